Context: an optimization exercise on an open-source flow, tuned for a short achievable clock period and few clock cycles. The choices shown serve that exercise and are no tape-out recipe. RTL that was checked went through simulation tests only; none was proved equivalent to the original. The runs stand in the order in which they began. Some may have run side by side, so a run need not build on the results above it, and the first need not be the original design. The series may have gaps, and a smaller design here may also do less where the tests do not look. The RTL of run 2 was laid out without a check of its function. Power figures rest on the tool's default switching activity, not on a simulated workload.

File: flow/run.sh
#!/bin/bash
# synth_recipe.tcl (not shown) runs the flow's synth.tcl, then flattens the netlist and writes it again
# the make line also repeats each setting of config.mk as NAME=value (left out here)
make -C /OpenROAD-flow-scripts/flow DESIGN_CONFIG=/design/flow/config.mk WORK_HOME=/design/flow/orfs CLKGATE_MAP_FILE= SYNTH_SCRIPT=/design/flow/synth_recipe.tcl finish
File: flow/config.mk
export PLATFORM = sky130hd
export DESIGN_NAME = mips
export DESIGN_NICKNAME = mips
export VERILOG_FILES = /design/flow/design.v
export SDC_FILE = /design/flow/constraint.sdc
export NUM_CORES = 4
export LEC_CHECK = 0
export CAP_MARGIN = 20
export CORE_MARGIN = 2
export CORE_UTILIZATION = 40
export SLEW_MARGIN = 20
File: flow/constraint.sdc
create_clock -name core_clock -period 5.5 [get_ports {clk}]
set_input_delay 1.1000 -clock core_clock [delete_from_list [all_inputs] [get_ports {clk}]]
set_output_delay 1.1000 -clock core_clock [all_outputs]
set_load 0.01 [all_outputs]
File: flow/design.v
module mips(input  logic       clk, reset,
            input  logic [7:0] memdata,
            output logic [7:0] adr,
            output logic       memread, memwrite,
            output logic [7:0] writedata);
  logic       alusrca, iord, memtoreg, hit, cachewrite, morc, morw, pcen, regdst;
  logic       regwrite, zero;
  logic [2:0] alucontrol;
  logic [1:0] alusrcb;
  logic [5:0] funct;
  logic [3:0] irwrite;
  logic [7:0] cachedata, dpdata, cacheout;
  logic [5:0] op;
  logic [1:0] pcsrc;
  cache cache_0(.address(adr), .clk(clk), .reset(reset), .data_in(cachedata),
                .we(cachewrite), .data_out(cacheout), .hit(hit));
  controller_plabased controll_0(clk, reset, hit, op, funct, zero, memread, memwrite,
                    cachewrite, morc, morw,
                    alusrca, memtoreg, iord, pcen, regwrite, regdst,
                    pcsrc, alusrcb, alucontrol, irwrite);
  datapath0 #(8, 3)
            dp(clk, reset, dpdata, alusrca, memtoreg, iord, pcen,
               regwrite, regdst, pcsrc, alusrcb, irwrite, alucontrol,
               zero, op, funct, adr, writedata);
  mux2 #(8) cachemux(memdata, writedata, morw, cachedata);
  mux2 #(8) dpmux(memdata, cacheout, morc, dpdata);
endmodule
module controller_plabased(input  logic       clk, reset, hit,
                           input  logic [5:0] op,
                           input  logic [5:0] funct,
                           input  logic       zero,
                           output logic       memread, memwrite, cachewrite, morc, morw, alusrca,
                           output logic       memtoreg, iord, pcen,
                           output logic       regwrite, regdst,
                           output logic [1:0] pcsrc, alusrcb,
                           output logic [2:0] alucontrol,
                           output logic [3:0] irwrite);
  logic            pcwrite, branch;
  logic     [1:0]  aluop;
  logic     [10:0] in;
  logic            cw, cr;
  logic     [26:0] out;
  logic     [4:0]  state;
  logic     [4:0]  nextstate;
  always_ff @(posedge clk)
     if(reset) state <= 5'b00000;
     else      state <= nextstate;
  assign in = {op,state};
  assign {aluop, branch, pcwrite, irwrite, alusrcb, pcsrc, regdst, regwrite,
          iord, memtoreg, alusrca, memwrite, memread, nextstate, cw, cr, morw} = out;
  assign cachewrite = cw | (cr & ~hit);
  assign morc       = cr & hit;
  aludec  ac(aluop, funct, alucontrol);
  assign pcen = pcwrite | (branch & zero);  
  always_comb
    casez(in)
      11'b??????00000: out = 27'b000000000000000000010000000;
      11'b??????10000: out = 27'b000100010100000000100001010;
      11'b??????00001: out = 27'b000000000000000000010001000;
      11'b??????10001: out = 27'b000100100100000000100010010;
      11'b??????00010: out = 27'b000000000000000000010010000;
      11'b??????10010: out = 27'b000101000100000000100011010;
      11'b??????00011: out = 27'b000000000000000000010011000;
      11'b??????10011: out = 27'b000110000100000000100100010;
      11'b10000000100: out = 27'b000000001100000000000101000;
      11'b10100000100: out = 27'b000000001100000000000101000;
      11'b00000000100: out = 27'b000000001100000000001001000;
      11'b00010000100: out = 27'b000000001100000000001011000;
      11'b00001000100: out = 27'b000000001100000000001100000;
      11'b10000000101: out = 27'b000000001000000010000110000;
      11'b10100000101: out = 27'b000000001000000010001000000;
      11'b??????00110: out = 27'b000000001000000010010110000;
      11'b??????10110: out = 27'b000000000000001000100111010;
      11'b??????00111: out = 27'b000000000000010100000000000;
      11'b??????01000: out = 27'b000000000000001001000000101;
      11'b??????01001: out = 27'b100000000000000010001010000;
      11'b??????01010: out = 27'b000000000000110000000000000;
      11'b??????01011: out = 27'b011000000001000010000000000;
      11'b??????01100: out = 27'b000100000010000000000000000;
      default:          out = 27'b000000000000000000000000000;
    endcase
endmodule
module aludec(input  logic [1:0] aluop,
              input  logic [5:0] funct,
              output logic [2:0] alucontrol);
  localparam logic [5:0] ADD = 6'b100000,
                         SUB = 6'b100010,
                         AND = 6'b100100,
                         OR  = 6'b100101,
                         SLT = 6'b101010;
  always_comb
    case (aluop)
      2'b00: alucontrol = 3'b010;   
      2'b01: alucontrol = 3'b110;   
      default: case(funct)       
                 ADD: alucontrol = 3'b010;
                 SUB: alucontrol = 3'b110;
                 AND: alucontrol = 3'b000;
                 OR:  alucontrol = 3'b001;
                 SLT: alucontrol = 3'b111;
                 default:   alucontrol = 3'b101;  
               endcase
    endcase
endmodule
module datapath0 #(parameter WIDTH = 8, REGBITS = 3)
                 (input  logic             clk, reset,
                  input  logic [WIDTH-1:0] memdata,
                  input  logic             alusrca, memtoreg, iord,
                  input  logic             pcen, regwrite, regdst,
                  input  logic [1:0]       pcsrc, alusrcb,
                  input  logic [3:0]       irwrite,
                  input  logic [2:0]       alucontrol,
                  output logic             zero,
                  output logic [5:0]       op,
                  output logic [5:0]       funct,
                  output logic [WIDTH-1:0] adr, writedata);
  logic [REGBITS-1:0] ra1, ra2, wa;
  logic [WIDTH-1:0]   pc, nextpc, data, rd1, rd2, wd, a, srca,
                      srcb, aluresult, aluout, immx4;
  logic [31:0]        instr;
  localparam logic [WIDTH-1:0] CONST_ONE = 1;
  assign op = instr[31:26];
  assign funct = instr[5:0];
  assign immx4 = {instr[WIDTH-3:0],2'b00};
  assign ra1 = instr[REGBITS+20:21];
  assign ra2 = instr[REGBITS+15:16];
  mux2       #(REGBITS) regmux(instr[REGBITS+15:16],
                               instr[REGBITS+10:11], regdst, wa);
  flopen     #(8)      ir0(clk, irwrite[0], memdata[7:0], instr[7:0]);
  flopen     #(8)      ir1(clk, irwrite[1], memdata[7:0], instr[15:8]);
  flopen     #(8)      ir2(clk, irwrite[2], memdata[7:0], instr[23:16]);
  flopen     #(8)      ir3(clk, irwrite[3], memdata[7:0], instr[31:24]);
  flopenr    #(WIDTH)  pcreg(clk, reset, pcen, nextpc, pc);
  flop       #(WIDTH)  datareg(clk, memdata, data);
  flop       #(WIDTH)  areg(clk, rd1, a);
  flop       #(WIDTH)  wrdreg(clk, rd2, writedata);
  flop       #(WIDTH)  resreg(clk, aluresult, aluout);
  mux2       #(WIDTH)  adrmux(pc, aluout, iord, adr);
  mux2       #(WIDTH)  src1mux(pc, a, alusrca, srca);
  mux4       #(WIDTH)  src2mux(writedata, CONST_ONE, instr[WIDTH-1:0],
                               immx4, alusrcb, srcb);
  mux3       #(WIDTH)  pcmux(aluresult, aluout, immx4,
                             pcsrc, nextpc);
  mux2       #(WIDTH)  wdmux(aluout, data, memtoreg, wd);
  regfile    #(WIDTH,REGBITS) rf(clk, regwrite, ra1, ra2,
                                 wa, wd, rd1, rd2);
  alu        #(WIDTH) alunit(srca, srcb, alucontrol, aluresult, zero);
endmodule
module alu #(parameter WIDTH = 8)
            (input  logic [WIDTH-1:0] a, b,
             input  logic [2:0]       alucontrol,
             output logic [WIDTH-1:0] result,
             output logic             zero);
  logic [WIDTH-1:0] b2, andresult, orresult, sumresult, sltresult;
  andN    andblock(a, b, andresult);
  orN     orblock(a, b, orresult);
  condinv binv(b, alucontrol[2], b2);
  adder   addblock(a, b2, alucontrol[2], sumresult);
  assign sltresult = {{(WIDTH-1){1'b0}}, sumresult[WIDTH-1]};
  mux4 resultmux(andresult, orresult, sumresult, sltresult, alucontrol[1:0], result);
  zerodetect #(WIDTH) zd(result, zero);
endmodule
module regfile #(parameter WIDTH = 8, REGBITS = 3)
                (input  logic               clk,
                 input  logic               regwrite,
                 input  logic [REGBITS-1:0] ra1, ra2, wa,
                 input  logic [WIDTH-1:0]   wd,
                 output logic [WIDTH-1:0]   rd1, rd2);
   logic [WIDTH-1:0] RAM [2**REGBITS-1:0];
  always @(posedge clk)
    if (regwrite) RAM[wa] <= wd;
  assign rd1 = (ra1 != 0) ? RAM[ra1] : 0;
  assign rd2 = (ra2 != 0) ? RAM[ra2] : 0;
endmodule
module zerodetect #(parameter WIDTH = 8)
                   (input  logic [WIDTH-1:0] a,
                    output logic             y);
   assign y = (a==0);
endmodule
module flop #(parameter WIDTH = 8)
             (input  logic             clk,
              input  logic [WIDTH-1:0] d,
              output logic [WIDTH-1:0] q);
  always_ff @(posedge clk)
    q <= d;
endmodule
module flopen #(parameter WIDTH = 8)
               (input  logic             clk, en,
                input  logic [WIDTH-1:0] d,
                output logic [WIDTH-1:0] q);
  always_ff @(posedge clk)
    if (en) q <= d;
endmodule
module flopenr #(parameter WIDTH = 8)
                (input  logic             clk, reset, en,
                 input  logic [WIDTH-1:0] d,
                 output logic [WIDTH-1:0] q);
  always_ff @(posedge clk)
    if      (reset) q <= 0;
    else if (en)    q <= d;
endmodule
module mux2 #(parameter WIDTH = 8)
             (input  logic [WIDTH-1:0] d0, d1,
              input  logic             s,
              output logic [WIDTH-1:0] y);
  assign y = s ? d1 : d0;
endmodule
module mux3 #(parameter WIDTH = 8)
             (input  logic [WIDTH-1:0] d0, d1, d2,
              input  logic [1:0]       s,
              output logic [WIDTH-1:0] y);
  always_comb
    casez (s)
      2'b00:   y = d0;
      2'b01:   y = d1;
      default: y = d2;
    endcase
endmodule
module mux4 #(parameter WIDTH = 8)
             (input  logic [WIDTH-1:0] d0, d1, d2, d3,
              input  logic [1:0]       s,
              output logic [WIDTH-1:0] y);
  always_comb
    case (s)
      2'b00: y = d0;
      2'b01: y = d1;
      2'b10: y = d2;
      2'b11: y = d3;
    endcase
endmodule
module andN #(parameter WIDTH = 8)
             (input  logic [WIDTH-1:0] a, b,
              output logic [WIDTH-1:0] y);
  assign y = a & b;
endmodule
module orN #(parameter WIDTH = 8)
            (input  logic [WIDTH-1:0] a, b,
             output logic [WIDTH-1:0] y);
  assign y = a | b;
endmodule
module inv #(parameter WIDTH = 8)
            (input  logic [WIDTH-1:0] a,
             output logic [WIDTH-1:0] y);
  assign y = ~a;
endmodule
module condinv #(parameter WIDTH = 8)
                (input  logic [WIDTH-1:0] a,
                 input  logic             invert,
                 output logic [WIDTH-1:0] y);
  logic [WIDTH-1:0] ab;
  inv  inverter(a, ab);
  mux2 invmux(a, ab, invert, y);
endmodule
module adder #(parameter WIDTH = 8)
              (input  logic [WIDTH-1:0] a, b,
               input  logic             cin,
               output logic [WIDTH-1:0] y);
  assign y = a + b + cin;
endmodule
module cache(input  logic [7:0] address,
             input  logic       clk, reset,
             input  logic [7:0] data_in,
             input  logic       we,
             output logic [7:0] data_out,
             output logic       hit);
  logic [15:0] wl;
  logic [3:0]  tag_out;
  logic        valid_out, tag_match;
  decoder dec(address[3:0], wl);
  sram sram_0(clk, reset, we, wl, we, address[7:4], data_in, tag_out, data_out, valid_out);
  assign tag_match = (address[7:4] == tag_out);
  assign hit = valid_out & tag_match;
endmodule
module sram(clk, reset, we, wl, valid_in, tag_in, data_in, tag_out, data_out, valid_out);
	input logic clk;
	input logic reset;
	input logic we;
	input logic valid_in;
	input logic [15:0] wl;
	input logic [3:0] tag_in;
	input logic [7:0] data_in;
	output logic [3:0] tag_out;
	output logic [7:0] data_out;
	output logic valid_out;
	logic [7:0] ramD[15:0];
	logic [3:0] ramT[15:0];
	logic [15:0] ramV;
	logic [3:0] addr;
	encoder enc(wl, addr);
	always @ (posedge clk)
	begin
		if (we)
		begin
			ramT[addr] <= tag_in;
			ramD[addr] <= data_in;
		end
	end
	always @ (posedge clk)
	begin
		if (reset)
			ramV <= 16'b0;
		else if (we)
			ramV[addr] <= valid_in;
	end
	assign	tag_out = ramT[addr];
	assign	data_out = ramD[addr];
	assign 	valid_out = ramV[addr];
endmodule
module encoder(input logic [15:0] in, output logic [3:0] out);
	always_comb
	  casez (in)
		  16'b0000000000000001 : out = 0;
		  16'b0000000000000010 : out = 1;
		  16'b0000000000000100 : out = 2;
		  16'b0000000000001000 : out = 3;
		  16'b0000000000010000 : out = 4;
		  16'b0000000000100000 : out = 5;
		  16'b0000000001000000 : out = 6;
		  16'b0000000010000000 : out = 7;
		  16'b0000000100000000 : out = 8;
		  16'b0000001000000000 : out = 9;
		  16'b0000010000000000 : out = 10;
		  16'b0000100000000000 : out = 11;
		  16'b0001000000000000 : out = 12;
		  16'b0010000000000000 : out = 13;
		  16'b0100000000000000 : out = 14;
		  16'b1000000000000000 : out = 15;
	  default: out = 4'b0;
	  endcase
endmodule
module decoder(input logic [3:0] in, output logic [15:0] out);
	always_comb
	  case (in)
		  0 : out = 16'b0000000000000001;
		  1 : out = 16'b0000000000000010;
		  2 : out = 16'b0000000000000100;
		  3 : out = 16'b0000000000001000;
		  4 : out = 16'b0000000000010000;
		  5 : out = 16'b0000000000100000;
		  6 : out = 16'b0000000001000000;
		  7 : out = 16'b0000000010000000;
		  8 : out = 16'b0000000100000000;
		  9 : out = 16'b0000001000000000;
		  10 : out = 16'b0000010000000000;
		  11 : out = 16'b0000100000000000;
		  12 : out = 16'b0001000000000000;
		  13 : out = 16'b0010000000000000;
		  14 : out = 16'b0100000000000000;
		  15 : out = 16'b1000000000000000;
	  endcase
endmodule
==> results.txt, run 1 <==
The largest net degree at the start of global routing came out at 35. The number of buffers added to fix hold violations after cts is 0. The mean area per synthesized cell came out at around 13 µm². STA classifies the critical path startpoint as a register. Yosys mapped the design onto 83 distinct sky130hd cell types. Summed over all instances, the cell type with the most area after synthesis is sky130_fd_sc_hd__edfxtp_1. The initial antenna violation count came out at 0. The clock drives ~330 sinks. The total count of max-transition violations in the final report is 0. Before antenna repair, the detailed router went through 5 iterations. After clock tree synthesis, the repair step resized 0 gates.

The critical-path cell with the highest stage delay is sky130_fd_sc_hd__or3_1. The final worst clock skew is 0.0239 ns. The number of buffers added by the clock tree synthesis step came out at 38. Summing every instance area after synthesis gives approximately 15,000 µm². The data arrival time of the worst path is between 5 and 6 ns. The count of standard-cell rows is 71. At the worst endpoint, the required time is between 5 and 6 ns. Counting instances in the post-synthesis netlist gives the leading cell types as 273 x sky130_fd_sc_hd__edfxtp_1, 127 x sky130_fd_sc_hd__nand2_1, 69 x sky130_fd_sc_hd__nor2_1.

The routability-driven placement congestion ratio came out at roughly 0.9. The global-route wire length before repair came out at 61,600 µm. The worst slack at placement is about 0.42 ns. The total I/O pin count came out at 28.

Of the available clock period, the critical path in the final layout requires 0.927. Max-cap violations in this run came to 0. The initial utilization of the core area, before any placement, comes to 0.408. The clock latency on the worst-skew pair is between 0.5 and 0.6 ns. The flow ran to the end and the layout has no timing, DRC or antenna violations.

The width of the die is roughly 200 µm. The count of non-filler cells in the finished layout came out at about 1,700. Yosys attributes the largest share of cell area to sky130_fd_sc_hd__edfxtp_1 53%, sky130_fd_sc_hd__dfxtp_1 7.9%, sky130_fd_sc_hd__mux4_2 7.6%, sky130_fd_sc_hd__nand2_1 3.1%, sky130_fd_sc_hd__mux2_2 2.9%. The total power divided by cell area came out at around 340 nW/µm².

The combined global-route utilization of all metal layers came out at 0.200. The final critical-path setup slack came out at ~0.40 ns. The total count of hold-check failures in the final report is 0. The core region area is 37,800 µm². TritonCTS built the clock tree. The mean routed wirelength per cell is between 20 and 25 µm. The achievable clock frequency came out at between 0.15 and 0.2 GHz.

The post-synthesis cell count is ~1,200. Summed over all layers, the routed wires come to 40,400 µm. After detailed placement, the design holds a cell count of 1,658. The proportion of netlist area held by the largest area contributor came out at 0.531. The clock-pin slew on the worst setup and hold paths came out at about 0.06 ns. The total congestion overflow after global routing came out at 0. The area growth from synthesis to final layout came out at 13.6%.

Setup violations remaining at the end of the flow were counted as 0. The via count normalized by instance count is slightly below 6. The tightest slew margin relative to the limit came out at 0.267. The number of global-route vias before repair came out at 9,893.

The slew at the pin closest to its max-slew limit is ~1.1 ns. The number of DRC markers in iteration 0 is 976. The number of input and output port buffers inserted came out at 27. The leakage power summed over all cells is 5.96 nW. Along the worst path, the maximum fanout reaches 9. The fraction of final layout cells sized beyond drive strength 1 is 0.169. The register-to-register path setup slack came out at approximately 0.4 ns. After layout, the minimum clock period comes to 5.10 ns. The total number of H-tree levels came out at 2. The final net count came out at 1,210.

The post-synth net total is between 1,000 and 1,500. The number of setup buffers added after CTS came out at 0. In the synthesized netlist the dominant register cell turns out to be sky130_fd_sc_hd__edfxtp_1.

The total number of yosys warnings came out at 12. Walking the worst path, the cells encountered are or3_1 > o31a_1 > nor2_2 > nand2_1 > a21oi_1 > xnor2_1 > ha_1 > nand2_1 > a21oi_1 > mux2_2 > o21a_1 > a311o_1 > o211ai_2 > nand4_2 > o31ai_4 > buf_4 > nor2_1 > a211oi_1. The count of flip-flops with a built-in enable after synthesis is ~270. The area of placed instances came out at about 16,000 µm². Setup repair after global routing left no endpoint under its margin. The die covers 40,200 µm².

The worst setup path is captured at a register. The synthesized design contains roughly 330 register bits. The number of routed nets with antenna violations is 0.

The root cell of the clock tree is sky130_fd_sc_hd__clkbuf_16. The maximum resistive drop on vdd is about 240 µV. The proportion of register bits with asynchronous set or reset after synthesis is 0.

The total non-filler cell area in the finished layout came out at 17,500 µm². The detailed-placement wirelength estimate is ~27,000 µm. The most common cell in the synthesized netlist is sky130_fd_sc_hd__edfxtp_1. Of the synthesized area, sequential elements account for 0.610. The startpoint-to-endpoint class of the critical path is register to register. The number of vias after detailed routing is ~10,000. The stage delay of the slowest cell on the critical path came out at 0.47 ns. The clock passes through at most 3 buffers. The tightest min-delay check is of the register to register type. The final sum of negative setup slack is 0 ns. The height of the die came out at approximately 200 µm. The final antenna diode count is 0. For this run, design rule violations remaining after detail routing come to 0.
[area by class of cell]
cell class                      count  area, µm²
Fill cell                        3424      20300
Multi-Input combinational cell    731       5660
Inverter                           28        105
Tap cell                          511        639
Sequential cell                   334       9420
Timing Repair Buffer               55        500
Clock buffer                       50       1050
Clock inverter                     17        168
[power by group]
part | total [W] | switching (W) | internal (W)
clock | 0.00244 | 0.000999 | 0.00144
combinational | 0.000682 | 0.000431 | 0.000251
sequential | 0.00292 | 0.0000789 | 0.00284
total | 0.00604 | 0.00151 | 0.00453
[worst max-delay path: cells and delay by family, from the launching register on]
kind / cells / cell delay [ns]
DFF: 1 / 0.46
buffers and inverters: 1 / 0.23
muxes: 1 / 0.38
and+or+nand+nor: 6 / 1.21
adders and majority gates: 1 / 0.31
xor gates and xnor gates: 1 / 0.14
AOI/OAI and AO/OA: 8 / 2.26
[path summary, 6_finish.rpt]
path / depth (start not counted) / endpoint / start
setup / recovery: 18 / dp.pcreg.q[2] / dp.ir3.q[4]
hold / removal: 1 / cache_0.sram_0.ramV[8] / cache_0.sram_0.ramV[8]
setup reg to reg: 18 / dp.pcreg.q[2] / dp.ir3.q[4]
hold reg to reg: 1 / cache_0.sram_0.ramV[8] / cache_0.sram_0.ramV[8]
[per-stage QoR]
stage | total power, W | utilization | hold slack [ns]
floorplan | 0.00339 | - | 0.437
global placement | 0.00364 | 0.431 | 0.462
detailed placement | 0.00364 | 0.431 | 0.461
CTS | 0.00608 | 0.463 | 0.482
global route | 0.00625 | 0.463 | 0.504
finish | 0.00604 | 0.463 | 0.487
[cell families after synthesis]
| logic type | after synthesis | synth area share |
|---|---|---|
| AOI/OAI and AO/OA | 236 | 0.109 |
| xor gates and xnor gates | 21 | 0.0119 |
| adders and majority gates | 14 | 0.0115 |
| buffers and inverters | 90 | 0.0254 |
| DFF | 334 | 0.610 |
| muxes | 124 | 0.126 |
| and+or+nand+nor | 336 | 0.106 |
[routing by layer]
layer	wire [µm]	up-vias	global-route usage
met1	18900	5090	0.298
met2	18300	366	0.313
li1	-	4556	-
met3	2470	60	0.0261
met4	728	0	0.0468
met5	0	-	0
[sequential cells by signal (all words and copies together), names as in the netlist, 5 cells and up]
name,flops
cache_0.sram_0.ramD,128
dp.rf.RAM,58
dp.ir2.q,6
dp.wrdreg.q,8
dp.datareg.q,8
dp.ir0.q,8
dp.pcreg.q,8
controll_0.state,5
cache_0.sram_0.ramT,64
dp.ir3.q,6
cache_0.sram_0.ramV,16
dp.areg.q,8
dp.resreg.q,8
[placed cells by master (no fill, tap or decap), drive strengths merged, types with 4 or more instances in the layout]
cell | Yosys | final
nor3b | 5 | 5
nor2b | 5 | 5
mux2 | 40 | 40
or2 | 6 | 6
nand2 | 127 | 127
clkdlybuf4s50 | 0 | 27
nor2 | 70 | 70
o22ai | 5 | 5
clkinv | 0 | 11
a32oi | 13 | 13
inv | 28 | 29
o21ai | 41 | 41
nand4 | 6 | 6
ha | 11 | 11
o31ai | 14 | 14
nand3 | 22 | 22
edfxtp | 273 | 273
a22o | 5 | 5
a211oi | 9 | 9
a221o | 7 | 7
a22oi | 36 | 36
nor4 | 4 | 4
dfxtp | 61 | 61
or4b | 4 | 4
a31oi | 8 | 8
and3 | 33 | 33
nor3 | 20 | 20
and2 | 10 | 10
mux4 | 52 | 52
buf | 26 | 28
xor2 | 9 | 9
o21a | 5 | 5
a21oi | 48 | 48
o211ai | 6 | 6
xnor2 | 12 | 12
nand2b | 12 | 12
a221oi | 10 | 10
a21o | 5 | 5
mux2i | 32 | 32
clkbuf | 36 | 50
Testbench counts, summed over its fixed seeds: cycles 407,160.
==> run 2, diff against run 1 <==
==> flow/design.v (replaced) <==
module mips(input  logic       clk, reset,
            input  logic [7:0] memdata,
            output logic [7:0] adr,
            output logic       memread, memwrite,
            output logic [7:0] writedata);
  localparam logic [5:0] OP_R = 6'b000000, OP_LB = 6'b100000, OP_SB = 6'b101000,
                         OP_BEQ = 6'b000100, OP_J = 6'b000010;
  logic [7:0] adr_q, wd_q;
  logic       rd_q, wr_q, ld_q;       
  logic       rec_v, rec_ld;
  logic [7:0] rec_a, rec_d;
  assign adr       = adr_q;
  assign memread   = rd_q;
  assign memwrite  = wr_q;
  assign writedata = wd_q;
  always_ff @(posedge clk) begin
    rec_v  <= !reset && (rd_q || wr_q);
    rec_ld <= !reset && rd_q && ld_q;
    rec_a  <= adr_q;
    rec_d  <= wr_q ? wd_q : memdata;
  end
  logic [7:0]   md [0:255];
  logic [255:0] mv;
  always_ff @(posedge clk)
    if (rec_v) md[rec_a] <= rec_d;
  always_ff @(posedge clk)
    if (reset)      mv <= '0;
    else if (rec_v) mv[rec_a] <= 1'b1;
  logic [63:0] rdy_c, full_c, rdy_q;
  always_comb
    for (int w = 0; w < 64; w++) begin
      logic [5:0] o;
      o = md[4*w+3][7:2];
      rdy_c[w]  = mv[4*w+3] & mv[4*w] & (mv[4*w+2] | (o == OP_J)) &
                  (mv[4*w+1] | (o != OP_R));
      full_c[w] = &mv[4*w +: 4];
    end
  always_ff @(posedge clk)
    if (reset) rdy_q <= '0;
    else       rdy_q <= rdy_c;
  logic [7:0] rf [1:7];
  function automatic logic [7:0] rfr(input logic [2:0] a);
    rfr = (a == 3'd0) ? 8'd0 : rf[a];
  endfunction
  logic [5:0]  pcw;                  
  logic [31:0] ir;                   
  logic        ir_v;
  logic [5:0]  ir_pc1;               
  logic        e_v, e_r, e_lb, e_sb, e_beq;
  logic [2:0]  e_alu;                
  logic [7:0]  e_a, e_b, e_sd;
  logic [2:0]  e_wreg;               
  logic [2:0]  e_lrt;                
  logic [5:0]  e_bt;                 
  logic        m1_v, m2_v, ms1_v, ms2_v;
  logic [7:0]  ld_a;
  logic [2:0]  ld_rt;
  logic [8:0]  cand [0:15];
  logic        fw_v;
  logic [7:0]  fw_d;
  logic [5:0]  pf_w;
  logic [1:0]  pf_ph;                
  logic [5:0]  pf_op;
  logic        pf_stc, pf_stn;       
  logic [1:0]  pf_mv;                
  logic [7:0] sum, bb, alu_o;
  logic       sub;
  assign sub   = (e_alu == 3'd1) || (e_alu == 3'd4);
  assign bb    = sub ? ~e_b : e_b;
  assign sum   = e_a + bb + {7'd0, sub};
  always_comb
    case (e_alu)
      3'd2:    alu_o = e_a & e_b;
      3'd3:    alu_o = e_a | e_b;
      3'd4:    alu_o = {7'd0, sum[7]};
      default: alu_o = sum;
    endcase
  logic btaken, st_go;
  assign btaken = e_v && e_beq && (e_a == e_b);
  assign st_go  = e_v && e_sb;
  logic [5:0] d_op, d_fn;
  logic [2:0] d_rs, d_rt, d_rd;
  logic       d_r, d_lb, d_sb, d_beq, d_j;
  assign d_op  = ir[31:26];
  assign d_fn  = ir[5:0];
  assign d_rs  = ir[23:21];
  assign d_rt  = ir[18:16];
  assign d_rd  = ir[13:11];
  assign d_r   = d_op == OP_R;
  assign d_lb  = d_op == OP_LB;
  assign d_sb  = d_op == OP_SB;
  assign d_beq = d_op == OP_BEQ;
  assign d_j   = d_op == OP_J;
  logic       ld_busy;
  logic [2:0] busy_rt;
  assign ld_busy = (e_v && e_lb) || m1_v || m2_v || ms1_v || ms2_v;
  assign busy_rt = (e_v && e_lb) ? e_lrt : ld_rt;
  logic d_rd_rs, d_rd_rt, dstall;
  assign d_rd_rs = d_r || d_lb || d_sb || d_beq;
  assign d_rd_rt = d_r || d_sb || d_beq;
  assign dstall  = ir_v && ld_busy &&
                   (d_lb || d_sb ||
                    (busy_rt != 3'd0 &&
                     ((d_rd_rs && d_rs == busy_rt) || (d_rd_rt && d_rt == busy_rt) ||
                      (d_r && d_rd == busy_rt))));
  logic [7:0] d_a, d_b;
  always_comb begin
    d_a = (e_v && e_r && e_wreg != 3'd0 && e_wreg == d_rs) ? alu_o : rfr(d_rs);
    d_b = (e_v && e_r && e_wreg != 3'd0 && e_wreg == d_rt) ? alu_o : rfr(d_rt);
  end
  logic [2:0] d_alu;
  always_comb
    if (!d_r) d_alu = d_beq ? 3'd1 : 3'd0;
    else case (d_fn)
      6'b100010: d_alu = 3'd1;
      6'b100100: d_alu = 3'd2;
      6'b100101: d_alu = 3'd3;
      6'b101010: d_alu = 3'd4;
      default:   d_alu = 3'd0;
    endcase
  logic d_go, jredir;
  assign d_go   = ir_v && !dstall && !btaken;
  assign jredir = d_go && d_j;
  always_ff @(posedge clk) begin
    if (reset) e_v <= 1'b0;
    else       e_v <= d_go && !d_j;
    e_r   <= d_r;
    e_lb  <= d_lb;
    e_sb  <= d_sb;
    e_beq <= d_beq;
    e_alu <= d_alu;
    e_a   <= d_a;
    e_b   <= (d_lb || d_sb) ? ir[7:0] : d_b;
    e_sd  <= d_b;
    e_wreg <= d_r ? d_rd : 3'd0;
    e_lrt <= d_rt;
    e_bt  <= ir_pc1 + ir[5:0];
  end
  logic [31:0] fword;
  assign fword = {md[{pcw,2'd3}], md[{pcw,2'd2}], md[{pcw,2'd1}], md[{pcw,2'd0}]};
  logic frdy;
  assign frdy = rdy_q[pcw];
  always_ff @(posedge clk) begin
    if (reset) begin
      pcw  <= 6'd0;
      ir_v <= 1'b0;
    end else if (btaken) begin
      pcw  <= e_bt;
      ir_v <= 1'b0;
    end else if (jredir) begin
      pcw  <= ir[5:0];
      ir_v <= 1'b0;
    end else if (dstall) begin
    end else if (frdy) begin
      pcw    <= pcw + 6'd1;
      ir_v   <= 1'b1;
      ir     <= fword;
      ir_pc1 <= pcw + 6'd1;
    end else
      ir_v <= 1'b0;
  end
  logic       m2_hit, ld_miss;
  logic [7:0] m2_d;
  logic [8:0] c2;
  assign c2     = cand[ld_a[7:4]];
  assign m2_hit = fw_v || c2[8];
  assign m2_d   = fw_v ? fw_d : c2[7:0];
  assign ld_miss = m2_v && !m2_hit;
  always_ff @(posedge clk) begin
    if (reset) begin
      m1_v <= 1'b0; m2_v <= 1'b0; ms1_v <= 1'b0; ms2_v <= 1'b0;
    end else begin
      m1_v  <= e_v && e_lb;
      m2_v  <= m1_v;
      ms1_v <= ld_miss;
      ms2_v <= ms1_v;
    end
    if (e_v && e_lb) begin
      ld_a  <= alu_o;
      ld_rt <= e_lrt;
    end
    for (int g = 0; g < 16; g++)
      cand[g] <= {mv[{g[3:0], ld_a[3:0]}], md[{g[3:0], ld_a[3:0]}]};
    fw_v <= rec_v && rec_a == ld_a;
    fw_d <= rec_d;
  end
  always_ff @(posedge clk) begin
    if (e_v && e_r && e_wreg != 3'd0) rf[e_wreg] <= alu_o;
    if (m2_v && m2_hit && ld_rt != 3'd0) rf[ld_rt] <= m2_d;
    if (ms2_v && ld_rt != 3'd0) rf[ld_rt] <= rec_d;
  end
  logic [5:0] pf_dist, pf_back, pf_w1;
  logic       skip, fwait, pf_redir;
  assign pf_dist  = pf_w - pcw;
  assign pf_back  = pcw - pf_w;
  assign skip     = pf_dist <= 6'd2;
  assign fwait    = !frdy;
  assign pf_redir = fwait && pf_back >= 6'd3;
  assign pf_w1    = pf_w + 6'd1;
  logic [5:0] op_now;
  assign op_now = (rec_v && rec_a == {pf_w, 2'd3}) ? rec_d[7:2] : pf_op;
  logic       pf_req;
  logic [7:0] pf_adr;
  logic [5:0] pf_nw;
  logic [1:0] pf_nph;
  always_comb begin
    pf_req = 1'b1;
    pf_nw  = pf_w;
    pf_nph = pf_ph;
    pf_adr = {pf_w, 2'd3};
    if (pf_redir) begin
      pf_adr = {pcw, 2'd3}; pf_nw = pcw; pf_nph = 2'd1;
    end else case (pf_ph)
      2'd0: begin pf_adr = {pf_w, 2'd3}; pf_nph = 2'd1; end
      2'd1: if (pf_mv == 2'd0 ? pf_stc : pf_mv == 2'd1 ? pf_stn : 1'b0) begin
              pf_adr = {pf_w1, 2'd3}; pf_nw = pf_w1; pf_nph = 2'd1;
            end else begin
              pf_adr = {pf_w, 2'd0}; pf_nph = 2'd2;
            end
      2'd2: if (skip && op_now == OP_J) begin
              pf_adr = {pf_w1, 2'd3}; pf_nw = pf_w1; pf_nph = 2'd1;
            end else begin
              pf_adr = {pf_w, 2'd2}; pf_nph = 2'd3;
            end
      default: if (skip && op_now != OP_R) begin
              pf_adr = {pf_w1, 2'd3}; pf_nw = pf_w1; pf_nph = 2'd1;
            end else begin
              pf_adr = {pf_w, 2'd1}; pf_nw = pf_w1; pf_nph = 2'd0;
            end
    endcase
  end
  always_ff @(posedge clk) begin
    if (reset) begin
      adr_q <= 8'd3; rd_q <= 1'b1; wr_q <= 1'b0; ld_q <= 1'b0;
      pf_w  <= 6'd0; pf_ph <= 2'd1;
    end else if (st_go) begin
      adr_q <= alu_o; wd_q <= e_sd; rd_q <= 1'b0; wr_q <= 1'b1; ld_q <= 1'b0;
    end else if (ld_miss) begin
      adr_q <= ld_a; rd_q <= 1'b1; wr_q <= 1'b0; ld_q <= 1'b1;
    end else begin
      adr_q <= pf_adr; rd_q <= pf_req; wr_q <= 1'b0; ld_q <= 1'b0;
      pf_w  <= pf_nw; pf_ph <= pf_nph;
    end
    if (rec_v && rec_a == {pf_w, 2'd3}) pf_op <= rec_d[7:2];
    pf_stc <= !reset && (skip ? rdy_c[pf_w] : full_c[pf_w]);
    pf_stn <= !reset && ((pf_dist <= 6'd1) ? rdy_c[pf_w1] : full_c[pf_w1]);
    if (reset || st_go || ld_miss) pf_mv <= 2'd0;
    else pf_mv <= pf_redir ? 2'd2 : (pf_nw != pf_w) ? 2'd1 : 2'd0;
  end
endmodule
==> run 2 against run 1 <==
  * Synthesized area rose to 7.9 times the previous value
  * Die area rose to 7.7 times the previous value
  * Maximum frequency up 9.0%
  * Synthesized cell count rose to 6.2 times the previous value
  * Sequential power rose to 7.8 times the previous value
  * Routed wire length rose to 11 times the previous value
  * Register-to-register slack better by 0.42 ns
  * Clock power rose to 8.3 times the previous value
  * Flip-flop and latch count up 2391
  * Count of clock-buffer cells in the layout up 345
  * Via count rose to 7.5 times the previous value
  * Largest cell class unchanged
==> results.txt, run 2 <==
The number of routed nets with antenna violations came out at 0. The total wire length after detailed routing is 447,000 µm. Walking the worst path, the cells encountered are buf_12 > buf_4 > ha_1 > o21a_1 > nand2_1 > a21boi_0 > o21ai_0 > a2111oi_0 > buf_4 > or2_1 > o31ai_1 > a2111oi_0. The sequential standard cell area came out at between 70,000 and 80,000 µm². The leakage power summed over all cells is ~44 nW. The total count of hold-check failures in the final report is 0. The total number of yosys warnings is 2. The height of the die is around 550 µm. Counting the buffers created by CTS gives between 200 and 300.

The cell area after synthesis is about 120,000 µm². The global-route wire length before repair came out at around 600,000 µm. The total count of max-transition violations in the final report came out at 0. By area, the combinational part of the netlist is dominated by multiplexers. The post-synthesis simple-gate area fraction came out at 0.0548. The routability-driven placement congestion ratio came out at ~1. In the final layout, the multi-input gates occupy approximately 43,000 µm². The effective utilization at floorplan is 0.402. The number of buffers between clock root and the deepest sink is 4. Hold repair after CTS inserted 0 buffers. Setup repair after global routing left no endpoint under its margin. The stage delay of the slowest cell on the critical path came out at just over 0.9 ns. In the final layout, the share of cells above drive strength 1 is 0.295. The design draws roughly 0.047 W.

The worst register-to-register path ends at adr_q[7]. The sort of element at the start of the critical path is a register. On the critical path the largest part of the delay comes from compound AO/OA/AOI/OAI gates.

The final worst clock skew is between 0.05 and 0.06 ns. Counting instances in the post-synthesis netlist gives the leading cell types as 2,149 x sky130_fd_sc_hd__edfxtp_1, 1,253 x sky130_fd_sc_hd__mux4_2, 758 x sky130_fd_sc_hd__nor2_1. The detailed-placement wirelength estimate is about 310,000 µm. The beginning of the worst hold path is e_sd[1].

The core utilization of the finished layout came out at 0.457. The flip-flop count of the largest register after layout came out at 2,048. The number of DRC markers in iteration 0 is between 10,000 and 15,000. The worst hold path terminates at wd_q[1].

Of the total synthesized cell area, the portion taken by full adders, half adders and majority gates is 0.00519. In this run the worst path has a maximum fanout of about 110. The final net count came out at about 7,400. The portion of the clock cycle consumed by the worst path in the final layout came out at 0.850. The leading area contributor after synthesis is sky130_fd_sc_hd__edfxtp_1.

The data arrival time of the worst path came out at about 5.5 ns. In the final layout, the registers with the most flip-flops are md x2048, mv x256, cand x144. Setup violations remaining at the end of the flow were counted as 0. The area enclosed by the die boundary came out at around 310,000 µm². In this run, distinct cell masters in the synthesized netlist total slightly above 90. The post-synth net total is approximately 7,200.

The number of setup buffers added after CTS came out at 0. Compared with the post-synthesis result, the final layout area differs by 13.7%. Clock tree synthesis found a total of ~2,700 sinks. The clock-pin slew on the worst setup and hold paths is 0.06 ns. The number of global-route vias before repair is around 73,000. The portion of synthesized area spent on multiplexers is 0.249. The count of flip-flops with a built-in enable after synthesis came out at roughly 2,100.

The total power divided by cell area is 341 nW/µm². The most instantiated library cell after synthesis is sky130_fd_sc_hd__edfxtp_1. For this run, the leading register cell type out of synthesis is sky130_fd_sc_hd__edfxtp_1. The number of input and output port buffers inserted is 27. The total I/O pin count came out at 28. The achievable clock frequency came out at 0.214 GHz. The register containing the most flip-flops in the final layout is md.

The post-synthesis cell count is ~7,200. The critical path contains buffers and inverters numbering 3 combined. Of the total synthesized cell area, the portion taken by XOR and XNOR cells is 0.00470. The later pin in the worst-skew pair is clocked with a latency of between 0.9 and 1 ns. A synthesized cell averages between 15 and 20 µm². The via count normalized by instance count came out at 6.50. Of the post-synthesis cell area, the dominant cell type holds 0.532. The slowest stage of the critical path is the sky130_fd_sc_hd__buf_4 cell. The startpoint-to-endpoint class of the critical path is register to register.

The DRC violations left is 0. The worst register-to-register path has a setup slack of 0.82 ns. The final sum of negative setup slack is 0 ns. The library cells used most frequently in the layout, excluding fill and tap cells, are 2,149 x sky130_fd_sc_hd__edfxtp_1, 1,253 x sky130_fd_sc_hd__mux4_2, 728 x sky130_fd_sc_hd__nor2_1.

The mean routed wirelength per cell came out at a little under 40 µm. The total number of H-tree levels is 5. Across every metal layer, demand over resource in global routing totals 0.287. Of all flip-flops after synthesis, the portion carrying an async set or reset was 0.

The core region area is a little over 300,000 µm². The die is between 500 and 600 µm wide. The required time of the critical path is around 6.3 ns. The count of non-filler cells in the finished layout is about 12,000. The slew at the pin closest to its max-slew limit came out at ~1.3 ns. The root cell of the clock tree is sky130_fd_sc_hd__clkbuf_16. Counting instances, the worst hold path has a depth of 0. Of the synthesized area, sequential elements account for 0.627. The share of the synthesized area in compound gates (AO/OA/AOI/OAI) came out at 0.0410.

The first-pass detailed-route iteration total came out at 10. The time the final worst path needs with I/O delays and setup came out at ~4.7 ns. The register bit count reported by yosys is 2,725. The initial antenna violation count is 51. In this run the worst hold path is classified as register to register. The startpoint identified for the worst register-to-register timing path is pcw[1]. Counting tap cells, the placed design contains a total of 11,000 instances. The fill cell total of the finished layout is around 25,000.

The kind of capture point of the worst setup path is a register. Leaving out fill and tap cells, the most frequent cell in the layout is sky130_fd_sc_hd__edfxtp_1. The flow ran to the end and the layout has no timing, DRC or antenna violations. TritonCTS built the clock tree. The depth of the most critical reg-to-reg path is 12. The total of cells resized after clock tree synthesis came out at 0.

The max capacitance violation total is 0. The count of standard-cell rows is a little over 200. The number of vias after detailed routing is around 75,000. The maximum resistive drop on vdd came out at 419 µV. The total overflow left after global routing is 0. By area the synthesized netlist is led by sky130_fd_sc_hd__edfxtp_1 53%, sky130_fd_sc_hd__mux4_2 23%, sky130_fd_sc_hd__dfxtp_1 9.5%, sky130_fd_sc_hd__nor2_1 2.3%, sky130_fd_sc_hd__a21oi_1 1.6%. The tightest slew margin relative to the limit is 0.116. The largest net degree at the start of global routing came out at around 170.
[run 2: changes by cell type after synthesis, moves of 50 or more]
cell,change
sky130_fd_sc_hd__dfxtp_1,+515
sky130_fd_sc_hd__mux2i_1,+116
sky130_fd_sc_hd__clkbuf_1,+349
sky130_fd_sc_hd__a211oi_1,+54
sky130_fd_sc_hd__nor2_1,+689
sky130_fd_sc_hd__edfxtp_1,+1876
sky130_fd_sc_hd__mux4_2,+1201
sky130_fd_sc_hd__a21oi_1,+353
sky130_fd_sc_hd__buf_1,+106
sky130_fd_sc_hd__nor3_1,+63
sky130_fd_sc_hd__nand3_1,+79
sky130_fd_sc_hd__nor2b_1,+50
sky130_fd_sc_hd__nand2_1,+123
[run 2: cell families after synthesis]
logic type                 Yosys count
and+or+nand+nor                   1480
buffers and inverters              599
adders and majority gates           48
xor gates and xnor gates            63
AOI/OAI and AO/OA                  811
DFF                               2725
muxes                             1441
[run 2: worst register-to-register path, delay by kind of cell, from the launching register on]
kind / cells / cell delay, ns
and+or+nand+nor: 2 / 0.51
adders and majority gates: 1 / 0.31
buffers and inverters: 3 / 1.93
AOI/OAI and AO/OA: 6 / 1.46
DFF: 1 / 0.36
[run 2: worst max-delay path by stage]
stage | from | end | slack, ns | depth (start not counted)
2_1_floorplan | rec_d[6] | adr_q[5] | 0.11 | 8
3_3_place_gp | pcw[1] | adr_q[1] | 0.97 | 12
6_report | pcw[1] | adr_q[7] | 0.82 | 12
5_1_grt | pcw[1] | adr_q[1] | 0.68 | 12
3_5_place_dp | ld_a[7] | rf[5][1] | 1.04 | 9
4_1_cts | ld_a[7] | rf[5][4] | 1.02 | 9
[run 2: stage by stage]
stage / hold slack (ns) / setup WS, ns / area (µm²)
3_5_place_dp: 0.396 / 1.04 / 128000
6_report: 0.407 / 0.824 / 138000
5_1_grt: 0.415 / 0.678 / 138000
3_3_place_gp: 0.403 / 0.974 / 128000
4_1_cts: 0.411 / 1.02 / 138000
2_1_floorplan: 0.346 / 0.115 / 121000
[run 2: report_power, final]
part	internal [W]	leakage, nW	switching (W)
Combinational	0.00103	14.7	0.00303
Clock	0.0118	4.83	0.00857
Sequential	0.0224	24.0	0.000308
[run 2: area by class of cell]
cell class,instances,share of cell area
sequential,2725,0.551
multi-input combinational,3843,0.313
clock buffer,395,0.0598
tap,3978,0.0360
timing repair buffer,414,0.0258
clock inverter,147,0.0115
inverter,74,0.00205
antenna,18,0.000326
[run 2: routing by layer]
layer,global-route usage,wire length [µm]
met5,0,519
met4,0.144,26700
met3,0.0729,51300
met2,0.422,197000
met1,0.397,172000
==> run 3, diff against run 2 <==
==> flow/design.v (replaced) <==
module mips(input  logic       clk, reset,
            input  logic [7:0] memdata,
            output logic [7:0] adr,
            output logic       memread, memwrite,
            output logic [7:0] writedata);
  localparam logic [5:0] OP_R = 6'b000000, OP_LB = 6'b100000, OP_SB = 6'b101000,
                         OP_BEQ = 6'b000100, OP_J = 6'b000010;
  function automatic logic [63:0] oh64(input logic [5:0] a);
    oh64 = 64'd1 << a;
  endfunction
  function automatic logic [15:0] oh16(input logic [3:0] a);
    oh16 = 16'd1 << a;
  endfunction
  logic [7:0] adr_q, wd_q;
  logic       rd_q, wr_q, ld_q;       
  logic         rec_v;
  logic [7:0]   rec_a, rec_d;
  logic [255:0] rec_oh;               
  assign adr       = adr_q;
  assign memread   = rd_q;
  assign memwrite  = wr_q;
  assign writedata = wd_q;
  always_ff @(posedge clk) begin
    rec_v <= !reset && (rd_q || wr_q);
    rec_a <= adr_q;
    rec_d <= wr_q ? wd_q : memdata;
    rec_oh <= (!reset && (rd_q || wr_q)) ? (256'd1 << adr_q) : '0;
  end
  logic [7:0]   md [0:255];
  logic [255:0] mv;
  always_ff @(posedge clk)
    for (int i = 0; i < 256; i++)
      if (rec_oh[i]) md[i] <= rec_d;
  always_ff @(posedge clk)
    if (reset) mv <= '0;
    else       mv <= mv | rec_oh;
  logic [63:0]  rdy_c, rdy_q;
  logic [255:0] mvn;
  assign mvn = mv | rec_oh;
  always_comb
    for (int w = 0; w < 64; w++) begin
      logic [5:0] o;
      o = rec_oh[4*w+3] ? rec_d[7:2] : md[4*w+3][7:2];
      rdy_c[w] = mvn[4*w+3] & mvn[4*w] & (mvn[4*w+2] | (o == OP_J)) &
                 (mvn[4*w+1] | (o != OP_R));
    end
  always_ff @(posedge clk)
    if (reset) rdy_q <= '0;
    else       rdy_q <= rdy_c;
  logic [7:0] rf [1:7];
  function automatic logic [7:0] rfr(input logic [2:0] a);
    rfr = (a == 3'd0) ? 8'd0 : rf[a];
  endfunction
  logic [5:0]  pcw;                  
  logic [63:0] pch;                  
  logic [31:0] ir;                   
  logic        ir_v;
  logic [5:0]  ir_pc;                
  logic        e_v, e_r, e_lb, e_sb, e_beq;
  logic        e_add, e_sub, e_and, e_or, e_slt;
  logic [7:0]  e_a, e_b, e_imm;
  logic [15:0] e_lo;                 
  logic [3:0]  e_hi;                 
  logic [7:0]  e_la;                 
  logic [2:0]  e_wreg;               
  logic [2:0]  e_lrt;                
  logic [5:0]  e_bt, e_pc;
  logic        w_v;                  
  logic [7:0]  w_a;
  logic [15:0] w_hi;                 
  logic [2:0]  w_rt;
  logic [8:0]  cand [0:15];
  logic        w_fv;                 
  logic [7:0]  w_fd;
  logic        ms1, ms2;             
  logic        ms1_wb, ms2_wb;       
  logic [2:0]  ms1_rt, ms2_rt;
  logic        rp_q;                 
  logic [5:0]  rp_pc;
  logic       w_hit, w_miss;
  logic [7:0] w_d;
  always_comb begin
    logic [8:0] c2;
    c2 = '0;
    for (int g = 0; g < 16; g++) c2 = c2 | ({9{w_hi[g]}} & cand[g]);
    w_hit = w_fv || c2[8];
    w_d   = w_fv ? w_fd : c2[7:0];
  end
  assign w_miss = w_v && !w_hit;
  logic       e_ok;
  assign e_ok = e_v && !rp_q;
  logic [7:0] sum, dif, alu_o, st_a;
  assign sum   = e_a + e_b;
  assign dif   = e_a - e_b;
  assign alu_o = ({8{e_add}} & sum) | ({8{e_sub}} & dif) |
                 ({8{e_and}} & (e_a & e_b)) | ({8{e_or}} & (e_a | e_b)) |
                 {7'd0, e_slt & dif[7]};
  assign st_a  = e_a + e_imm;
  logic btaken, st_go, e_wen;
  assign btaken = e_ok && e_beq && (e_a == e_b);
  assign st_go  = e_ok && e_sb && !w_miss;
  assign e_wen  = e_ok && e_r && e_wreg != 3'd0;
  logic [5:0] d_op, d_fn;
  logic [2:0] d_rs, d_rt, d_rd;
  logic       d_r, d_lb, d_sb, d_beq, d_j;
  assign d_op  = ir[31:26];
  assign d_fn  = ir[5:0];
  assign d_rs  = ir[23:21];
  assign d_rt  = ir[18:16];
  assign d_rd  = ir[13:11];
  assign d_r   = d_op == OP_R;
  assign d_lb  = d_op == OP_LB;
  assign d_sb  = d_op == OP_SB;
  assign d_beq = d_op == OP_BEQ;
  assign d_j   = d_op == OP_J;
  logic d_urs, d_urt;
  assign d_urs = (d_r || d_lb || d_sb || d_beq) && d_rs != 3'd0;
  assign d_urt = (d_r || d_sb || d_beq) && d_rt != 3'd0;
  logic le;                           
  assign le = e_ok && e_lb;
  logic hz_le, hz_ms, hz_ers, hz_mem, dstall;
  assign hz_le  = le && e_lrt != 3'd0 &&
                  ((d_urs && d_rs == e_lrt) || (d_urt && d_rt == e_lrt));
  assign hz_ms  = ms1 && ms1_rt != 3'd0 &&
                  ((d_urs && d_rs == ms1_rt) || (d_urt && d_rt == ms1_rt));
  assign hz_ers = d_lb && d_urs &&
                  ((e_wen && e_wreg == d_rs) || (w_v && w_rt == d_rs) ||
                   (ms2 && ms2_rt == d_rs));
  assign hz_mem = (d_lb || d_sb) && (ms1 || ms2);
  assign dstall = ir_v && (hz_le || hz_ms || hz_ers || hz_mem);
  logic       fa_e, fb_e;
  logic [7:0] d_a, d_b, d_a0, d_b0;
  always_comb begin
    fa_e = e_wen && e_wreg == d_rs;
    fb_e = e_wen && e_wreg == d_rt;
    if (w_v && w_rt != 3'd0 && w_rt == d_rs)          d_a0 = w_d;
    else if (ms2 && ms2_wb && ms2_rt != 3'd0 && ms2_rt == d_rs) d_a0 = rec_d;
    else                                              d_a0 = rfr(d_rs);
    if (w_v && w_rt != 3'd0 && w_rt == d_rt)          d_b0 = w_d;
    else if (ms2 && ms2_wb && ms2_rt != 3'd0 && ms2_rt == d_rt) d_b0 = rec_d;
    else                                              d_b0 = rfr(d_rt);
    d_a = fa_e ? alu_o : d_a0;
    d_b = fb_e ? alu_o : d_b0;
  end
  logic d_go, jredir;
  assign d_go   = ir_v && !dstall && !btaken && !rp_q;
  assign jredir = d_go && d_j;
  logic [7:0] d_la;
  assign d_la = rfr(d_rs) + ir[7:0];
  always_ff @(posedge clk) begin
    if (reset) e_v <= 1'b0;
    else       e_v <= d_go && !d_j;
    e_r   <= d_r;
    e_lb  <= d_lb;
    e_sb  <= d_sb;
    e_beq <= d_beq;
    e_add <= d_r && d_fn == 6'b100000;
    e_sub <= d_r && d_fn == 6'b100010;
    e_and <= d_r && d_fn == 6'b100100;
    e_or  <= d_r && d_fn == 6'b100101;
    e_slt <= d_r && d_fn == 6'b101010;
    e_a   <= d_a;
    e_b   <= d_b;
    e_imm <= ir[7:0];
    e_la  <= d_la;
    e_lo  <= oh16(d_la[3:0]);
    e_hi  <= d_la[7:4];
    e_wreg <= d_r ? d_rd : 3'd0;
    e_lrt <= d_rt;
    e_bt  <= ir_pc + 6'd1 + ir[5:0];
    e_pc  <= ir_pc;
  end
  logic [63:0] uj_q;
  logic [5:0]  ut_q [0:63];
  always_ff @(posedge clk)
    for (int w = 0; w < 64; w++) begin
      logic [5:0] o;
      o = md[4*w+3][7:2];
      uj_q[w] <= !reset && rdy_q[w] &&
                 (o == OP_J || (o == OP_BEQ && md[4*w+2][7:5] == md[4*w+2][2:0]));
      ut_q[w] <= (o == OP_J) ? md[4*w][5:0] : 6'(w + 1) + md[4*w][5:0];
    end
  logic [31:0] fword;
  logic        frdy;                 
  logic        la2_j, lat_j;         
  logic [5:0]  la2_t, lat_t;
  logic [63:0] latp1, lath, bth, jth, rph;
  logic        la_j;                 
  logic [5:0]  la_t;
  logic        r_hold, r_adv, r_skip, r_bt, r_j, r_rp;
  assign latp1 = oh64(la_t + 6'd1);
  assign lath  = oh64(la_t);
  assign bth   = oh64(e_bt);
  assign jth   = oh64(ir[5:0]);
  assign rph   = oh64(rp_pc);
  always_comb begin
    fword = '0;
    la2_j = 1'b0; la2_t = '0;
    lat_j = 1'b0; lat_t = '0;
    r_hold = 1'b0; r_adv = 1'b0; r_skip = 1'b0; r_bt = 1'b0; r_j = 1'b0; r_rp = 1'b0;
    for (int w = 0; w < 64; w++) begin
      fword = fword | ({32{pch[w]}} & {md[4*w+3], md[4*w+2], md[4*w+1], md[4*w]});
      la2_j = la2_j | (pch[(w + 62) % 64] & uj_q[w]);
      la2_t = la2_t | ({6{pch[(w + 62) % 64]}} & ut_q[w]);
      lat_j = lat_j | (latp1[w] & uj_q[w]);
      lat_t = lat_t | ({6{latp1[w]}} & ut_q[w]);
      r_hold = r_hold | (pch[w] & rdy_q[w]);
      r_adv  = r_adv  | (pch[(w + 63) % 64] & rdy_q[w]);
      r_skip = r_skip | (lath[w] & rdy_q[w]);
      r_bt   = r_bt   | (bth[w] & rdy_q[w]);
      r_j    = r_j    | (jth[w] & rdy_q[w]);
      r_rp   = r_rp   | (rph[w] & rdy_q[w]);
    end
  end
  logic ir_ld, skip;
  assign ir_ld = frdy && !(ir_v && dstall);
  assign skip  = la_j;
  always_ff @(posedge clk) begin
    if (reset) begin
      pcw <= 6'd0;
      pch <= 64'd1;
      la_j <= 1'b0;
      frdy <= 1'b0;
    end else if (rp_q) begin
      pcw <= rp_pc;
      pch <= rph;
      la_j <= 1'b0;
      frdy <= r_rp;
    end else if (btaken) begin
      pcw <= e_bt;
      pch <= bth;
      la_j <= 1'b0;
      frdy <= r_bt;
    end else if (jredir) begin
      pcw <= ir[5:0];
      pch <= jth;
      la_j <= 1'b0;
      frdy <= r_j;
    end else if (ir_ld && skip) begin
      pcw <= la_t;
      pch <= lath;
      la_j <= lat_j; la_t <= lat_t;
      frdy <= r_skip;
    end else if (ir_ld) begin
      pcw <= pcw + 6'd1;
      pch <= {pch[62:0], pch[63]};
      la_j <= la2_j; la_t <= la2_t;
      frdy <= r_adv;
    end else
      frdy <= r_hold;
    if (reset || rp_q || btaken || jredir) ir_v <= 1'b0;
    else if (!(ir_v && dstall))            ir_v <= frdy;
    if (ir_ld) begin
      ir    <= fword;
      ir_pc <= pcw;
    end
  end
  always_ff @(posedge clk) begin
    if (reset) w_v <= 1'b0;
    else       w_v <= le && !w_miss;
    w_a  <= e_la;
    w_hi <= oh16(e_hi);
    w_rt <= e_lrt;
    for (int g = 0; g < 16; g++) begin
      logic [8:0] c;
      c = '0;
      for (int l = 0; l < 16; l++)
        c = c | ({9{e_lo[l]}} & {mv[16*g+l], md[16*g+l]});
      cand[g] <= c;
    end
    if (wr_q && adr_q == e_la) begin
      w_fv <= 1'b1; w_fd <= wd_q;
    end else begin
      w_fv <= rec_v && rec_a == e_la; w_fd <= rec_d;
    end
  end
  logic d_fw;
  assign d_fw = w_rt != 3'd0 &&
                ((d_urs && d_rs == w_rt && !fa_e) || (d_urt && d_rt == w_rt && !fb_e));
  always_ff @(posedge clk) begin
    if (reset) begin
      ms1 <= 1'b0; ms2 <= 1'b0; rp_q <= 1'b0;
    end else begin
      ms1  <= w_miss;
      ms2  <= ms1;
      rp_q <= w_miss && ((e_ok && (e_lb || e_sb)) || (d_go && !d_j && d_fw));
    end
    rp_pc <= (e_ok && (e_lb || e_sb)) ? e_pc : ir_pc;
    ms1_rt <= w_rt;
    ms1_wb <= !(e_wen && e_wreg == w_rt);
    ms2_rt <= ms1_rt;
    ms2_wb <= ms1_wb && !(e_wen && e_wreg == ms1_rt);
  end
  always_ff @(posedge clk)
    for (int r = 1; r < 8; r++)
      if (e_wen && e_wreg == 3'(r))
        rf[r] <= alu_o;
      else if (w_v && w_hit && w_rt == 3'(r))
        rf[r] <= w_d;
      else if (ms2 && ms2_wb && ms2_rt == 3'(r))
        rf[r] <= rec_d;
  logic [5:0]  pf_w, pf_w1;          
  logic [1:0]  pf_ph;                
  logic [5:0]  pf_op;
  logic [63:0] iss;                  
  logic        pf_isq;               
  logic        pf_rq;                
  logic fiss;
  always_comb begin
    fiss = 1'b0;
    for (int w = 0; w < 64; w++) fiss = fiss | (pch[w] & iss[w]);
  end
  logic [5:0] op_now;
  assign op_now = (rec_v && rec_a == {pf_w, 2'd3}) ? rec_d[7:2] : pf_op;
  logic [7:0] pf_adr;
  logic [1:0] pf_nph;
  logic       pf_next, pf_done;      
  always_comb begin
    pf_nph  = pf_ph;
    pf_adr  = {pf_w, 2'd3};
    pf_next = 1'b0;
    pf_done = 1'b0;
    if (pf_rq) begin
      pf_adr = {pcw, 2'd3}; pf_nph = 2'd1;
    end else case (pf_ph)
      2'd0: begin pf_adr = {pf_w, 2'd3}; pf_nph = 2'd1; end
      2'd1: begin pf_adr = {pf_w, 2'd0}; pf_nph = 2'd2; end
      2'd2: if (pf_isq || op_now == OP_J) begin
              pf_adr = {pf_w1, 2'd3}; pf_nph = 2'd1; pf_next = 1'b1; pf_done = 1'b1;
            end else begin
              pf_adr = {pf_w, 2'd2}; pf_nph = 2'd3;
            end
      default: if (op_now != OP_R) begin
              pf_adr = {pf_w1, 2'd3}; pf_nph = 2'd1; pf_next = 1'b1; pf_done = 1'b1;
            end else begin
              pf_adr = {pf_w, 2'd1}; pf_nph = 2'd0; pf_next = 1'b1; pf_done = 1'b1;
            end
    endcase
  end
  logic pf_issue;
  assign pf_issue = !st_go && !w_miss;
  logic [5:0] pcw1;
  assign pcw1 = pcw + 6'd1;
  always_ff @(posedge clk) begin
    wd_q <= e_b;
    if (reset) begin
      adr_q <= 8'd3; rd_q <= 1'b1; wr_q <= 1'b0; ld_q <= 1'b0;
    end else if (st_go) begin
      adr_q <= st_a; rd_q <= 1'b0; wr_q <= 1'b1; ld_q <= 1'b0;
    end else if (w_miss) begin
      adr_q <= w_a; rd_q <= 1'b1; wr_q <= 1'b0; ld_q <= 1'b1;
    end else begin
      adr_q <= pf_adr; rd_q <= 1'b1; wr_q <= 1'b0; ld_q <= 1'b0;
    end
    if (reset) begin
      pf_w <= 6'd0; pf_w1 <= 6'd1; pf_ph <= 2'd1;
    end else if (pf_issue) begin
      pf_ph <= pf_nph;
      if (pf_rq) begin
        pf_w <= pcw; pf_w1 <= pcw1;
      end else if (pf_next) begin
        pf_w <= pf_w1; pf_w1 <= pf_w1 + 6'd1;
      end
    end
    if (rec_v && rec_a == {pf_w, 2'd3}) pf_op <= rec_d[7:2];
    pf_isq <= iss[pf_w];
    pf_rq  <= !reset && !frdy && !fiss && pf_w != pcw && !rp_q && !btaken && !jredir &&
              !(pf_rq && pf_issue);
    if (reset) iss <= '0;
    else if (pf_issue && pf_done && !pf_rq && !pf_isq) iss[pf_w] <= 1'b1;
  end
endmodule
--- a/flow/config.mk
+++ b/flow/config.mk
@@ -7,2 +7,3 @@
 export LEC_CHECK = 0
+export ABC_CLOCK_PERIOD_IN_PS = 2400
 export CAP_MARGIN = 20
@@ -10,2 +11,3 @@
 export CORE_UTILIZATION = 40
+export SETUP_SLACK_MARGIN = 2.9
 export SLEW_MARGIN = 20
==> run 3 against run 2 <==
  * The run now fails in global routing (5_1_grt)
  * Synthesized area increased by 26%
  * Synthesized cell count increased by 75%
==> results.txt, run 3 <==
The total number of H-tree levels is 5. The total I/O pin count is 28. The share of the Yosys chip area taken by registers is 0.617. The most instantiated flip-flop cell in the synthesis netlist is sky130_fd_sc_hd__edfxtp_1.

The number of buffers added by the clock tree synthesis step came out at a little under 400. The width of the die is around 620 µm. In this run, distinct cell masters in the synthesized netlist total 91.

Across every metal layer, demand over resource in global routing totals 0.842. The proportion of netlist area held by the largest area contributor came out at 0.421. The total congestion overflow after global routing came out at around 3,000. The run stopped with a tool error. The register bit count reported by yosys came out at roughly 3,600. Row generation in the floorplan step produced 226 rows. The total number of yosys warnings came out at 13. Routability-driven placement finished with a final weighted congestion of roughly 1.3. The tool reported: "[ERROR GRT-0116] Global routing finished with congestion. Check the congestion regions in the DRC Viewer". The post-synth net total is roughly 13,000. The synthesized design spends more area on one cell type than any other, namely sky130_fd_sc_hd__edfxtp_1. In the post-synthesis netlist, the biggest area contributors are sky130_fd_sc_hd__edfxtp_1 42%, sky130_fd_sc_hd__dfxtp_1 20%, sky130_fd_sc_hd__a221oi_1 6.4%, sky130_fd_sc_hd__a22o_1 6.4%, sky130_fd_sc_hd__nor2_1 3.0%. The number of buffers between clock root and the deepest sink is 4. Detailed placement ended at an HPWL of about 1,100,000 µm. Summing every instance area after synthesis gives approximately 150,000 µm².

The placed instance count came out at about 17,000. Input and output buffers added on the ports amount to 27. The root cell of the clock tree is sky130_fd_sc_hd__clkbuf_16. In this run, synthesis inferred 2,139 flip-flops with an integrated enable. The largest net degree at the start of global routing came out at 143. In the synthesized netlist, the cells that appear most often are 2,139 x sky130_fd_sc_hd__edfxtp_1, 1,492 x sky130_fd_sc_hd__dfxtp_1, 1,218 x sky130_fd_sc_hd__nor2_1. The number of buffers added to fix hold violations after cts is 0. Among all cell types in the netlist, the one instantiated most often is sky130_fd_sc_hd__edfxtp_1.

The mean area per synthesized cell came out at roughly 12 µm². The height of the die is around 620 µm. The global-route wire length before repair came out at 2,180,000 µm. The effective utilization at floorplan came out at 0.402.

The flow stopped in global routing (5_1_grt). The clock drives 3,631 sinks. In the synthesized netlist, the number of instances is around 13,000.

The number of global-route vias before repair came out at ~170k. The proportion of register bits with asynchronous set or reset after synthesis came out at 0.
run 3: power by group through the flow:
stage	clock [W]	sequential [W]	combinational, W
floorplan	0	0.0300	0.00167
global placement	0	0.0303	0.00369
detailed placement	0	0.0303	0.00371
CTS	0.0280	0.0296	0.00428
run 3: how the worst max path moves through the flow:
stage / start / end / slack, ns
after CTS: la_t[1] / la_j / 2.10
after detailed placement: la_t[2] / la_j / 0.42
after global placement: la_t[2] / la_j / 0.48
after floorplan: rec_d[1] / md[0][1] / 1.25
run 3: routing by layer:
metal / overflow / track usage
met1: 53 / 0.854
met3: 73 / 0.766
met5: 10 / 0.550
met4: 981 / 0.779
met2: 1949 / 0.945
run 3: through the flow:
stage	worst slack [ns]	area, µm²	utilization
after CTS	2.10	191000	0.503
after floorplan	1.25	153000	-
after detailed placement	0.422	164000	0.431
after global placement	0.482	163000	0.431
run 3: cells by family after synthesis:
kind of cell               synth area share
AOI/OAI and AO/OA                     0.198
DFF                                   0.617
buffers and inverters                0.0276
xor gates and xnor gates             0.0320
adders and majority gates           0.00968
muxes                                0.0173
and+or+nand+nor                      0.0988
run 3: timing repair:
action | in CTS
endpoints found under the setup margin | 1206
buffers inserted | 574
resized for setup | 1501
cloned | 56
pin swaps | 341
Testbench counts for the RTL of run 3, summed over its fixed seeds: cycles 64,361.
==> run 4, diff against run 3 <==
--- a/flow/design.v
+++ b/flow/design.v
@@ -13,4 +13,10 @@
   endfunction
-  logic [7:0] adr_q, wd_q;
-  logic       rd_q, wr_q, ld_q;       
+  function automatic logic [63:0] rot(input logic [63:0] v, input int n);
+    rot = (v << n) | (v >> (64 - n));
+  endfunction
+  function automatic logic lk(input logic [63:0] sel, input logic [63:0] v);
+    lk = |(sel & v);
+  endfunction
+  logic [7:0]   adr_q, wd_q;
+  logic         rd_q, wr_q, ld_q;     
   logic         rec_v;
@@ -23,5 +29,5 @@
   always_ff @(posedge clk) begin
-    rec_v <= !reset && (rd_q || wr_q);
-    rec_a <= adr_q;
-    rec_d <= wr_q ? wd_q : memdata;
+    rec_v  <= !reset && (rd_q || wr_q);
+    rec_a  <= adr_q;
+    rec_d  <= wr_q ? wd_q : memdata;
     rec_oh <= (!reset && (rd_q || wr_q)) ? (256'd1 << adr_q) : '0;
@@ -49,2 +55,29 @@
     else       rdy_q <= rdy_c;
+  logic [63:0] uj_q, pr_q, sw_q;
+  logic [5:0]  ut_q [0:63];
+  always_ff @(posedge clk)
+    for (int w = 0; w < 64; w++) begin
+      logic [5:0] o0, o1;
+      logic [2:0] s0, t0, d0, s1, t1, d1, w0d;
+      logic       r0, l0, st0, b0, r1, b1, l1, st1, rd1s, rd1t;
+      logic [2:0] w1d;
+      o0 = md[4*w+3][7:2];
+      s0 = md[4*w+2][7:5]; t0 = md[4*w+2][2:0]; d0 = md[4*w+1][5:3];
+      o1 = md[(4*w+7)%256][7:2];
+      s1 = md[(4*w+6)%256][7:5]; t1 = md[(4*w+6)%256][2:0]; d1 = md[(4*w+5)%256][5:3];
+      r0 = o0 == OP_R; l0 = o0 == OP_LB; st0 = o0 == OP_SB; b0 = o0 == OP_BEQ;
+      r1 = o1 == OP_R; b1 = o1 == OP_BEQ; l1 = o1 == OP_LB; st1 = o1 == OP_SB;
+      w0d = r0 ? d0 : l0 ? t0 : 3'd0;
+      w1d = r1 ? d1 : l1 ? t1 : 3'd0;
+      rd1s = r1 || b1 || l1 || st1;
+      rd1t = r1 || b1 || st1;
+      uj_q[w] <= !reset && rdy_q[w] && (o0 == OP_J || (o0 == OP_BEQ && s0 == t0));
+      ut_q[w] <= (o0 == OP_J) ? md[4*w][5:0] : 6'(w + 1) + md[4*w][5:0];
+      pr_q[w] <= !reset && rdy_q[w] && rdy_q[(w+1)%64] &&
+                 (((r0 || l0 || st0) && (r1 || b1) && !(b1 && s1 == t1)) ||
+                  (r0 && (l1 || st1)) || (b0 && r1)) &&
+                 (w0d == 3'd0 || (!(rd1s && s1 == w0d) && !(rd1t && t1 == w0d) &&
+                                  w1d != w0d));
+      sw_q[w] <= r0 && (l1 || st1);
+    end
   logic [7:0] rf [1:7];
@@ -55,5 +88,6 @@
   logic [63:0] pch;                  
-  logic [31:0] ir;                   
-  logic        ir_v;
+  logic [31:0] ir0, ir1;             
+  logic        ir_v, ir_2;           
   logic [5:0]  ir_pc;                
+  logic [5:0]  ir_pc0;               
   logic        e_v, e_r, e_lb, e_sb, e_beq;
@@ -66,3 +100,7 @@
   logic [2:0]  e_lrt;                
-  logic [5:0]  e_bt, e_pc;
+  logic [5:0]  e_bt, e_pc;           
+  logic        f_v, f_r, f_beq;      
+  logic        f_add, f_sub, f_and, f_or, f_slt;
+  logic [7:0]  f_a, f_b;
+  logic [2:0]  f_wreg;
   logic        w_v;                  
@@ -73,2 +111,3 @@
   logic        w_fv;                 
+  logic        w_vh;                 
   logic [7:0]  w_fd;
@@ -85,3 +124,3 @@
     for (int g = 0; g < 16; g++) c2 = c2 | ({9{w_hi[g]}} & cand[g]);
-    w_hit = w_fv || c2[8];
+    w_hit = w_fv || w_vh;
     w_d   = w_fv ? w_fd : c2[7:0];
@@ -89,4 +128,5 @@
   assign w_miss = w_v && !w_hit;
-  logic       e_ok;
+  logic e_ok, f_ok;
   assign e_ok = e_v && !rp_q;
+  assign f_ok = f_v && !rp_q;
   logic [7:0] sum, dif, alu_o, st_a;
@@ -98,14 +138,23 @@
   assign st_a  = e_a + e_imm;
-  logic btaken, st_go, e_wen;
-  assign btaken = e_ok && e_beq && (e_a == e_b);
+  logic [7:0] fsum, fdif, alu1_o;
+  assign fsum   = f_a + f_b;
+  assign fdif   = f_a - f_b;
+  assign alu1_o = ({8{f_add}} & fsum) | ({8{f_sub}} & fdif) |
+                  ({8{f_and}} & (f_a & f_b)) | ({8{f_or}} & (f_a | f_b)) |
+                  {7'd0, f_slt & fdif[7]};
+  logic btaken, st_go, e_wen, f_wen;
+  logic bt0;
+  assign bt0    = e_ok && e_beq && (e_a == e_b);
+  assign btaken = bt0 || (f_ok && f_beq && (f_a == f_b));
   assign st_go  = e_ok && e_sb && !w_miss;
   assign e_wen  = e_ok && e_r && e_wreg != 3'd0;
-  logic [5:0] d_op, d_fn;
-  logic [2:0] d_rs, d_rt, d_rd;
-  logic       d_r, d_lb, d_sb, d_beq, d_j;
-  assign d_op  = ir[31:26];
-  assign d_fn  = ir[5:0];
-  assign d_rs  = ir[23:21];
-  assign d_rt  = ir[18:16];
-  assign d_rd  = ir[13:11];
+  assign f_wen  = f_ok && f_r && f_wreg != 3'd0 && !bt0;
+  logic [5:0] d_op, d_fn, g_op, g_fn;
+  logic [2:0] d_rs, d_rt, d_rd, g_rs, g_rt, g_rd;
+  logic       d_r, d_lb, d_sb, d_beq, d_j, g_r, g_beq;
+  assign d_op  = ir0[31:26];
+  assign d_fn  = ir0[5:0];
+  assign d_rs  = ir0[23:21];
+  assign d_rt  = ir0[18:16];
+  assign d_rd  = ir0[13:11];
   assign d_r   = d_op == OP_R;
@@ -115,8 +164,17 @@
   assign d_j   = d_op == OP_J;
-  logic d_urs, d_urt;
+  assign g_op  = ir1[31:26];
+  assign g_fn  = ir1[5:0];
+  assign g_rs  = ir1[23:21];
+  assign g_rt  = ir1[18:16];
+  assign g_rd  = ir1[13:11];
+  assign g_r   = g_op == OP_R;
+  assign g_beq = g_op == OP_BEQ;
+  logic d_urs, d_urt, g_urs, g_urt;
   assign d_urs = (d_r || d_lb || d_sb || d_beq) && d_rs != 3'd0;
   assign d_urt = (d_r || d_sb || d_beq) && d_rt != 3'd0;
+  assign g_urs = g_rs != 3'd0;
+  assign g_urt = g_rt != 3'd0;
   logic le;                           
   assign le = e_ok && e_lb;
-  logic hz_le, hz_ms, hz_ers, hz_mem, dstall;
+  logic hz_le, hz_ms, hz_ers, hz_mem, hz_g, dstall;
   assign hz_le  = le && e_lrt != 3'd0 &&
@@ -126,20 +184,27 @@
   assign hz_ers = d_lb && d_urs &&
-                  ((e_wen && e_wreg == d_rs) || (w_v && w_rt == d_rs) ||
-                   (ms2 && ms2_rt == d_rs));
+                  ((e_wen && e_wreg == d_rs) || (f_wen && f_wreg == d_rs) ||
+                   (w_v && w_rt == d_rs) || (ms2 && ms2_rt == d_rs));
   assign hz_mem = (d_lb || d_sb) && (ms1 || ms2);
-  assign dstall = ir_v && (hz_le || hz_ms || hz_ers || hz_mem);
-  logic       fa_e, fb_e;
-  logic [7:0] d_a, d_b, d_a0, d_b0;
-  always_comb begin
-    fa_e = e_wen && e_wreg == d_rs;
-    fb_e = e_wen && e_wreg == d_rt;
-    if (w_v && w_rt != 3'd0 && w_rt == d_rs)          d_a0 = w_d;
-    else if (ms2 && ms2_wb && ms2_rt != 3'd0 && ms2_rt == d_rs) d_a0 = rec_d;
-    else                                              d_a0 = rfr(d_rs);
-    if (w_v && w_rt != 3'd0 && w_rt == d_rt)          d_b0 = w_d;
-    else if (ms2 && ms2_wb && ms2_rt != 3'd0 && ms2_rt == d_rt) d_b0 = rec_d;
-    else                                              d_b0 = rfr(d_rt);
-    d_a = fa_e ? alu_o : d_a0;
-    d_b = fb_e ? alu_o : d_b0;
-  end
+  assign hz_g   = ir_2 &&
+                  ((le && e_lrt != 3'd0 &&
+                    ((g_urs && g_rs == e_lrt) || (g_urt && g_rt == e_lrt))) ||
+                   (ms1 && ms1_rt != 3'd0 &&
+                    ((g_urs && g_rs == ms1_rt) || (g_urt && g_rt == ms1_rt))) ||
+                   ((d_lb || d_sb) && le && ir_pc == ir_pc0));
+  assign dstall = ir_v && (hz_le || hz_ms || hz_ers || hz_mem || hz_g);
+  function automatic logic [7:0] opnd(input logic [2:0] r);
+    if (w_v && w_rt != 3'd0 && w_rt == r)          opnd = w_d;
+    else if (ms2 && ms2_wb && ms2_rt != 3'd0 && ms2_rt == r) opnd = rec_d;
+    else                                           opnd = rfr(r);
+  endfunction
+  function automatic logic [7:0] byp(input logic [2:0] r, input logic [7:0] v);
+    if (f_wen && f_wreg == r)      byp = alu1_o;
+    else if (e_wen && e_wreg == r) byp = alu_o;
+    else                           byp = v;
+  endfunction
+  logic [7:0] d_a, d_b, g_a, g_b;
+  assign d_a = byp(d_rs, opnd(d_rs));
+  assign d_b = byp(d_rt, opnd(d_rt));
+  assign g_a = byp(g_rs, opnd(g_rs));
+  assign g_b = byp(g_rt, opnd(g_rt));
   logic d_go, jredir;
@@ -148,6 +213,10 @@
   logic [7:0] d_la;
-  assign d_la = rfr(d_rs) + ir[7:0];
+  assign d_la = rfr(d_rs) + ir0[7:0];
   always_ff @(posedge clk) begin
-    if (reset) e_v <= 1'b0;
-    else       e_v <= d_go && !d_j;
+    if (reset) begin
+      e_v <= 1'b0; f_v <= 1'b0;
+    end else begin
+      e_v <= d_go && !d_j;
+      f_v <= d_go && ir_2;
+    end
     e_r   <= d_r;
@@ -163,3 +232,3 @@
     e_b   <= d_b;
-    e_imm <= ir[7:0];
+    e_imm <= ir0[7:0];
     e_la  <= d_la;
@@ -169,90 +238,193 @@
     e_lrt <= d_rt;
-    e_bt  <= ir_pc + 6'd1 + ir[5:0];
+    e_bt  <= d_beq ? ir_pc + 6'd1 + ir0[5:0] : ir_pc + 6'd2 + ir1[5:0];
     e_pc  <= ir_pc;
+    f_r   <= g_r;
+    f_beq <= g_beq;
+    f_add <= g_r && g_fn == 6'b100000;
+    f_sub <= g_r && g_fn == 6'b100010;
+    f_and <= g_r && g_fn == 6'b100100;
+    f_or  <= g_r && g_fn == 6'b100101;
+    f_slt <= g_r && g_fn == 6'b101010;
+    f_a   <= g_a;
+    f_b   <= g_b;
+    f_wreg <= g_r ? g_rd : 3'd0;
   end
-  logic [63:0] uj_q;
-  logic [5:0]  ut_q [0:63];
-  always_ff @(posedge clk)
-    for (int w = 0; w < 64; w++) begin
-      logic [5:0] o;
-      o = md[4*w+3][7:2];
-      uj_q[w] <= !reset && rdy_q[w] &&
-                 (o == OP_J || (o == OP_BEQ && md[4*w+2][7:5] == md[4*w+2][2:0]));
-      ut_q[w] <= (o == OP_J) ? md[4*w][5:0] : 6'(w + 1) + md[4*w][5:0];
-    end
-  logic [31:0] fword;
-  logic        frdy;                 
-  logic        la2_j, lat_j;         
-  logic [5:0]  la2_t, lat_t;
-  logic [63:0] latp1, lath, bth, jth, rph;
-  logic        la_j;                 
-  logic [5:0]  la_t;
-  logic        r_hold, r_adv, r_skip, r_bt, r_j, r_rp;
-  assign latp1 = oh64(la_t + 6'd1);
-  assign lath  = oh64(la_t);
-  assign bth   = oh64(e_bt);
-  assign jth   = oh64(ir[5:0]);
-  assign rph   = oh64(rp_pc);
+  logic       frdy, fpair, fswap;
+  logic       la1_j, la2_j;
+  logic [5:0] la1_t, la2_t;
+  function automatic logic [5:0] lt(input logic [63:0] h);
+    lt = '0;
+    for (int w = 0; w < 64; w++) lt = lt | ({6{h[w]}} & ut_q[w]);
+  endfunction
+  logic [63:0] h_a1, h_a2, h_s1, h_s2, h_bt, h_j, h_rp;
+  assign h_a1 = rot(pch, 1);
+  assign h_a2 = rot(pch, 2);
+  assign h_s1 = oh64(la1_t);
+  assign h_s2 = oh64(la2_t);
+  assign h_bt = oh64(e_bt);
+  assign h_j  = oh64(ir0[5:0]);
+  assign h_rp = oh64(rp_pc);
+  logic [31:0] fw0, fw1;
   always_comb begin
-    fword = '0;
-    la2_j = 1'b0; la2_t = '0;
-    lat_j = 1'b0; lat_t = '0;
-    r_hold = 1'b0; r_adv = 1'b0; r_skip = 1'b0; r_bt = 1'b0; r_j = 1'b0; r_rp = 1'b0;
+    fw0 = '0;
+    fw1 = '0;
     for (int w = 0; w < 64; w++) begin
-      fword = fword | ({32{pch[w]}} & {md[4*w+3], md[4*w+2], md[4*w+1], md[4*w]});
-      la2_j = la2_j | (pch[(w + 62) % 64] & uj_q[w]);
-      la2_t = la2_t | ({6{pch[(w + 62) % 64]}} & ut_q[w]);
-      lat_j = lat_j | (latp1[w] & uj_q[w]);
-      lat_t = lat_t | ({6{latp1[w]}} & ut_q[w]);
-      r_hold = r_hold | (pch[w] & rdy_q[w]);
-      r_adv  = r_adv  | (pch[(w + 63) % 64] & rdy_q[w]);
-      r_skip = r_skip | (lath[w] & rdy_q[w]);
-      r_bt   = r_bt   | (bth[w] & rdy_q[w]);
-      r_j    = r_j    | (jth[w] & rdy_q[w]);
-      r_rp   = r_rp   | (rph[w] & rdy_q[w]);
+      fw0 = fw0 | ({32{pch[w]}} & {md[4*w+3], md[4*w+2], md[4*w+1], md[4*w]});
+      fw1 = fw1 | ({32{h_a1[w]}} & {md[4*w+3], md[4*w+2], md[4*w+1], md[4*w]});
     end
   end
-  logic ir_ld, skip;
-  assign ir_ld = frdy && !(ir_v && dstall);
-  assign skip  = la_j;
+  logic        sk_v, sk_2;
+  logic [31:0] sk0, sk1;
+  logic [5:0]  sk_pc, sk_pc0;
+  logic ir_ld, pop, flush;
+  assign ir_ld = frdy && !sk_v;
+  assign pop   = d_go;
+  assign flush = rp_q || btaken || jredir;
+  logic [5:0]  n_pcw;
+  logic [63:0] n_pch;
+  always_comb begin
+    if (rp_q)                        begin n_pcw = rp_pc;       n_pch = h_rp; end
+    else if (btaken)                 begin n_pcw = e_bt;        n_pch = h_bt; end
+    else if (jredir)                 begin n_pcw = ir0[5:0];    n_pch = h_j;  end
+    else if (ir_ld && fpair && la2_j) begin n_pcw = la2_t;      n_pch = h_s2; end
+    else if (ir_ld && fpair)         begin n_pcw = pcw + 6'd2;  n_pch = h_a2; end
+    else if (ir_ld && la1_j)         begin n_pcw = la1_t;       n_pch = h_s1; end
+    else if (ir_ld)                  begin n_pcw = pcw + 6'd1;  n_pch = h_a1; end
+    else                             begin n_pcw = pcw;         n_pch = pch;  end
+  end
+  logic c_hold_r, c_hold_p, c_hold_j1, c_hold_j2;
+  logic [5:0] c_hold_t1, c_hold_t2;
+  assign c_hold_r  = lk(pch, rdy_q);
+  assign c_hold_p  = lk(pch, pr_q);
+  logic c_hold_s;
+  assign c_hold_s  = lk(pch, sw_q);
+  assign c_hold_j1 = lk(rot(pch, 1), uj_q);
+  assign c_hold_j2 = lk(rot(pch, 2), uj_q);
+  assign c_hold_t1 = lt(rot(pch, 1));
+  assign c_hold_t2 = lt(rot(pch, 2));
+  logic c_a1_r, c_a1_p, c_a1_j1, c_a1_j2;
+  logic [5:0] c_a1_t1, c_a1_t2;
+  assign c_a1_r  = lk(h_a1, rdy_q);
+  assign c_a1_p  = lk(h_a1, pr_q);
+  logic c_a1_s;
+  assign c_a1_s  = lk(h_a1, sw_q);
+  assign c_a1_j1 = lk(rot(h_a1, 1), uj_q);
+  assign c_a1_j2 = lk(rot(h_a1, 2), uj_q);
+  assign c_a1_t1 = lt(rot(h_a1, 1));
+  assign c_a1_t2 = lt(rot(h_a1, 2));
+  logic c_a2_r, c_a2_p, c_a2_j1, c_a2_j2;
+  logic [5:0] c_a2_t1, c_a2_t2;
+  assign c_a2_r  = lk(h_a2, rdy_q);
+  assign c_a2_p  = lk(h_a2, pr_q);
+  logic c_a2_s;
+  assign c_a2_s  = lk(h_a2, sw_q);
+  assign c_a2_j1 = lk(rot(h_a2, 1), uj_q);
+  assign c_a2_j2 = lk(rot(h_a2, 2), uj_q);
+  assign c_a2_t1 = lt(rot(h_a2, 1));
+  assign c_a2_t2 = lt(rot(h_a2, 2));
+  logic c_s1_r, c_s1_p, c_s1_j1, c_s1_j2;
+  logic [5:0] c_s1_t1, c_s1_t2;
+  assign c_s1_r  = lk(h_s1, rdy_q);
+  assign c_s1_p  = lk(h_s1, pr_q);
+  logic c_s1_s;
+  assign c_s1_s  = lk(h_s1, sw_q);
+  assign c_s1_j1 = lk(rot(h_s1, 1), uj_q);
+  assign c_s1_j2 = lk(rot(h_s1, 2), uj_q);
+  assign c_s1_t1 = lt(rot(h_s1, 1));
+  assign c_s1_t2 = lt(rot(h_s1, 2));
+  logic c_s2_r, c_s2_p, c_s2_j1, c_s2_j2;
+  logic [5:0] c_s2_t1, c_s2_t2;
+  assign c_s2_r  = lk(h_s2, rdy_q);
+  assign c_s2_p  = lk(h_s2, pr_q);
+  logic c_s2_s;
+  assign c_s2_s  = lk(h_s2, sw_q);
+  assign c_s2_j1 = lk(rot(h_s2, 1), uj_q);
+  assign c_s2_j2 = lk(rot(h_s2, 2), uj_q);
+  assign c_s2_t1 = lt(rot(h_s2, 1));
+  assign c_s2_t2 = lt(rot(h_s2, 2));
+  logic c_bt_r, c_bt_p, c_bt_j1, c_bt_j2;
+  logic [5:0] c_bt_t1, c_bt_t2;
+  assign c_bt_r  = lk(h_bt, rdy_q);
+  assign c_bt_p  = lk(h_bt, pr_q);
+  logic c_bt_s;
+  assign c_bt_s  = lk(h_bt, sw_q);
+  assign c_bt_j1 = lk(rot(h_bt, 1), uj_q);
+  assign c_bt_j2 = lk(rot(h_bt, 2), uj_q);
+  assign c_bt_t1 = lt(rot(h_bt, 1));
+  assign c_bt_t2 = lt(rot(h_bt, 2));
+  logic c_j_r, c_j_p, c_j_j1, c_j_j2;
+  logic [5:0] c_j_t1, c_j_t2;
+  assign c_j_r  = lk(h_j, rdy_q);
+  assign c_j_p  = lk(h_j, pr_q);
+  logic c_j_s;
+  assign c_j_s  = lk(h_j, sw_q);
+  assign c_j_j1 = lk(rot(h_j, 1), uj_q);
+  assign c_j_j2 = lk(rot(h_j, 2), uj_q);
+  assign c_j_t1 = lt(rot(h_j, 1));
+  assign c_j_t2 = lt(rot(h_j, 2));
+  logic c_rp_r, c_rp_p, c_rp_j1, c_rp_j2;
+  logic [5:0] c_rp_t1, c_rp_t2;
+  assign c_rp_r  = lk(h_rp, rdy_q);
+  assign c_rp_p  = lk(h_rp, pr_q);
+  logic c_rp_s;
+  assign c_rp_s  = lk(h_rp, sw_q);
+  assign c_rp_j1 = lk(rot(h_rp, 1), uj_q);
+  assign c_rp_j2 = lk(rot(h_rp, 2), uj_q);
+  assign c_rp_t1 = lt(rot(h_rp, 1));
+  assign c_rp_t2 = lt(rot(h_rp, 2));
+  logic n_r, n_p, n_s, n_j1, n_j2;
+  logic [5:0] n_t1, n_t2;
+  always_comb begin
+    if (rp_q) begin n_r = 1'b0; n_p = 1'b0; n_s = 1'b0; n_j1 = 1'b0; n_j2 = 1'b0; n_t1 = c_hold_t1; n_t2 = c_hold_t2; end
+    else if (btaken) begin n_r = c_bt_r; n_p = c_bt_p; n_s = c_bt_s; n_j1 = c_bt_j1; n_j2 = c_bt_j2; n_t1 = c_bt_t1; n_t2 = c_bt_t2; end
+    else if (jredir) begin n_r = 1'b0; n_p = 1'b0; n_s = 1'b0; n_j1 = 1'b0; n_j2 = 1'b0; n_t1 = c_hold_t1; n_t2 = c_hold_t2; end
+    else if (ir_ld && fpair && la2_j) begin n_r = c_s2_r; n_p = c_s2_p; n_s = c_s2_s; n_j1 = c_s2_j1; n_j2 = c_s2_j2; n_t1 = c_s2_t1; n_t2 = c_s2_t2; end
+    else if (ir_ld && fpair) begin n_r = c_a2_r; n_p = c_a2_p; n_s = c_a2_s; n_j1 = c_a2_j1; n_j2 = c_a2_j2; n_t1 = c_a2_t1; n_t2 = c_a2_t2; end
+    else if (ir_ld && la1_j) begin n_r = c_s1_r; n_p = c_s1_p; n_s = c_s1_s; n_j1 = c_s1_j1; n_j2 = c_s1_j2; n_t1 = c_s1_t1; n_t2 = c_s1_t2; end
+    else if (ir_ld) begin n_r = c_a1_r; n_p = c_a1_p; n_s = c_a1_s; n_j1 = c_a1_j1; n_j2 = c_a1_j2; n_t1 = c_a1_t1; n_t2 = c_a1_t2; end
+    else begin n_r = c_hold_r; n_p = c_hold_p; n_s = c_hold_s; n_j1 = c_hold_j1; n_j2 = c_hold_j2; n_t1 = c_hold_t1; n_t2 = c_hold_t2; end
+  end
   always_ff @(posedge clk) begin
     if (reset) begin
-      pcw <= 6'd0;
-      pch <= 64'd1;
-      la_j <= 1'b0;
-      frdy <= 1'b0;
-    end else if (rp_q) begin
-      pcw <= rp_pc;
-      pch <= rph;
-      la_j <= 1'b0;
-      frdy <= r_rp;
-    end else if (btaken) begin
-      pcw <= e_bt;
-      pch <= bth;
-      la_j <= 1'b0;
-      frdy <= r_bt;
-    end else if (jredir) begin
-      pcw <= ir[5:0];
-      pch <= jth;
-      la_j <= 1'b0;
-      frdy <= r_j;
-    end else if (ir_ld && skip) begin
-      pcw <= la_t;
-      pch <= lath;
-      la_j <= lat_j; la_t <= lat_t;
-      frdy <= r_skip;
-    end else if (ir_ld) begin
-      pcw <= pcw + 6'd1;
-      pch <= {pch[62:0], pch[63]};
-      la_j <= la2_j; la_t <= la2_t;
-      frdy <= r_adv;
-    end else
-      frdy <= r_hold;
-    if (reset || rp_q || btaken || jredir) ir_v <= 1'b0;
-    else if (!(ir_v && dstall))            ir_v <= frdy;
-    if (ir_ld) begin
-      ir    <= fword;
-      ir_pc <= pcw;
+      pcw <= 6'd0; pch <= 64'd1;
+      frdy <= 1'b0; fpair <= 1'b0; fswap <= 1'b0; la1_j <= 1'b0; la2_j <= 1'b0;
+    end else begin
+      pcw   <= n_pcw;
+      pch   <= n_pch;
+      frdy  <= n_r;
+      fpair <= n_p;
+      fswap <= n_s;
+      la1_j <= n_j1;
+      la2_j <= 1'b0;
+    end
+    la1_t <= n_t1;
+    la2_t <= n_t2;
+    if (reset || flush) begin
+      ir_v <= 1'b0;
+      sk_v <= 1'b0;
+    end else if (pop || !ir_v) begin
+      ir_v <= sk_v || ir_ld;
+      sk_v <= 1'b0;
+    end else if (ir_ld)
+      sk_v <= 1'b1;
+    if (pop || !ir_v) begin
+      ir0    <= sk_v ? sk0 : nb0;
+      ir1    <= sk_v ? sk1 : nb1;
+      ir_2   <= sk_v ? sk_2 : fpair;
+      ir_pc  <= sk_v ? sk_pc : nb_pc;
+      ir_pc0 <= sk_v ? sk_pc0 : pcw;
+    end
+    if (!sk_v) begin
+      sk0    <= nb0;
+      sk1    <= nb1;
+      sk_2   <= fpair;
+      sk_pc  <= nb_pc;
+      sk_pc0 <= pcw;
     end
   end
+  logic [31:0] nb0, nb1;
+  logic [5:0]  nb_pc;
+  assign nb0   = (fpair && fswap) ? fw1 : fw0;
+  assign nb1   = (fpair && fswap) ? fw0 : fw1;
+  assign nb_pc = (fpair && fswap) ? pcw + 6'd1 : pcw;
   always_ff @(posedge clk) begin
@@ -262,2 +434,12 @@
     w_hi <= oh16(e_hi);
+    begin
+      logic [15:0] hh;
+      logic        vh;
+      hh = oh16(e_hi);
+      vh = 1'b0;
+      for (int g = 0; g < 16; g++)
+        for (int l = 0; l < 16; l++)
+          vh = vh | (hh[g] & e_lo[l] & mv[16*g+l]);
+      w_vh <= vh;
+    end
     w_rt <= e_lrt;
@@ -276,5 +458,9 @@
   end
+  function automatic logic takes_w(input logic [2:0] r, input logic u);
+    takes_w = u && r == w_rt && !(e_wen && e_wreg == r) && !(f_wen && f_wreg == r);
+  endfunction
   logic d_fw;
   assign d_fw = w_rt != 3'd0 &&
-                ((d_urs && d_rs == w_rt && !fa_e) || (d_urt && d_rt == w_rt && !fb_e));
+                (takes_w(d_rs, d_urs) || takes_w(d_rt, d_urt) ||
+                 (ir_2 && (takes_w(g_rs, g_urs) || takes_w(g_rt, g_urt))));
   always_ff @(posedge clk) begin
@@ -287,7 +473,7 @@
     end
-    rp_pc <= (e_ok && (e_lb || e_sb)) ? e_pc : ir_pc;
+    rp_pc <= (e_ok && (e_lb || e_sb)) ? e_pc : ir_pc0;
     ms1_rt <= w_rt;
-    ms1_wb <= !(e_wen && e_wreg == w_rt);
+    ms1_wb <= !(e_wen && e_wreg == w_rt) && !(f_wen && f_wreg == w_rt);
     ms2_rt <= ms1_rt;
-    ms2_wb <= ms1_wb && !(e_wen && e_wreg == ms1_rt);
+    ms2_wb <= ms1_wb && !(e_wen && e_wreg == ms1_rt) && !(f_wen && f_wreg == ms1_rt);
   end
@@ -295,3 +481,5 @@
     for (int r = 1; r < 8; r++)
-      if (e_wen && e_wreg == 3'(r))
+      if (f_wen && f_wreg == 3'(r))
+        rf[r] <= alu1_o;
+      else if (e_wen && e_wreg == 3'(r))
         rf[r] <= alu_o;
@@ -308,6 +496,3 @@
   logic fiss;
-  always_comb begin
-    fiss = 1'b0;
-    for (int w = 0; w < 64; w++) fiss = fiss | (pch[w] & iss[w]);
-  end
+  assign fiss = lk(pch, iss);
   logic [5:0] op_now;
--- a/flow/config.mk
+++ b/flow/config.mk
@@ -10,3 +10,4 @@
 export CORE_MARGIN = 2
-export CORE_UTILIZATION = 40
+export CORE_UTILIZATION = 30
+export PLACE_DENSITY = 0.42
 export SETUP_SLACK_MARGIN = 2.9
==> run 4 against run 3 <==
  * The run again fails in global routing (5_1_grt)
  * Synthesized cell count grew 53%
  * Synthesized area grew 31%
==> results.txt, run 4 <==
Entering global routing, the biggest net connects about 120 pins. The share of the Yosys chip area taken by registers is 0.497. Of the total synthesized cell area, the portion taken by XOR and XNOR cells is 0.0443. The placed instance count came out at 28,100. The count of unique library cells instantiated by Yosys came out at 100. The routability-driven placement congestion ratio came out at between 1 and 1.5. sky130_fd_sc_hd__edfxtp_1 takes more of the synthesized area than any other cell.

The post-synthesis mux area share came out at 0.0199. The width of the die came out at 819 µm. In this run the deepest clock path goes through 4 buffers. The first global-routing pass estimated 3,880,000 µm of wire. For this run, the leading register cell type out of synthesis is sky130_fd_sc_hd__edfxtp_1. The total number of H-tree levels came out at 5. The run stopped with a tool error.

The post-synth net total is about 19,000. Among all cell types in the netlist, the one instantiated most often is sky130_fd_sc_hd__edfxtp_1. The register bit count reported by yosys came out at approximately 3,900. The combined global-route utilization of all metal layers is 0.857. The total I/O pin count came out at 28. The number of buffers added to fix hold violations after cts is 0. The share of the synthesized area in compound gates (AO/OA/AOI/OAI) is 0.256.

The post-synthesis cell count came out at roughly 19,000. The number of input and output port buffers inserted is 27. The total congestion overflow after global routing is 8,078. In this run the core area contains 299 standard-cell rows. The number of global-route vias before repair came out at ~290k. In this run, synthesis inferred approximately 2,200 flip-flops with an integrated enable. Of the total synthesized cell area, the portion taken by AND, OR, NAND and NOR gates is 0.133. The proportion of register bits with asynchronous set or reset after synthesis came out at 0. Of the post-synthesis cell area, the dominant cell type holds 0.326. The cell area after synthesis came out at 199,000 µm². For this run, the number of Yosys warnings is 13. By area the synthesized netlist is led by sky130_fd_sc_hd__edfxtp_1 33%, sky130_fd_sc_hd__dfxtp_1 17%, sky130_fd_sc_hd__a221oi_1 7.4%, sky130_fd_sc_hd__a22o_1 7.1%, sky130_fd_sc_hd__a22oi_1 3.9%. The clock sink count is a little under 4,000. The mean area per synthesized cell came out at 10.4 µm². The height of the die came out at 819 µm.

Buffers inserted during clock tree synthesis total approximately 450. The adder and majority gate portion of the synthesized area is 0.00966. The effective utilization at floorplan is 0.301. By count the netlist is led by 2,161 x sky130_fd_sc_hd__edfxtp_1, 1,698 x sky130_fd_sc_hd__dfxtp_1, 1,690 x sky130_fd_sc_hd__a221oi_1. The stage where the run came to a stop is global routing (5_1_grt). The root cell of the clock tree is sky130_fd_sc_hd__clkbuf_16. After synthesis, the largest family of logic cells by area is compound AO/OA/AOI/OAI gates.

The detailed-placement wirelength estimate is slightly below 2,000,000 µm. The area of placed instances is ~220,000 µm². The first error in the log reads "[ERROR GRT-0116] Global routing finished with congestion. Check the congestion regions in the DRC Viewer".
==> run 4: cell count changes after synthesis, sizes merged, moves of 254 or more <==
cell    delta
a221oi   +577
a22o     +506
a22oi    +684
clkbuf   +723
nand2    +362
nand4    +353
nor2     +319
xor2     +254
==> run 4: routing by layer <==
metal	track usage	overflow
met1	0.872	466
met4	0.799	2357
met3	0.780	629
met2	0.950	4545
met5	0.623	81
==> run 4: logic make-up after synthesis <==
| kind of cell | Yosys count |
|---|---|
| AO/OA/AOI/OAI | 6518 |
| multiplexers | 329 |
| XOR/XNOR | 1007 |
| flip-flops | 3859 |
| buffers and inverters | 2097 |
| AND/OR/NAND/NOR | 5225 |
| adder cells (fa/ha/maj) | 149 |
==> run 4: worst max path at each step <==
stage                       start       to  cells past startpoint
after floorplan            e_a[3]   ir0[0]                     12
after global placement    ir0[21]  e_lo[6]                     10
after detailed placement  ir0[21]  e_lo[6]                     10
after CTS                 ir1[22]   pch[5]                     13
==> run 4: stage by stage <==
step / hold WS [ns] / util / worst slack (ns)
3_5_place_dp: 0.371 / 0.334 / 0.868
2_1_floorplan: 0.326 / - / 2.54
4_1_cts: 0.370 / 0.410 / 2.18
3_3_place_gp: 0.373 / 0.333 / 0.395
==> run 4: timing repair <==
action | in CTS
cloned | 96
gates resized for setup | 3295
endpoints found under the setup margin | 2033
pin swaps | 724
setup buffers | 1854
==> run 4: power by group through the flow <==
stage | registers (W) | clock network [W] | logic [W]
after floorplan | 0.0329 | 0 | 0.0101
after global placement | 0.0361 | 0 | 0.0240
after detailed placement | 0.0361 | 0 | 0.0241
after CTS | 0.0351 | 0.0326 | 0.0300
Testbench counts for the RTL of run 4, summed over its fixed seeds: cycles 58,964.
==> run 5, diff against run 4 <==
==> flow/design.v (replaced) <==
module mips(input  logic       clk, reset,
            input  logic [7:0] memdata,
            output logic [7:0] adr,
            output logic       memread, memwrite,
            output logic [7:0] writedata);
  localparam logic [5:0] OP_R = 6'b000000, OP_LB = 6'b100000, OP_SB = 6'b101000,
                         OP_BEQ = 6'b000100, OP_J = 6'b000010;
  function automatic logic [63:0] oh64(input logic [5:0] a);
    oh64 = 64'd1 << a;
  endfunction
  function automatic logic [15:0] oh16(input logic [3:0] a);
    oh16 = 16'd1 << a;
  endfunction
  logic [7:0] adr_q, wd_q;
  logic       rd_q, wr_q, ld_q;       
  logic         rec_v;
  logic [7:0]   rec_a, rec_d;
  logic [255:0] rec_oh;               
  assign adr       = adr_q;
  assign memread   = rd_q;
  assign memwrite  = wr_q;
  assign writedata = wd_q;
  always_ff @(posedge clk) begin
    rec_v <= !reset && (rd_q || wr_q);
    rec_a <= adr_q;
    rec_d <= wr_q ? wd_q : memdata;
    rec_oh <= (!reset && (rd_q || wr_q)) ? (256'd1 << adr_q) : '0;
  end
  logic [7:0]   md [0:255];
  logic [255:0] mv;
  always_ff @(posedge clk)
    for (int i = 0; i < 256; i++)
      if (rec_oh[i]) md[i] <= rec_d;
  always_ff @(posedge clk)
    if (reset) mv <= '0;
    else       mv <= mv | rec_oh;
  logic [63:0]  rdy_c, rdy_q;
  logic [255:0] mvn;
  assign mvn = mv | rec_oh;
  always_comb
    for (int w = 0; w < 64; w++) begin
      logic [5:0] o;
      o = rec_oh[4*w+3] ? rec_d[7:2] : md[4*w+3][7:2];
      rdy_c[w] = mvn[4*w+3] & mvn[4*w] & (mvn[4*w+2] | (o == OP_J)) &
                 (mvn[4*w+1] | (o != OP_R));
    end
  always_ff @(posedge clk)
    if (reset) rdy_q <= '0;
    else       rdy_q <= rdy_c;
  logic [7:0] rf [1:7];
  function automatic logic [7:0] rfr(input logic [2:0] a);
    rfr = (a == 3'd0) ? 8'd0 : rf[a];
  endfunction
  logic [5:0]  pcw;                  
  logic [63:0] pch;                  
  logic [31:0] ir;                   
  logic        ir_v;
  logic [5:0]  ir_pc;                
  logic        e_v, e_r, e_lb, e_sb, e_beq;
  logic        e_add, e_sub, e_and, e_or, e_slt;
  logic [7:0]  e_a, e_b, e_imm;
  logic [15:0] e_lo;                 
  logic [3:0]  e_hi;                 
  logic [7:0]  e_la;                 
  logic [2:0]  e_wreg;               
  logic [2:0]  e_lrt;                
  logic [5:0]  e_bt, e_pc;
  logic        w_v;                  
  logic [7:0]  w_a;
  logic [15:0] w_hi;                 
  logic [2:0]  w_rt;
  logic [8:0]  cand [0:15];
  logic        w_fv;                 
  logic        w_vh;                 
  logic [7:0]  w_fd;
  logic        ms1, ms2;             
  logic        ms1_wb, ms2_wb;       
  logic [2:0]  ms1_rt, ms2_rt;
  logic        rp_q;                 
  logic [5:0]  rp_pc;
  logic       w_hit, w_miss;
  logic [7:0] w_d;
  always_comb begin
    logic [8:0] c2;
    c2 = '0;
    for (int g = 0; g < 16; g++) c2 = c2 | ({9{w_hi[g]}} & cand[g]);
    w_hit = w_fv || w_vh;
    w_d   = w_fv ? w_fd : c2[7:0];
  end
  assign w_miss = w_v && !w_hit;
  logic       e_ok;
  assign e_ok = e_v && !rp_q;
  logic [7:0] sum, dif, alu_o, st_a;
  assign sum   = e_a + e_b;
  assign dif   = e_a - e_b;
  assign alu_o = ({8{e_add}} & sum) | ({8{e_sub}} & dif) |
                 ({8{e_and}} & (e_a & e_b)) | ({8{e_or}} & (e_a | e_b)) |
                 {7'd0, e_slt & dif[7]};
  assign st_a  = e_a + e_imm;
  logic btaken, st_go, e_wen;
  assign btaken = e_ok && e_beq && (e_a == e_b);
  assign st_go  = e_ok && e_sb && !w_miss;
  assign e_wen  = e_ok && e_r && e_wreg != 3'd0;
  logic [5:0] d_op, d_fn;
  logic [2:0] d_rs, d_rt, d_rd;
  logic       d_r, d_lb, d_sb, d_beq, d_j;
  assign d_op  = ir[31:26];
  assign d_fn  = ir[5:0];
  assign d_rs  = ir[23:21];
  assign d_rt  = ir[18:16];
  assign d_rd  = ir[13:11];
  assign d_r   = d_op == OP_R;
  assign d_lb  = d_op == OP_LB;
  assign d_sb  = d_op == OP_SB;
  assign d_beq = d_op == OP_BEQ;
  assign d_j   = d_op == OP_J;
  logic d_urs, d_urt;
  assign d_urs = (d_r || d_lb || d_sb || d_beq) && d_rs != 3'd0;
  assign d_urt = (d_r || d_sb || d_beq) && d_rt != 3'd0;
  logic le;                           
  assign le = e_ok && e_lb;
  logic hz_le, hz_ms, hz_ers, hz_mem, dstall;
  assign hz_le  = le && e_lrt != 3'd0 &&
                  ((d_urs && d_rs == e_lrt) || (d_urt && d_rt == e_lrt));
  assign hz_ms  = ms1 && ms1_rt != 3'd0 &&
                  ((d_urs && d_rs == ms1_rt) || (d_urt && d_rt == ms1_rt));
  assign hz_ers = d_lb && d_urs &&
                  ((e_wen && e_wreg == d_rs) || (w_v && w_rt == d_rs) ||
                   (ms2 && ms2_rt == d_rs));
  assign hz_mem = (d_lb || d_sb) && (ms1 || ms2);
  assign dstall = ir_v && (hz_le || hz_ms || hz_ers || hz_mem);
  logic       fa_e, fb_e;
  logic [7:0] d_a, d_b, d_a0, d_b0;
  always_comb begin
    fa_e = e_wen && e_wreg == d_rs;
    fb_e = e_wen && e_wreg == d_rt;
    if (w_v && w_rt != 3'd0 && w_rt == d_rs)          d_a0 = w_d;
    else if (ms2 && ms2_wb && ms2_rt != 3'd0 && ms2_rt == d_rs) d_a0 = rec_d;
    else                                              d_a0 = rfr(d_rs);
    if (w_v && w_rt != 3'd0 && w_rt == d_rt)          d_b0 = w_d;
    else if (ms2 && ms2_wb && ms2_rt != 3'd0 && ms2_rt == d_rt) d_b0 = rec_d;
    else                                              d_b0 = rfr(d_rt);
    d_a = fa_e ? alu_o : d_a0;
    d_b = fb_e ? alu_o : d_b0;
  end
  logic d_go, jredir;
  assign d_go   = ir_v && !dstall && !btaken && !rp_q;
  assign jredir = ir_v && d_j && !btaken && !rp_q;
  logic [7:0] d_la;
  assign d_la = rfr(d_rs) + ir[7:0];
  always_ff @(posedge clk) begin
    if (reset) e_v <= 1'b0;
    else       e_v <= d_go && !d_j;
    e_r   <= d_r;
    e_lb  <= d_lb;
    e_sb  <= d_sb;
    e_beq <= d_beq;
    e_add <= d_r && d_fn == 6'b100000;
    e_sub <= d_r && d_fn == 6'b100010;
    e_and <= d_r && d_fn == 6'b100100;
    e_or  <= d_r && d_fn == 6'b100101;
    e_slt <= d_r && d_fn == 6'b101010;
    e_a   <= d_a;
    e_b   <= d_b;
    e_imm <= ir[7:0];
    e_la  <= d_la;
    e_lo  <= oh16(d_la[3:0]);
    e_hi  <= d_la[7:4];
    e_wreg <= d_r ? d_rd : 3'd0;
    e_lrt <= d_rt;
    e_bt  <= ir_pc + 6'd1 + ir[5:0];
    e_pc  <= ir_pc;
  end
  logic [63:0] uj_q;
  logic [5:0]  ut_q [0:63];
  always_ff @(posedge clk)
    for (int w = 0; w < 64; w++) begin
      logic [5:0] o;
      o = md[4*w+3][7:2];
      uj_q[w] <= !reset && rdy_q[w] &&
                 (o == OP_J || (o == OP_BEQ && md[4*w+2][7:5] == md[4*w+2][2:0]));
      ut_q[w] <= (o == OP_J) ? md[4*w][5:0] : 6'(w + 1) + md[4*w][5:0];
    end
  logic [31:0] fword;
  logic        frdy;                 
  logic        la2_j, lat_j;         
  logic [5:0]  la2_t, lat_t;
  logic [63:0] latp1, lath, bth, jth, rph;
  logic        la_j;                 
  logic [5:0]  la_t;
  logic        r_hold, r_adv, r_skip, r_bt, r_j, r_rp;
  assign latp1 = oh64(la_t + 6'd1);
  assign lath  = oh64(la_t);
  assign bth   = oh64(e_bt);
  assign jth   = oh64(ir[5:0]);
  assign rph   = oh64(rp_pc);
  always_comb begin
    fword = '0;
    la2_j = 1'b0; la2_t = '0;
    lat_j = 1'b0; lat_t = '0;
    r_hold = 1'b0; r_adv = 1'b0; r_skip = 1'b0; r_bt = 1'b0; r_j = 1'b0; r_rp = 1'b0;
    for (int w = 0; w < 64; w++) begin
      fword = fword | ({32{pch[w]}} & {md[4*w+3], md[4*w+2], md[4*w+1], md[4*w]});
      la2_j = la2_j | (pch[(w + 62) % 64] & uj_q[w]);
      la2_t = la2_t | ({6{pch[(w + 62) % 64]}} & ut_q[w]);
      lat_j = lat_j | (latp1[w] & uj_q[w]);
      lat_t = lat_t | ({6{latp1[w]}} & ut_q[w]);
      r_hold = r_hold | (pch[w] & rdy_q[w]);
      r_adv  = r_adv  | (pch[(w + 63) % 64] & rdy_q[w]);
      r_skip = r_skip | (lath[w] & rdy_q[w]);
      r_bt   = r_bt   | (bth[w] & rdy_q[w]);
      r_j    = r_j    | (jth[w] & rdy_q[w]);
      r_rp   = r_rp   | (rph[w] & rdy_q[w]);
    end
  end
  logic        sk_v;
  logic [31:0] sk;
  logic [5:0]  sk_pc;
  logic f_push, skip, pop, flush;
  assign f_push = frdy && !sk_v;
  assign skip   = la_j;
  assign pop    = d_go;
  assign flush  = rp_q || btaken || jredir;
  always_ff @(posedge clk) begin
    if (reset) begin
      pcw <= 6'd0;
      pch <= 64'd1;
      la_j <= 1'b0;
      frdy <= 1'b0;
    end else if (rp_q) begin
      pcw <= rp_pc;
      pch <= rph;
      la_j <= 1'b0;
      frdy <= r_rp;
    end else if (btaken) begin
      pcw <= e_bt;
      pch <= bth;
      la_j <= 1'b0;
      frdy <= r_bt;
    end else if (jredir) begin
      pcw <= ir[5:0];
      pch <= jth;
      la_j <= 1'b0;
      frdy <= r_j;
    end else if (f_push && skip) begin
      pcw <= la_t;
      pch <= lath;
      la_j <= lat_j; la_t <= lat_t;
      frdy <= r_skip;
    end else if (f_push) begin
      pcw <= pcw + 6'd1;
      pch <= {pch[62:0], pch[63]};
      la_j <= la2_j; la_t <= la2_t;
      frdy <= r_adv;
    end else
      frdy <= r_hold;
    if (reset || flush) begin
      ir_v <= 1'b0;
      sk_v <= 1'b0;
    end else if (pop || !ir_v) begin
      ir_v <= sk_v || f_push;
      sk_v <= 1'b0;
    end else if (f_push)
      sk_v <= 1'b1;
    if (pop || !ir_v) begin
      ir    <= sk_v ? sk : fword;
      ir_pc <= sk_v ? sk_pc : pcw;
    end
    if (!sk_v) begin
      sk    <= fword;
      sk_pc <= pcw;
    end
  end
  always_ff @(posedge clk) begin
    if (reset) w_v <= 1'b0;
    else       w_v <= le && !w_miss;
    w_a  <= e_la;
    w_hi <= oh16(e_hi);
    begin
      logic [15:0] hh;
      logic        vh;
      hh = oh16(e_hi);
      vh = 1'b0;
      for (int g = 0; g < 16; g++)
        for (int l = 0; l < 16; l++)
          vh = vh | (hh[g] & e_lo[l] & mv[16*g+l]);
      w_vh <= vh;
    end
    w_rt <= e_lrt;
    for (int g = 0; g < 16; g++) begin
      logic [8:0] c;
      c = '0;
      for (int l = 0; l < 16; l++)
        c = c | ({9{e_lo[l]}} & {mv[16*g+l], md[16*g+l]});
      cand[g] <= c;
    end
    if (wr_q && adr_q == e_la) begin
      w_fv <= 1'b1; w_fd <= wd_q;
    end else begin
      w_fv <= rec_v && rec_a == e_la; w_fd <= rec_d;
    end
  end
  logic d_fw;
  assign d_fw = w_rt != 3'd0 &&
                ((d_urs && d_rs == w_rt && !fa_e) || (d_urt && d_rt == w_rt && !fb_e));
  always_ff @(posedge clk) begin
    if (reset) begin
      ms1 <= 1'b0; ms2 <= 1'b0; rp_q <= 1'b0;
    end else begin
      ms1  <= w_miss;
      ms2  <= ms1;
      rp_q <= w_miss && ((e_ok && (e_lb || e_sb)) || (d_go && !d_j && d_fw));
    end
    rp_pc <= (e_ok && (e_lb || e_sb)) ? e_pc : ir_pc;
    ms1_rt <= w_rt;
    ms1_wb <= !(e_wen && e_wreg == w_rt);
    ms2_rt <= ms1_rt;
    ms2_wb <= ms1_wb && !(e_wen && e_wreg == ms1_rt);
  end
  always_ff @(posedge clk)
    for (int r = 1; r < 8; r++)
      if (e_wen && e_wreg == 3'(r))
        rf[r] <= alu_o;
      else if (w_v && w_hit && w_rt == 3'(r))
        rf[r] <= w_d;
      else if (ms2 && ms2_wb && ms2_rt == 3'(r))
        rf[r] <= rec_d;
  logic [5:0]  pf_w, pf_w1;          
  logic [1:0]  pf_ph;                
  logic [5:0]  pf_op;
  logic [63:0] iss;                  
  logic        pf_isq;               
  logic        pf_rq;                
  logic fiss;
  always_comb begin
    fiss = 1'b0;
    for (int w = 0; w < 64; w++) fiss = fiss | (pch[w] & iss[w]);
  end
  logic [5:0] op_now;
  assign op_now = (rec_v && rec_a == {pf_w, 2'd3}) ? rec_d[7:2] : pf_op;
  logic [7:0] pf_adr;
  logic [1:0] pf_nph;
  logic       pf_next, pf_done;      
  always_comb begin
    pf_nph  = pf_ph;
    pf_adr  = {pf_w, 2'd3};
    pf_next = 1'b0;
    pf_done = 1'b0;
    if (pf_rq) begin
      pf_adr = {pcw, 2'd3}; pf_nph = 2'd1;
    end else case (pf_ph)
      2'd0: begin pf_adr = {pf_w, 2'd3}; pf_nph = 2'd1; end
      2'd1: begin pf_adr = {pf_w, 2'd0}; pf_nph = 2'd2; end
      2'd2: if (pf_isq || op_now == OP_J) begin
              pf_adr = {pf_w1, 2'd3}; pf_nph = 2'd1; pf_next = 1'b1; pf_done = 1'b1;
            end else begin
              pf_adr = {pf_w, 2'd2}; pf_nph = 2'd3;
            end
      default: if (op_now != OP_R) begin
              pf_adr = {pf_w1, 2'd3}; pf_nph = 2'd1; pf_next = 1'b1; pf_done = 1'b1;
            end else begin
              pf_adr = {pf_w, 2'd1}; pf_nph = 2'd0; pf_next = 1'b1; pf_done = 1'b1;
            end
    endcase
  end
  logic pf_issue;
  assign pf_issue = !st_go && !w_miss;
  logic [5:0] pcw1;
  assign pcw1 = pcw + 6'd1;
  always_ff @(posedge clk) begin
    wd_q <= e_b;
    if (reset) begin
      adr_q <= 8'd3; rd_q <= 1'b1; wr_q <= 1'b0; ld_q <= 1'b0;
    end else if (st_go) begin
      adr_q <= st_a; rd_q <= 1'b0; wr_q <= 1'b1; ld_q <= 1'b0;
    end else if (w_miss) begin
      adr_q <= w_a; rd_q <= 1'b1; wr_q <= 1'b0; ld_q <= 1'b1;
    end else begin
      adr_q <= pf_adr; rd_q <= 1'b1; wr_q <= 1'b0; ld_q <= 1'b0;
    end
    if (reset) begin
      pf_w <= 6'd0; pf_w1 <= 6'd1; pf_ph <= 2'd1;
    end else if (pf_issue) begin
      pf_ph <= pf_nph;
      if (pf_rq) begin
        pf_w <= pcw; pf_w1 <= pcw1;
      end else if (pf_next) begin
        pf_w <= pf_w1; pf_w1 <= pf_w1 + 6'd1;
      end
    end
    if (rec_v && rec_a == {pf_w, 2'd3}) pf_op <= rec_d[7:2];
    pf_isq <= iss[pf_w];
    pf_rq  <= !reset && !frdy && !fiss && pf_w != pcw && !rp_q && !btaken && !jredir &&
              !(pf_rq && pf_issue);
    if (reset) iss <= '0;
    else if (pf_issue && pf_done && !pf_rq && !pf_isq) iss[pf_w] <= 1'b1;
  end
endmodule
--- a/flow/config.mk
+++ b/flow/config.mk
@@ -8,7 +8,9 @@
 export ABC_CLOCK_PERIOD_IN_PS = 2400
-export CAP_MARGIN = 20
+export CAP_MARGIN = 40
+export CELL_PAD_IN_SITES_DETAIL_PLACEMENT = 1
+export CELL_PAD_IN_SITES_GLOBAL_PLACEMENT = 2
 export CORE_MARGIN = 2
-export CORE_UTILIZATION = 30
-export PLACE_DENSITY = 0.42
-export SETUP_SLACK_MARGIN = 2.9
-export SLEW_MARGIN = 20
+export CORE_UTILIZATION = 20
+export PLACE_DENSITY = 0.4
+export SETUP_SLACK_MARGIN = 2.0
+export SLEW_MARGIN = 40
==> run 5 against run 4 <==
  * The run now finishes clean
  * Synthesized cell count down 34%
  * Synthesized area is 23% lower
==> results.txt, run 5 <==
The proportion of netlist area held by the largest area contributor came out at 0.419. The required time of the critical path came out at approximately 6.3 ns. The first global-routing pass estimated around 2,300,000 µm of wire. The first routing iteration left about 32,000 violations. The core region area came out at 764,000 µm². The final-layout worst hold slack is around 0.37 ns. The tightest slew margin relative to the limit came out at 0.180.

The final worst clock skew came out at between 0.09 and 0.1 ns. The time the final worst path needs with I/O delays and setup is 3.88 ns. In this run the static leakage power is just under 70 nW. Synthesis produced 12,700 cells. The total count of hold-check failures in the final report is 0. The launch instance of the worst register-to-register path is pch[54]. The number of global-route vias before repair was around 140k. The slew at the pin closest to its max-slew limit is between 1 and 1.5 ns. The first-pass detailed-route iteration total is 9.

The clock-pin slew on the worst setup and hold paths is approximately 0.060 ns. Entering global routing, the biggest net connects 102 pins. The clock sink count is between 3,000 and 4,000. Of the total power, registers draw 0.381.

Sorting the synthesized cells by area gives the leading types as sky130_fd_sc_hd__edfxtp_1 42%, sky130_fd_sc_hd__dfxtp_1 20%, sky130_fd_sc_hd__a221oi_1 5.0%, sky130_fd_sc_hd__a22o_1 4.8%, sky130_fd_sc_hd__a22oi_1 3.8%. The detailed-placement wirelength estimate is between 1,500,000 and 2,000,000 µm. VDD sags by at most between 300 and 400 µV. The achievable clock frequency is between 0.2 and 0.3 GHz. The sequential standard cell area came out at roughly 95,000 µm². The hold path depth is 0. The core utilization of the finished layout came out at 0.262.

The power share of the clock group came out at 0.380. The TritonCTS clock tree is yes. The synthesized design spends more area on one cell type than any other, namely sky130_fd_sc_hd__edfxtp_1. The area of the multi-input gates came out at ~57,000 µm². In this run the remaining antenna-violating nets after routing total 0. The path category of the worst min-delay check is register to register. The register bit count reported by yosys is approximately 3,600. Yosys mapped a number of flops with a built-in enable equal to around 2,100. Summing every instance area after synthesis gives between 150,000 and 200,000 µm². The total setup violations reported at the end of the flow came out at 0. The sort of element at the start of the critical path is a register. The layout has between 80,000 and 90,000 filler cells. The total count of max-transition violations in the final report is 0. The startpoint-to-endpoint class of the critical path is register to register. The DRC violations left is 0. The combined global-route utilization of all metal layers is 0.482. Setup repair after global routing could not meet its margin everywhere.

Counting every net in the synthesized netlist gives 12,800. The total non-filler cell area in the finished layout is ~200,000 µm². The critical-path maximum fanout is 25. The final net count came out at 14,100. The switching fraction of total power is 0.382.

The total power divided by cell area came out at ~440 nW/µm². The effective utilization at floorplan came out at 0.201. The area enclosed by the die boundary is ~770,000 µm². The final route contains about 160k vias.

In the final layout, the registers with the most flip-flops are md x2048, ut_q x384. The mean routed wirelength per cell came out at between 70 and 80 µm. The initial antenna violation count came out at 607.

The total congestion overflow after global routing is 0. The depth of the most critical reg-to-reg path came out at 12. The H-tree was split into 5 levels. Port buffering added 27 buffers.

Among all cell types in the netlist, the one instantiated most often is sky130_fd_sc_hd__edfxtp_1. The clock latency on the worst-skew pair is ~1.2 ns. Leaving out fill and tap cells, the most frequent cell in the layout is sky130_fd_sc_hd__edfxtp_1. The number of buffers added to fix hold violations after cts is 0. The worst hold path begins at e_b[2]. A synthesized cell averages 12.1 µm². The routability-driven placement congestion ratio is about 1.1. The number of buffers added by the clock tree synthesis step is ~460. The data arrival time of the worst path came out at 4.70 ns.

The total I/O pin count is 28. The flip-flop count of the largest register after layout came out at ~2,000. The final layout contains routed wiring with a total length of around 1,900,000 µm. After synthesis, the share of flip-flops with an asynchronous set or reset is 0. The count of unique library cells instantiated by Yosys came out at slightly above 90. The area growth from synthesis to final layout came out at 30.5%. The internal power of the cells came out at approximately 0.054 W.

In the final layout, the share of cells above drive strength 1 is 0.227. The portion of the clock cycle consumed by the worst path in the final layout is 0.705. The end point of the worst hold path is wd_q[2]. The max capacitance violation total is 0. Once placement finished, the instance area stood at about 180,000 µm². In this run the clock root is driven by a sky130_fd_sc_hd__clkbuf_16.

Of the synthesized area, sequential elements account for 0.616. The height of the die came out at slightly below 900 µm. The register-to-register path setup slack came out at between 1.5 and 2 ns.

The worst setup path is captured at a register. In this run the critical register-to-register path is captured at ir[28]. Counting flops per register, the top entry is md.

Counting along the longest clock path gives a buffer depth of 4. In the layout the commonest cells are 2,139 x sky130_fd_sc_hd__edfxtp_1, 1,327 x sky130_fd_sc_hd__buf_4, 1,262 x sky130_fd_sc_hd__dfxtp_1. For this run, the leading register cell type out of synthesis is sky130_fd_sc_hd__edfxtp_1.

Ranked by instance count, the synthesized netlist is headed by 2,139 x sky130_fd_sc_hd__edfxtp_1, 1,507 x sky130_fd_sc_hd__dfxtp_1, 1,135 x sky130_fd_sc_hd__nor2_1. The net switching power of the design came out at roughly 0.034 W. In this run the core area contains ~320 standard-cell rows. The die is a little under 900 µm wide. The flow ran to the end and the layout has no timing, DRC or antenna violations. The via count normalized by instance count is between 6 and 7.

The relative contribution of combinational cells to total power is 0.239. The total number of yosys warnings came out at 13.
==> run 5: changes by cell type after synthesis, sizes merged, moves of 296 or more <==
cell / change
a221oi: -815
a22o: -768
clkbuf: -696
nor2: -403
nand2: -320
nand4: -296
==> run 5: metal layers <==
metal  up-vias  share of wire  track usage
li1      54000              -            -
met1     89200           0.38        0.566
met2     16300           0.40        0.669
met3      4598           0.11        0.194
met4       138           0.11        0.437
met5         -         0.0010      0.00541
==> run 5: cell families after synthesis <==
kind of cell,Yosys count,synth area share
buffers and inverters,1130,0.0279
multiplexers,214,0.0176
AO/OA/AOI/OAI,3850,0.195
XOR/XNOR,554,0.0317
flip-flops,3646,0.616
adder cells (fa/ha/maj),115,0.00964
AND/OR/NAND/NOR,3175,0.103
==> run 5: worst max-delay path: stages (launching register included) <==
cell and delay, ns:
sky130_fd_sc_hd__dfxtp_2 0.46, sky130_fd_sc_hd__buf_12 0.25, sky130_fd_sc_hd__a22oi_2 0.64, sky130_fd_sc_hd__nand3_2 0.25
sky130_fd_sc_hd__nor4_2 0.31, sky130_fd_sc_hd__buf_4 0.20, sky130_fd_sc_hd__buf_6 0.15, sky130_fd_sc_hd__nand4_1 0.16
sky130_fd_sc_hd__nor3_2 0.24, sky130_fd_sc_hd__buf_4 0.20, sky130_fd_sc_hd__buf_6 0.18, sky130_fd_sc_hd__buf_6 0.18
sky130_fd_sc_hd__a21oi_1 0.08
==> run 5: stage by stage <==
stage	TNS [ns]	std cells	power, W	worst slack (ns)
2_1_floorplan	0	12700	0.0383	1.25
3_3_place_gp	-3.47	23300	0.0528	-1.80
3_5_place_dp	0	23600	0.0532	0.535
4_1_cts	0	24500	0.0863	1.81
5_1_grt	0	24800	0.0881	1.96
6_report	0	25300	0.0882	1.62
==> run 5: worst max path at each step <==
stage | depth (start not counted) | endpoint | startpoint
floorplan | 0 | md[0][1] | rec_d[1]
global placement | 10 | ir[28] | pch[40]
detailed placement | 9 | la_t[2] | la_t[0]
CTS | 9 | la_t[2] | pch[53]
global route | 6 | cand[7][5] | e_lo[1]
finish | 12 | ir[28] | pch[54]
==> run 5: layout make-up <==
| cell class | count | share of cell area |
|---|---|---|
| antenna | 750 | 0.00938 |
| timing repair buffer | 1732 | 0.0827 |
| tap | 10200 | 0.0636 |
| inverter | 220 | 0.00415 |
| sequential | 3646 | 0.475 |
| clock buffer | 632 | 0.0661 |
| multi-input combinational | 7908 | 0.285 |
| clock inverter | 238 | 0.0141 |
==> run 5: what timing repair did <==
action	4_1_cts	5_1_grt
pin swaps	46	28
endpoints found under the setup margin	203	48
buffers inserted	79	9
resized for setup	224	76
cloned	1	1
==> run 5: power groups by stage <==
stage | clock network (W) | logic (W) | registers [W]
2_1_floorplan | 0 | 0.00716 | 0.0311
5_1_grt | 0.0345 | 0.0204 | 0.0333
3_5_place_dp | 0 | 0.0194 | 0.0337
3_3_place_gp | 0 | 0.0189 | 0.0339
4_1_cts | 0.0335 | 0.0196 | 0.0332
6_report | 0.0335 | 0.0211 | 0.0336
Testbench counts for the RTL of run 5, summed over its fixed seeds: cycles 64,364.

-- afterwards: timing with drivers on the ports --
The results above use ideal ports. As a check the final layouts listed here were re-extracted and re-timed, cells and wires unchanged. Step 1: set_driving_cell puts a clkbuf_16 on clk and a buf_2 on each other input, an assumption about the parent block. Step 2 adds t to the input delays and takes it off the output delays; t is the mean of the earliest and latest rising clock arrival at the registers after step 1. Input paths then give back, and output paths get back, about the clock's delay inside the block. a / b / c = ideal ports / drivers / drivers and shift; a / b = the first two.
| run | shift t [ns] | setup WS [ns] | worst slew at a driven data input, ns |
|---|---|---|---|
| run 1 | 0.576 | 0.401 / 0.401 / 0.401 | 0.04 |
| run 2 | 0.994 | 0.824 / 0.824 / 0.824 | 0.14 |
| run 5 | 1.284 | 1.624 / 1.624 / 1.527 | 0.06 |
After both steps every run listed still meets setup and hold. For run 5, which loses most, drivers alone change the setup slack by 0.000 ns; drivers and shift together by -0.097 ns.
